Context: an optimization exercise on an open-source flow, tuned for small area, a short achievable clock period and few clock cycles per item. The choices shown serve that exercise and are no tape-out recipe. At most, simulation tests tie the RTL to the original design; equivalence was not proved. Runs are listed by start time; runs that overlapped did not see each other's results, and the first one shown may already differ from the original design. The series may have gaps, and a smaller design here may also do less where the tests do not look. For runs 1, 2 and 4, only the layout was checked, not whether the RTL still works. Power figures rest on the tool's default switching activity, not on a simulated workload.

===== flow/config.mk =====
export PLATFORM = sky130hd
export DESIGN_NAME = GCD
export DESIGN_NICKNAME = GCD
export VERILOG_FILES = /design/flow/design.v
export SDC_FILE = /design/flow/constraint.sdc
export NUM_CORES = 4
export LEC_CHECK = 0
export CAP_MARGIN = 20
export CORE_MARGIN = 2
export CORE_UTILIZATION = 40
export SLEW_MARGIN = 20

===== flow/constraint.sdc =====
create_clock -name core_clock -period 4.5 [get_ports {clk}]
set_input_delay 0.9000 -clock core_clock [delete_from_list [all_inputs] [get_ports {clk}]]
set_output_delay 0.9000 -clock core_clock [all_outputs]
set_load 0.01 [all_outputs]

===== flow/design.v =====
`timescale 1ns/1ps
module GCD (
input  logic clk,
input  logic rst_n,
input  logic [31:0] a_in,
input  logic [31:0] b_in,
output logic done,
output logic [31:0] gcd
);
localparam int SH = 3;
localparam logic [1:0] LOAD = 2'd0, RUN = 2'd1, FIN = 2'd2;
logic [1:0]  state;
logic [31:0] a, b;
logic [4:0]  k;
logic        half;    
wire swap1 = half | (~a[0] & ~b[0]);    
wire use_a = ~(a[0] & ~b[0]) | half;    
wire use_b = a[0] & ~half;              
wire [31:0] x = a & {32{use_a}};
wire [31:0] y = b & {32{use_b}};
wire [31:0] gp [0:5];
wire [31:0] pp [0:5];
assign gp[0] = x & ~y;
assign pp[0] = ~(x ^ y);
for (genvar l = 0; l < 5; l++) begin : g_lvl
  for (genvar i = 0; i < 32; i++) begin : g_bit
    if ((i >> l) & 1) begin : g_op
      localparam int J = ((i >> l) << l) - 1;
      assign gp[l+1][i] = gp[l][i] | (pp[l][i] & gp[l][J]);
      assign pp[l+1][i] = pp[l][i] & pp[l][J];
    end else begin : g_pass
      assign gp[l+1][i] = gp[l][i];
      assign pp[l+1][i] = pp[l][i];
    end
  end
end
wire [31:0] gpre = gp[5];
wire [31:0] ppre = pp[5];
wire ge = gpre[31] | ppre[31];        
wire eq = ppre[31];                   
wire [31:0] c1 = {gpre[30:0] | ppre[30:0], 1'b1};
wire [31:0] c0 = {gpre[30:0], 1'b0};
wire [31:0] r = ge ? (pp[0] ^ c1) : ~(pp[0] ^ c0);    
wire [SH-1:0] dl = x[SH-1:0] - y[SH-1:0];
logic [31:0] r_sh;
always_comb begin
  logic z;
  r_sh = r >> 1;
  z = ~swap1;
  for (int i = 2; i <= SH; i++) begin
    z = z & ~dl[i-1];
    if (z) r_sh = r >> i;
  end
end
wire kz = (k == 5'd0);
assign done = shl & kz;
assign gcd = a;
wire run  = (state == RUN);
wire load = (state == LOAD);
wire fin  = (state == FIN);
wire shl  = fin | (run & eq);
always_ff @(posedge clk) begin
  if (load) begin
    a <= a_in;
    b <= b_in;
    k <= 5'd0;
    half <= 1'b0;
  end else begin
    b <= r_sh;
    half <= run & swap1 & ~half;
    if (shl) begin
      a <= {a[30:0], 1'b0};
      k <= k - 5'd1;
    end else begin
      if (ge) a <= b;
      if (half) k <= k + 5'd1;
    end
  end
end
always_ff @(posedge clk) begin
  if (rst_n) state <= LOAD;
  else if (load) state <= RUN;
  else if (shl && kz) state <= LOAD;
  else if (shl) state <= FIN;
end
endmodule

===== flow/run.sh =====
#!/bin/bash
# synth_recipe.tcl (not shown) runs the flow's synth.tcl, then flattens the netlist and writes it again
# the make line also repeats each setting of config.mk as NAME=value (left out here)
make -C /OpenROAD-flow-scripts/flow DESIGN_CONFIG=/design/flow/config.mk WORK_HOME=/design/flow/orfs CLKGATE_MAP_FILE= SYNTH_SCRIPT=/design/flow/synth_recipe.tcl finish

==> results of run 1 <==
[flip-flops by register name, indices dropped and copies added, names as in the netlist]
name / count
a: 32
b: 32
half: 1
k: 5
state: 2
[worst paths after layout]
check | endpoint | cells past startpoint | from | slack, ns
worst max-delay path | b[2] | 17 | half | 0.36
worst min-delay path | k[4] | 2 | k[4] | 0.53
worst max register to register | b[2] | 17 | half | 0.36
worst min register to register | k[4] | 2 | k[4] | 0.53
[cell type report]
class / instances / area [sq um] / share of cell area, %
Multi-Input combinational cell: 628 / 4450 / 54.8
Sequential cell: 72 / 1760 / 21.7
Timing Repair Buffer: 133 / 1260 / 15.5
Tap cell: 216 / 270 / 3.33
Clock buffer: 9 / 225 / 2.77
Inverter: 21 / 78.8 / 0.970
Clock inverter: 7 / 70.1 / 0.862
[routing by layer]
metal | vias to the layer above | global-route usage, % | wire, microns
li1 | 2991 | - | -
met1 | 2981 | 31.4 | 9320
met2 | 209 | 48.4 | 11400
met5 | - | 0 | 0
met3 | 43 | 3.58 | 990
met4 | 0 | 11.2 | 845
[synth_stat cells, types with 3 or more instances]
master,number
or3_1,3
clkbuf_1,33
a31oi_1,4
mux2i_1,63
xor2_1,13
o21ai_1,7
nand3_1,6
a221oi_1,6
o221ai_1,3
o22ai_1,6
nor2b_1,35
ha_1,36
nand4_1,6
buf_2,7
o21ai_0,29
and2_1,33
o21a_1,7
a22oi_1,8
nand2_1,80
dfxtp_1,40
o21bai_1,7
a21o_1,12
or2_2,5
and3_1,4
o211ai_1,4
mux2_2,5
a21oi_1,87
fa_1,7
a211oi_1,35
edfxtp_1,32
nor3_1,6
buf_6,4
nor2_1,44
inv_1,21
o31ai_1,6
a211o_1,8
xnor2_1,23
[critical path: stages (launching register included)]
cell	delay, ns
dfxtp_1	0.37
nor2b_4	0.19
nand2b_4	0.12
buf_4	0.22
and2_1	0.18
ha_1	0.29
buf_4	0.14
nand4_1	0.19
nor3_1	0.32
o31a_1	0.31
o21a_4	0.18
o21ai_4	0.06
nand2_4	0.27
buf_12	0.20
mux2i_1	0.32
xnor2_1	0.22
a21oi_1	0.11
a211o_1	0.31
[what timing repair did]
| item | CTS | global route |
|---|---|---|
| pin swaps | 0 | 1 |
| buffers inserted | 0 | 1 |
| endpoints found under the setup margin | 1 | 1 |
| resized for setup | 6 | 4 |
[through the flow]
stage / util (%) / hold WS, ns
finish: 51.3 / 0.526
global route: 51.3 / 0.559
CTS: 51.0 / 0.531
detailed placement: 49.0 / 0.513
global placement: 49.0 / 0.502
floorplan: - / 0.470
[placed cells by master, fill, tap and decap left out, types with 7 or more instances in the layout]
cell type	count
edfxtp_1	32
a21oi_1	87
and2_1	33
xor2_1	13
a211oi_1	35
dfxtp_1	38
o21ai_0	29
clkbuf_16	9
nor2_1	42
a211o_1	8
mux2i_1	63
fa_1	7
o21a_1	7
buf_4	33
a22oi_1	8
inv_1	21
ha_1	33
a21o_1	12
nor2b_1	34
clkdlybuf4s50_1	97
nand2_1	80
o21ai_1	7
o21bai_1	7
xnor2_1	22
[cell families (layout without fill, tap and decap cells)]
kind of cell | Yosys count | in the layout
AOI/OAI and AO/OA | 244 | 244
xor gates and xnor gates | 36 | 36
adders and majority gates | 43 | 43
buffers and inverters | 67 | 170
DFF | 72 | 72
muxes | 71 | 71
and+or+nand+nor | 234 | 234
==> impl_metrics.tcl, run 1 <==
set metrics [dict create \
    drv_slew 0 \
    antenna_cells 0 \
    numPortBuffers 98 \
    grt_pass1_wl_microns 34000 \
    die_y_microns 131 \
    placedCellCount 1069 \
    period_share_pct 92.1 \
    drc 0 \
    fin_skew_ns 0.00750 \
    crit_required_ns 4.72 \
    synth_top_family_by_area "compound AO/OA/AOI/OAI gates" \
    hp-class "flip-flop to flip-flop" \
    crit_path_end_kind "flip-flop" \
    setup-tns-final_ns 0 \
    max_slew_margin_pct 56.2 \
    syn_inst 767 \
    rsz0062_at_grt "false" \
    fmax_mhz 241 \
    synthesis.area_sq_mm 0.00644 \
    synth-simple-area-share_pct 18.2 \
    cts_root_buf "clkbuf_16" \
    synth_compound_area_share_pct 24.4 \
    cts_hold_buf 0 \
    cts_sinks 72 \
    drtAntennaViolNets 0 \
    final_cell_area_sq_mm 0.00812 \
    fillers 1517 \
    grt_max_degree 69 \
    post_drt_via_cell_ratio 5.73 \
    wl_microns 22500 \
    tightest_slew_ns 0.656 \
    syn_to_final_growth_pct 26.2 \
    status "no timing/DRC/antenna violations" \
    coreArea_sq_mm 0.0158 \
    dr_total_vias 6224 \
    place_congestion 0.976 \
    firstDrtPassIters 4 \
    cts_buffers 9 \
    layout-drive-gt1-share_pct 9.54 \
    setup_viol 0 \
    fin_crit_ns 4.14 \
    clock_path_buffers 2 \
    syn-num-nets 876 \
    clock_latency_ns 0.35 \
    synth_seq_cells 72 \
    antenna_found_initial 0 \
    finalHoldViolations 0 \
    stdcell_count 1086 \
    nets 974 \
    synthMuxAreaShare_pct 11.3 \
    wire_per_inst_microns 20.7 \
    cap_violations 0 \
    arrival_ns 4.37 \
    ys_seq_area_share_pct 27.4 \
    ys.flop_type "dfxtp_1" \
    htreeDepth 3 \
    synth_area_leaders "edfxtp_1, dfxtp_1, mux2i_1, ha_1, a21oi_1" \
    grt_util_all_layers_pct 26.6 \
    path_class "flip-flop to flip-flop" \
    yosysWarnings 1 \
    synth-edff-count 32 \
    place_area_sq_mm 0.00776 \
    synth.top_cell.area_share_pct 14.9 \
    cts.reportedPaths.clkPinSlew_ns 0.06 \
    setup_slack_ns 0.355 \
    start_kind "flip-flop" \
    num_io_pins 99 \
    dieArea_sq_mm 0.0171 \
    first_global_vias 6108 \
    die_x_microns 131 \
    synth_xor_xnor_area_share_pct 4.90 \
    crit_fanout 19 \
    dp_hpwl_microns 17100 \
    syn_area_per_cell_sq_um 8.40 \
    start_util_pct 40.7 \
    ys_async_sr_fraction_pct 0 \
    dpl_worst_slack_ns 0.138 \
    yosysUniqueCellTypes 64 \
    synth_adder_area_share_pct 9.17 \
    cts_tree "done" \
    row_count 46 \
    drt_iter0_markers 399 \
    overflow 0 \
    synth.largest_area_cell "edfxtp_1" \
]
Power of run 1 is not shown: default switching activity piles up to over one toggle a cycle in this logic, so the estimate is an artifact.
==> run 2, diff against run 1 <==
--- a/flow/config.mk
+++ b/flow/config.mk
@@ -9,3 +9,4 @@
 export CORE_MARGIN = 2
 export CORE_UTILIZATION = 40
+export SETUP_SLACK_MARGIN = 1.5
 export SLEW_MARGIN = 20
==> run 2 against run 1 <==
Against the previous run:
- largest cell class unchanged
- cell count increased by 5.2%
- via count increased by 5.8%
- utilization increased by 8.6 points
- critical endpoint is now b[15]
- setup slack improved by 0.34 ns
==> impl_metrics.tcl, run 2 <==
set metrics [dict create \
    cpMostUsedCell "buf_12" \
    crit_path_end_kind "flip-flop" \
    drv_slew 0 \
    drc 0 \
    overflow 0 \
    syn-num-nets 876 \
    cts.reportedPaths.clkPinSlew_ns 0.06 \
    utilization_pct 59.9 \
    firstDrtPassIters 5 \
    cts_hold_buf 0 \
    fin_crit_ns 3.81 \
    grt_util_all_layers_pct 26.8 \
    num_io_pins 99 \
    cts_root_buf "clkbuf_16" \
    layout-drive-gt1-share_pct 27.1 \
    max_slew_margin_pct 26.2 \
    htreeDepth 3 \
    syn_to_final_growth_pct 47.2 \
    syn_inst 767 \
    coreArea_sq_mm 0.0158 \
    antenna_found_initial 0 \
    cts_sinks 72 \
    ys_async_sr_fraction_pct 0 \
    die_y_microns 131 \
    drt_iter0_markers 404 \
    cp_slowest_cell "edfxtp_1" \
    tightest_slew_ns 1.11 \
    critPathBufInv 3 \
    fin_skew_ns 0.00893 \
    wire_per_inst_microns 20.1 \
    fillers 1415 \
    dieArea_sq_mm 0.0171 \
    setup_viol 0 \
    path_cells "nor2b_4 > buf_12 > nand2b_4 > and2_4 > ha_4 > fa_2 > nand3_4 > a21oi_4 > o31a_1 > o21a_4 > o21ai_4 > buf_12 > nand2_8 > buf_12 > mux2i_4 > xor2_2 > mux2_4 > a221oi_2" \
    drtAntennaViolNets 0 \
    first_global_vias 6605 \
    yosys-top-cells-count "a21oi_1, nand2_1, mux2i_1, nor2_1, dfxtp_1" \
    final_common_cell "clkdlybuf4s50_1" \
    reg_top3 "a (32), b (32), k (5)" \
    yosysWarnings 1 \
    slowest_delay_ns 0.37 \
    synth_area_leaders "edfxtp_1, dfxtp_1, mux2i_1, ha_1, a21oi_1" \
    hp-class "flip-flop to flip-flop" \
    ys_seq_area_share_pct 27.4 \
    grt_max_degree 37 \
    synth_most_common_cell "a21oi_1" \
    numPortBuffers 98 \
    ys.flop_type "dfxtp_1" \
    dp_hpwl_microns 15300 \
    cts_buffers 9 \
    finalHoldViolations 0 \
    yosysUniqueCellTypes 64 \
    synth.top_cell.area_share_pct 14.9 \
    post_drt_via_cell_ratio 5.76 \
    layout_common_cells "clkdlybuf4s50_1, a21oi_1, nand2_1, buf_4, mux2i_1" \
    clock_latency_ns 0.35 \
    crit_fanout 8 \
    clock_path_buffers 2 \
    row_count 46 \
    period_share_pct 84.7 \
    cts_tree "done" \
    dr_total_vias 6582 \
    rsz0062_at_grt "true" \
    synth.largest_area_cell "edfxtp_1" \
    status "no timing/DRC/antenna violations" \
    grt_pass1_wl_microns 34900 \
    cap_violations 0 \
    arrival_ns 4.07 \
    path_class "flip-flop to flip-flop" \
    synth_seq_cells 72 \
    antenna_cells 0 \
    crit_required_ns 4.76 \
    synth-edff-count 32 \
    start_util_pct 40.7 \
    crit_family "compound AO/OA/AOI/OAI gates" \
    fmax_mhz 262 \
    start_kind "flip-flop" \
    syn_area_per_cell_sq_um 8.40 \
    setup-tns-final_ns 0 \
    place_congestion 0.965 \
    synthesis.area_sq_mm 0.00644 \
    nets 1030 \
    die_x_microns 131 \
    wl_microns 23000 \
]
run 2: cell counts after synthesis:
No cell type changed its count.
run 2: final cells by class:
cell class              count  area, sq um  share of cell area [%]
repair buffers            185         1780                    18.8
flip-flops and latches     72         1760                    18.6
clock buffers              13          262                    2.76
clock inverters             3         15.0                   0.158
multi-input cells         632         5310                    56.0
inverters                  21         83.8                   0.884
well taps                 216          270                    2.85
run 2: repair_timing:
| item | in CTS | in global routing |
|---|---|---|
| pin swaps | 62 | 23 |
| setup buffers | 51 | 12 |
| endpoints found under the setup margin | 101 | 101 |
| gates resized for setup | 83 | 50 |
| cloned | 5 | 1 |
run 2: kinds of logic (layout without fill, tap and decap cells):
kind of cell,count (synthesis),in the layout,share of synthesized area (%)
AO/OA/AOI/OAI,244,244,24.4
XOR/XNOR,36,36,4.90
adder cells (fa/ha/maj),43,43,9.17
buffers and inverters,67,222,4.57
flip-flops,72,72,27.4
multiplexers,71,71,11.3
AND/OR/NAND/NOR,234,238,18.2
run 2: worst min-delay path: cells and delay by family (launching register included):
family	cells	cell delay, ns
simple gates	1	0.07
flops	1	0.34
xor+xnor	1	0.08
run 2: final timing paths:
check                           from  slack [ns]  cells past startpoint  endpoint
worst max register to register  a[0]        0.69                     18     b[15]
worst max-delay path            a[0]        0.69                     18     b[15]
worst min register to register  k[4]        0.53                      2      k[4]
worst min-delay path            k[4]        0.53                      2      k[4]
run 2: stage by stage:
| stage | worst slack (ns) | std cells | hold WS, ns | cell area [sq um] |
|---|---|---|---|---|
| global route | 0.598 | 1142 | 0.564 | 9480 |
| global placement | 0.265 | 1057 | 0.502 | 7940 |
| finish | 0.690 | 1142 | 0.528 | 9480 |
| floorplan | 0.454 | 767 | 0.470 | 6800 |
| detailed placement | 0.145 | 1057 | 0.512 | 7940 |
| CTS | 0.811 | 1129 | 0.534 | 9130 |
run 2: layer usage:
layer | GRT usage (%) | wire, microns | vias up
met5 | 0 | 0 | -
li1 | - | - | 3113
met2 | 46.3 | 11300 | 208
met4 | 10.1 | 564 | 0
met1 | 33.6 | 10000 | 3214
met3 | 4.40 | 1160 | 47
Power of run 2 is left out for the same reason.
==> run 3, diff against run 2 <==
--- a/flow/design.v
+++ b/flow/design.v
@@ -15,6 +15,5 @@
 logic        half;    
 wire swap1 = half | (~a[0] & ~b[0]);    
-wire use_a = ~(a[0] & ~b[0]) | half;    
-wire use_b = a[0] & ~half;              
+logic use_a, use_b;
 wire [31:0] x = a & {32{use_a}};
 wire [31:0] y = b & {32{use_b}};
@@ -42,5 +41,5 @@
 wire [31:0] c0 = {gpre[30:0], 1'b0};
 wire [31:0] r = ge ? (pp[0] ^ c1) : ~(pp[0] ^ c0);    
-wire [SH-1:0] dl = x[SH-1:0] - y[SH-1:0];
+wire [SH:0] dl = x[SH:0] - y[SH:0];
 logic [31:0] r_sh;
 always_comb begin
@@ -60,4 +59,7 @@
 wire fin  = (state == FIN);
 wire shl  = fin | (run & eq);
+wire half_nx = run & swap1 & ~half;
+wire a0_nx = swap1 ? b[0] : 1'b1;
+wire b0_nx = swap1 ? a[1] : |dl[SH:1];
 always_ff @(posedge clk) begin
   if (load) begin
@@ -66,7 +68,11 @@
     k <= 5'd0;
     half <= 1'b0;
+    use_a <= ~(a_in[0] & ~b_in[0]);
+    use_b <= a_in[0];
   end else begin
+    use_a <= ~(a0_nx & ~b0_nx) | half_nx;
+    use_b <= a0_nx & ~half_nx;
     b <= r_sh;
-    half <= run & swap1 & ~half;
+    half <= half_nx;
     if (shl) begin
       a <= {a[30:0], 1'b0};
--- a/flow/config.mk
+++ b/flow/config.mk
@@ -9,4 +9,3 @@
 export CORE_MARGIN = 2
 export CORE_UTILIZATION = 40
-export SETUP_SLACK_MARGIN = 1.5
 export SLEW_MARGIN = 20
==> run 3 against run 2 <==
Against the previous run:
- area after synthesis increased by 3.7%
- first-iteration DRC count increased by 32%
- utilization decreased by 9.5 points
- still clean
- synthesized cell count increased by 5.5%
- cell count decreased by 1.4%
- wire length decreased by 14%
- critical path depth decreased by 8
- critical path type is now flip-flop to output pin
- maximum frequency decreased by 8.6%
==> impl_metrics.tcl, run 3 <==
set metrics [dict create \
    syn_area_per_cell_sq_um 8.25 \
    cts_root_buf "clkbuf_16" \
    numPortBuffers 98 \
    die_y_microns 133 \
    post_cts_buffers 0 \
    final_cell_area_sq_mm 0.00830 \
    arrival_ns 3.27 \
    cts_tree "done" \
    first_global_vias 6198 \
    crit_path_end_kind "output pin" \
    synthesis.area_sq_mm 0.00668 \
    dr_total_vias 6388 \
    final_common_cell "nand2_1" \
    synth-edff-count 32 \
    slowest_delay_ns 0.57 \
    setup-tns-final_ns 0 \
    synth_seq_cells 74 \
    synth.top_cell.area_share_pct 14.4 \
    htreeDepth 3 \
    num_io_pins 99 \
    finalHoldViolations 0 \
    cts_sinks 74 \
    r2r-start "use_b" \
    clock_path_buffers 2 \
    fin_skew_ns 0.00799 \
    status "no timing/DRC/antenna violations" \
    syn_inst 809 \
    setup_viol 0 \
    ys_seq_area_share_pct 27.0 \
    drt_iter0_markers 533 \
    layout-drive-gt1-share_pct 9.82 \
    drtAntennaViolNets 0 \
    cts_buffers 9 \
    ys_async_sr_fraction_pct 0 \
    reg2reg_setup_slack_ns 0.57 \
    timing.rr.end "b[12]" \
    cap_violations 0 \
    period_share_pct 92.7 \
    row_count 47 \
    antenna_found_initial 0 \
    wl_microns 19700 \
    fmax_mhz 240 \
    post_drt_via_cell_ratio 5.67 \
    place_area_sq_mm 0.00798 \
    start_util_pct 40.6 \
    synth_most_common_cell "nand2_1" \
    layout_common_cells "nand2_1, clkdlybuf4s50_1, o21ai_0, mux2i_1, a21oi_1" \
    crit_end "done" \
    clock_latency_ns 0.36 \
    nets 1010 \
    yosys-top-cells-count "nand2_1, o21ai_0, mux2i_1, a21oi_1, nor2_1" \
    path_cells "buf_4 > and2_1 > ha_1 > and4_1 > nand3_1 > nor4_2 > buf_4 > a31oi_4 > nor3_2 > clkdlybuf4s50_1" \
    yosysWarnings 1 \
    drc 0 \
    cts.reportedPaths.clkPinSlew_ns 0.06 \
    wire_per_inst_microns 17.5 \
    firstDrtPassIters 6 \
    grt_max_degree 55 \
    dp_hpwl_microns 14400 \
    tightest_slew_ns 0.836 \
    overflow 0 \
    grt_util_all_layers_pct 22.6 \
    coreArea_sq_mm 0.0165 \
    synth.largest_area_cell "edfxtp_1" \
    path_class "flip-flop to output pin" \
    crit_fanout 19 \
    grt_pass1_wl_microns 32100 \
    place_congestion 0.932 \
    ys.flop_type "dfxtp_1" \
    max_slew_margin_pct 44.1 \
    antenna_cells 0 \
    rr_worst_depth 14 \
    start_kind "flip-flop" \
    reg_top3 "a (32), b (32), k (5)" \
    die_x_microns 133 \
    crit_required_ns 3.60 \
    dieArea_sq_mm 0.0177 \
    fin_crit_ns 4.17 \
    cp-startpoint "use_a" \
    rsz0062_at_grt "false" \
    synth_area_leaders "edfxtp_1, dfxtp_1, mux2i_1, ha_1, nand2_1" \
    drv_slew 0 \
    hp-class "flip-flop to flip-flop" \
    cp_slowest_cell "clkdlybuf4s50_1" \
    syn_to_final_growth_pct 24.3 \
    cpMostUsedCell "buf_4" \
    yosysUniqueCellTypes 73 \
    syn-num-nets 918 \
]
==> run 3: cell types whose count changed in the layout (fill, tap and decap cells not counted), moves of 28 or more <==
cell      change
o21ai_0      +54
nand2_1      +43
buf_4        -36
a211oi_1     -31
a21oi_1      -30
nor2b_1      -28
==> run 3: cell families after synthesis <==
kind of cell	Yosys count	synth area share [%]
xor+xnor	37	4.85
simple gates	269	19.4
mux	71	10.8
fa+ha+maj	43	8.84
flops	74	27.0
compound gates	237	24.0
buf+inv	78	5.13
==> run 3: how the worst min path moves through the flow <==
stage,start,end,cells past startpoint
after floorplan,k[3],k[3],2
after global placement,k[4],k[4],2
after detailed placement,k[4],k[4],2
after CTS,k[4],k[4],2
after global routing,k[2],k[2],2
final,k[4],k[4],2
==> run 3: timing repair <==
item                                    in CTS  in global routing
endpoints found under the setup margin       0                  1
hold buffers                                 0                  0
resized for setup                            0                  1
==> run 3: area by class of cell <==
cell class,instances,area (sq um)
Timing Repair Buffer,132,1240
Sequential cell,74,1800
Clock inverter,4,46.3
Fill cell,1614,8160
Clock buffer,12,268
Inverter,27,101
Multi-Input combinational cell,657,4570
Tap cell,220,275
==> run 3: per-stage QoR <==
stage	worst slack, ns	util (%)	hold slack (ns)	std cells
final	0.330	50.4	0.526	1126
after global routing	0.0935	50.4	0.564	1126
after floorplan	0.256	-	0.475	809
after CTS	0.244	50.4	0.528	1126
after detailed placement	0.617	48.5	0.514	1110
after global placement	0.647	48.5	0.502	1110
==> run 3: critical path: cells and delay by family (launching register included) <==
kind / cells / cell delay (ns)
adders and majority gates: 1 / 0.47
AOI/OAI and AO/OA: 1 / 0.10
buffers and inverters: 3 / 0.98
DFF: 1 / 0.31
and+or+nand+nor: 5 / 1.06
==> run 3: metal layers <==
metal	wire [microns]	share of wire [%]	GRT usage, %
met5	0	0	0
met3	932	4.7	4.22
met2	9030	46	36.5
met1	9400	48	31.0
met4	329	1.7	6.44
Testbench counts for the RTL of run 3, summed over its fixed seeds: cycles 83,220, items 4,000.
Power of run 3 is left out for the same reason.
==> run 4, diff against run 3 <==
--- a/flow/design.v
+++ b/flow/design.v
@@ -8,5 +8,5 @@
 output logic [31:0] gcd
 );
-localparam int SH = 3;
+localparam int SH = 4;
 localparam logic [1:0] LOAD = 2'd0, RUN = 2'd1, FIN = 2'd2;
 logic [1:0]  state;
@@ -15,5 +15,6 @@
 logic        half;    
 wire swap1 = half | (~a[0] & ~b[0]);    
-logic use_a, use_b;
+wire use_a = ~(a[0] & ~b[0]) | half;    
+wire use_b = a[0] & ~half;              
 wire [31:0] x = a & {32{use_a}};
 wire [31:0] y = b & {32{use_b}};
@@ -41,5 +42,5 @@
 wire [31:0] c0 = {gpre[30:0], 1'b0};
 wire [31:0] r = ge ? (pp[0] ^ c1) : ~(pp[0] ^ c0);    
-wire [SH:0] dl = x[SH:0] - y[SH:0];
+wire [SH-1:0] dl = x[SH-1:0] - y[SH-1:0];
 logic [31:0] r_sh;
 always_comb begin
@@ -59,7 +60,4 @@
 wire fin  = (state == FIN);
 wire shl  = fin | (run & eq);
-wire half_nx = run & swap1 & ~half;
-wire a0_nx = swap1 ? b[0] : 1'b1;
-wire b0_nx = swap1 ? a[1] : |dl[SH:1];
 always_ff @(posedge clk) begin
   if (load) begin
@@ -68,11 +66,7 @@
     k <= 5'd0;
     half <= 1'b0;
-    use_a <= ~(a_in[0] & ~b_in[0]);
-    use_b <= a_in[0];
   end else begin
-    use_a <= ~(a0_nx & ~b0_nx) | half_nx;
-    use_b <= a0_nx & ~half_nx;
     b <= r_sh;
-    half <= half_nx;
+    half <= run & swap1 & ~half;
     if (shl) begin
       a <= {a[30:0], 1'b0};
==> run 4 against run 3 <==
Against the previous run:
- via count is 4.1% higher
- design area grew 2.8%
- cell count grew 1.3%
- global-route usage is 1.5 points higher
- still clean
- setup slack got worse by 0.069 ns
- highest routed layer unchanged
- critical endpoint is now b[23]
- area after synthesis rose by 0.26%
- maximum frequency shrank 1.6%
- count of clock-buffer cells in the layout decreased by 2
- register-to-register slack got worse by 0.31 ns
- sequential share of layout area is 1.1 points lower
- synthesized cell count increased by 0.37%
==> impl_metrics.tcl, run 4 <==
set metrics [dict create \
    crit_path_end_kind "flip-flop" \
    htreeDepth 3 \
    cts_tree "done" \
    met2_usage_pct 38.0 \
    fillers 1596 \
    start_kind "flip-flop" \
    tightest_slew_ns 0.860 \
    overflow 0 \
    cts_root_buf "clkbuf_16" \
    synth_most_common_cell "nand2_1" \
    ys_async_sr_fraction_pct 0 \
    die_x_microns 133 \
    drc 0 \
    hp-class "flip-flop to flip-flop" \
    crit_required_ns 4.74 \
    layout_common_cells "nand2_1, clkdlybuf4s50_1, mux2i_1, o21ai_0, nor2_1" \
    max_slew_margin_pct 42.5 \
    setup_viol 0 \
    num_io_pins 99 \
    yosysUniqueCellTypes 79 \
    synth_seq_cells 72 \
    synth_area_leaders "edfxtp_1, dfxtp_1, mux2i_1, ha_1, nand2_1" \
    drv_slew 0 \
    crit_family "simple AND/OR/NAND/NOR gates" \
    yosys-top-cells-count "nand2_1, mux2i_1, o21ai_0, nor2_1, a21oi_1" \
    clock_path_buffers 2 \
    use_met3_pct 4.79 \
    dieArea_sq_mm 0.0178 \
    setup-tns-final_ns 0 \
    start_util_pct 40.7 \
    syn-num-nets 921 \
    die_y_microns 133 \
    cts_hold_buf 0 \
    ys_seq_area_share_pct 26.3 \
    wire_per_inst_microns 18.7 \
    coreArea_sq_mm 0.0165 \
    syn_to_final_growth_pct 27.4 \
    synth.largest_area_cell "edfxtp_1" \
    drtAntennaViolNets 0 \
    cp_slowest_cell "nor4b_2" \
    path_cells "nor2b_4 > nand2b_1 > buf_4 > and2_1 > ha_1 > fa_1 > nand3_1 > nand2_2 > a221oi_2 > o31a_2 > and2_4 > buf_4 > nor4b_1 > nor4b_2 > mux2i_1 > o221a_2" \
    layout-drive-gt1-share_pct 13.1 \
    drt_iter0_markers 535 \
    grt_util_all_layers_pct 24.1 \
    met1_usage_pct 33.0 \
    cts.reportedPaths.clkPinSlew_ns 0.06 \
    cap_violations 0 \
    top_usage_layer "met2" \
    fmax_mhz 236 \
    numPortBuffers 98 \
    critPathBufInv 2 \
    path_class "flip-flop to flip-flop" \
    cts_buffers 9 \
    cts_sinks 72 \
    dr_total_vias 6650 \
    fin_skew_ns 0.00633 \
    place_congestion 0.903 \
    synth.top_cell.area_share_pct 14.4 \
    status "no timing/DRC/antenna violations" \
    antenna_found_initial 0 \
    crit_fanout 17 \
    reg_top3 "a (32), b (32), k (5)" \
    syn_area_per_cell_sq_um 8.25 \
    nets 1025 \
    dpl_worst_slack_ns 0.192 \
    fin_crit_ns 4.24 \
    dp_hpwl_microns 15500 \
    slowest_delay_ns 0.51 \
    rsz0062_at_grt "false" \
    row_count 47 \
    cpMostUsedCell "buf_4" \
    synth-edff-count 32 \
    multi_input_area_sq_mm 0.00477 \
    period_share_pct 94.2 \
    finalHoldViolations 0 \
    final_common_cell "nand2_1" \
    grt_max_degree 67 \
    clock_latency_ns 0.35 \
    ys.flop_type "dfxtp_1" \
    wl_microns 21300 \
    grt_pass1_wl_microns 34300 \
    post_drt_via_cell_ratio 5.83 \
    synthesis.area_sq_mm 0.00670 \
    antenna_cells 0 \
    yosysWarnings 1 \
    setup_slack_ns 0.261 \
    firstDrtPassIters 4 \
    syn_inst 812 \
    first_global_vias 6519 \
    arrival_ns 4.48 \
    regArea_sq_mm 0.00176 \
]
run 4: cell types whose count changed in the layout (fill, tap and decap cells not counted), moves of 6 or more:
cell,before,now
inv_1,27,21
ha_4,0,7
nor2_1,45,52
o21ai_0,64,58
a211oi_1,2,11
nor3_1,14,8
buf_4,34,50
o221a_2,0,7
ha_1,36,27
mux2_2,7,1
a31oi_1,13,6
run 4: cell type report:
class	instances	area share, %
Multi-Input combinational cell	664	55.9
Sequential cell	72	20.7
Clock inverter	6	0.704
Inverter	21	0.924
Tap cell	220	3.23
Clock buffer	10	2.68
Timing Repair Buffer	148	15.9
run 4: worst register-to-register path, cell delays in order, from the launching register on:
cell      delay [ns]
edfxtp_1        0.35
nor2b_4         0.17
nand2b_1        0.08
buf_4           0.20
and2_1          0.19
ha_1            0.21
fa_1            0.47
nand3_1         0.18
nand2_2         0.11
a221oi_2        0.33
o31a_2          0.32
and2_4          0.29
buf_4           0.24
nor4b_1         0.09
nor4b_2         0.51
mux2i_1         0.15
o221a_2         0.24
run 4: final timing paths:
check	slack, ns	cells past startpoint	from	endpoint
worst max-delay path	0.26	16	a[0]	b[23]
worst min register to register	0.53	2	k[4]	k[4]
worst max register to register	0.26	16	a[0]	b[23]
worst min-delay path	0.53	2	k[4]	k[4]
run 4: logic make-up after synthesis:
| logic type | Yosys count | share of synthesized area, % |
|---|---|---|
| compound gates | 245 | 25.3 |
| xor+xnor | 33 | 4.32 |
| buf+inv | 76 | 5.12 |
| fa+ha+maj | 43 | 8.82 |
| mux | 61 | 9.23 |
| simple gates | 282 | 20.9 |
| flops | 72 | 26.3 |
run 4: routing by layer:
layer	wire length (microns)	part of all wire, %
met3	1110	5.2
met1	10100	47
met4	516	2.4
met2	9640	45
met5	0	0
run 4: per-stage QoR:
step	utilization, %	cells	instance area (sq um)	hold slack (ns)
floorplan	-	812	6700	0.470
global placement	48.9	1121	8060	0.513
detailed placement	48.9	1121	8060	0.511
CTS	51.2	1139	8440	0.526
global route	51.8	1141	8530	0.535
finish	51.8	1141	8530	0.527
run 4: what timing repair did:
action | in CTS | in global routing
endpoints found under the setup margin | 1 | 9
resized for setup | 12 | 12
buffers inserted | 2 | 2
pin swaps | 2 | 5
Power of run 4 is left out for the same reason.
==> run 5, diff against run 4 <==
--- a/flow/design.v
+++ b/flow/design.v
@@ -8,5 +8,5 @@
 output logic [31:0] gcd
 );
-localparam int SH = 4;
+localparam int SH = 3;
 localparam logic [1:0] LOAD = 2'd0, RUN = 2'd1, FIN = 2'd2;
 logic [1:0]  state;
@@ -15,6 +15,5 @@
 logic        half;    
 wire swap1 = half | (~a[0] & ~b[0]);    
-wire use_a = ~(a[0] & ~b[0]) | half;    
-wire use_b = a[0] & ~half;              
+logic use_a, use_b;
 wire [31:0] x = a & {32{use_a}};
 wire [31:0] y = b & {32{use_b}};
@@ -42,5 +41,5 @@
 wire [31:0] c0 = {gpre[30:0], 1'b0};
 wire [31:0] r = ge ? (pp[0] ^ c1) : ~(pp[0] ^ c0);    
-wire [SH-1:0] dl = x[SH-1:0] - y[SH-1:0];
+wire [SH:0] dl = x[SH:0] - y[SH:0];
 logic [31:0] r_sh;
 always_comb begin
@@ -60,4 +59,7 @@
 wire fin  = (state == FIN);
 wire shl  = fin | (run & eq);
+wire half_nx = run & swap1 & ~half;
+wire a0_nx = swap1 ? b[0] : 1'b1;
+wire b0_nx = swap1 ? a[1] : |dl[SH:1];
 always_ff @(posedge clk) begin
   if (load) begin
@@ -66,7 +68,11 @@
     k <= 5'd0;
     half <= 1'b0;
+    use_a <= ~(a_in[0] & ~b_in[0]);
+    use_b <= a_in[0];
   end else begin
+    use_a <= ~(a0_nx & ~b0_nx) | half_nx;
+    use_b <= a0_nx & ~half_nx;
     b <= r_sh;
-    half <= run & swap1 & ~half;
+    half <= half_nx;
     if (shl) begin
       a <= {a[30:0], 1'b0};
==> flow/flow/run.sh (new file) <==
#!/bin/bash
# The standard layout (standard.sh: ORFS synthesis through finish),
# with each port buffered by a small sky130_fd_sc_hd__buf_1 instead of the
# buffer cell buffer_ports picks by default. Nothing else changes.
set -euo pipefail
export BUFFER_PORTS_ARGS="-buffer_cell sky130_fd_sc_hd__buf_1"
bash standard.sh > standard.log 2>&1
==> flow/standard.sh (new file) <==
#!/bin/bash
# synth_recipe.tcl (not shown) runs the flow's synth.tcl, then flattens the netlist and writes it again
# the make line also repeats each setting of config.mk as NAME=value (left out here)
make -C /OpenROAD-flow-scripts/flow DESIGN_CONFIG=/design/flow/config.mk WORK_HOME=/design/flow/orfs CLKGATE_MAP_FILE= SYNTH_SCRIPT=/design/flow/synth_recipe.tcl "${@:-finish}"
removed: flow/run.sh
==> run 5 against run 4 <==
Against the previous run:
- synthesized cell count shrank 0.37%
- register-to-register slack gained 0.26 ns
- setup slack gained 0.14 ns
- sequential cell count grew 2
- first-iteration DRC count shrank 14%
- count of clock-buffer cells in the layout grew 1
- utilization shrank 5.3 points
- wire length shrank 9.2%
- non-clock buffer count shrank 21
- die area shrank 0.25%
- maximum frequency grew 3.3%
==> impl_metrics.tcl, run 5 <==
set metrics [dict create \
    dp_hpwl_microns 14300 \
    tightest_slew_ns 0.961 \
    yosys-top-cells-count "nand2_1, o21ai_0, mux2i_1, a21oi_1, nor2_1" \
    first_global_vias 6219 \
    syn-num-nets 918 \
    yosysUniqueCellTypes 73 \
    synth_seq_cells 74 \
    synth_area_leaders "edfxtp_1, dfxtp_1, mux2i_1, ha_1, nand2_1" \
    die_y_microns 133 \
    grt_max_degree 48 \
    clock_latency_ns 0.35 \
    setup-tns-final_ns 0 \
    die_x_microns 133 \
    place_congestion 0.925 \
    synthesis.area_sq_mm 0.00668 \
    arrival_ns 3.20 \
    fmax_mhz 244 \
    drv_slew 0 \
    cap_violations 0 \
    ys_async_sr_fraction_pct 0 \
    yosysWarnings 1 \
    htreeDepth 3 \
    drt_iter0_markers 458 \
    fin_skew_ns 0.00668 \
    synth.largest_area_cell "edfxtp_1" \
    nets 1005 \
    num_io_pins 99 \
    fillers 1710 \
    crit_fanout 16 \
    synth-edff-count 32 \
    layout_common_cells "nand2_1, buf_1, o21ai_0, mux2i_1, a21oi_1" \
    syn_inst 809 \
    firstDrtPassIters 5 \
    overflow 0 \
    wl_microns 19400 \
    cts_hold_buf 0 \
    synth_most_common_cell "nand2_1" \
    cts_sinks 74 \
    row_count 47 \
    numPortBuffers 98 \
    crit_path_end_kind "output pin" \
    dr_total_vias 6264 \
    start_kind "flip-flop" \
    grt_util_all_layers_pct 22.3 \
    syn_area_per_cell_sq_um 8.25 \
    start_util_pct 40.6 \
    clock_path_buffers 2 \
    syn_to_final_growth_pct 14.6 \
    ys.flop_type "dfxtp_1" \
    fin_crit_ns 4.10 \
    status "no timing/DRC/antenna violations" \
    period_share_pct 91.2 \
    path_class "flip-flop to output pin" \
    reg2reg_setup_slack_ns 0.52 \
    wire_per_inst_microns 17.3 \
    drc 0 \
    final_common_cell "nand2_1" \
    synth.top_cell.area_share_pct 14.4 \
    coreArea_sq_mm 0.0165 \
    cts_resized 0 \
    reg_top3 "a (32), b (32), k (5)" \
    post_drt_via_cell_ratio 5.59 \
    cts_tree "done" \
    ys_seq_area_share_pct 27.0 \
    post_cts_buffers 0 \
    dieArea_sq_mm 0.0177 \
    rsz0062_at_grt "false" \
    hp-class "flip-flop to flip-flop" \
    layout-drive-gt1-share_pct 9.32 \
    cts_buffers 9 \
    max_slew_margin_pct 35.8 \
    antenna_found_initial 0 \
    cts.reportedPaths.clkPinSlew_ns 0.06 \
    grt_pass1_wl_microns 31900 \
    finalHoldViolations 0 \
    crit_required_ns 3.60 \
    antenna_cells 0 \
    drtAntennaViolNets 0 \
    cts_root_buf "clkbuf_16" \
    setup_viol 0 \
]
## run 5: cell types whose count changed after synthesis, moves of 6 or more
cell,before,now
nor3_1,9,15
inv_1,21,27
o21ai_0,58,64
nor2_1,53,46
o221a_2,7,0
a211oi_1,11,2
a31oi_1,6,14
## run 5: cell families (layout without fill, tap and decap cells)
kind of cell	after synthesis	count (layout)	share of synthesized area, %
AO/OA/AOI/OAI	237	237	24.0
flip-flops	74	74	27.0
XOR/XNOR	37	37	4.85
AND/OR/NAND/NOR	269	269	19.4
adder cells (fa/ha/maj)	43	43	8.84
buffers and inverters	78	170	5.13
multiplexers	71	71	10.8
## run 5: worst max-delay path, stage by stage, from the launching register on
cell and delay, ns:
dfxtp_1 0.34, buf_4 0.24, nand2_1 0.09, ha_1 0.46
and4_1 0.33, nand2_1 0.22, nor4_2 0.48, a31oi_4 0.19
nor3_1 0.30, buf_1 0.19
## run 5: layout make-up
| class | instances | area (sq um) | area share (%) |
|---|---|---|---|
| multi-input combinational | 657 | 4570 | 59.7 |
| sequential | 74 | 1800 | 23.6 |
| timing repair buffer | 127 | 598 | 7.82 |
| tap | 220 | 275 | 3.60 |
| clock buffer | 11 | 253 | 3.30 |
| inverter | 27 | 101 | 1.32 |
| clock inverter | 5 | 52.6 | 0.687 |
## run 5: per-stage QoR
step	hold WS [ns]	setup slack [ns]	instance area [sq um]	cells	util (%)
final	0.540	0.397	7650	1121	46.5
after global placement	0.516	0.723	7340	1105	44.6
after global routing	0.546	0.106	7650	1121	46.5
after floorplan	0.475	0.256	6680	809	-
after detailed placement	0.520	0.635	7340	1105	44.6
after CTS	0.537	0.339	7650	1121	46.5
## run 5: final timing paths
check	from	cells after the start	to
worst min register to register	k[2]	2	k[2]
worst max-delay path	use_b	9	done
worst min-delay path	k[2]	2	k[2]
worst max register to register	use_b	14	b[13]
## run 5: metal layers
| metal | GRT usage, % | up-vias | routed length, microns |
|---|---|---|---|
| met1 | 30.1 | 2928 | 9110 |
| met2 | 36.7 | 183 | 8910 |
| met3 | 2.93 | 28 | 930 |
| met4 | 8.10 | 0 | 430 |
| li1 | - | 3125 | - |
| met5 | 0 | - | 0 |
Testbench counts for the RTL of run 5, summed over its fixed seeds: cycles 83,220, items 4,000.
Power of run 5 is left out for the same reason.
==> run 6, diff against run 5 <==
--- a/flow/config.mk
+++ b/flow/config.mk
@@ -8,4 +8,5 @@
 export CAP_MARGIN = 20
 export CORE_MARGIN = 2
-export CORE_UTILIZATION = 40
+export CORE_UTILIZATION = 60
+export SETUP_SLACK_MARGIN = 0.8
 export SLEW_MARGIN = 20
==> run 6 against run 5 <==
Against the previous run:
- still clean
- sequential share of layout area shrank 1.7 points
- area after synthesis unchanged
- highest routed layer unchanged
- count of clock-buffer cells in the layout did not move
==> impl_metrics.tcl, run 6 <==
set metrics [dict create \
    status "no timing/DRC/antenna violations" \
    cts_root_buf "clkbuf_8" \
    syn_area_per_cell_sq_um 8.25 \
    crit_family "compound AO/OA/AOI/OAI gates" \
    dieArea_sq_mm 0.0120 \
    ys_seq_area_share_pct 27.0 \
    final_common_cell "nand2_1" \
    grt_pass1_wl_microns 31400 \
    setup-tns-final_ns 0 \
    slowest_delay_ns 0.51 \
    post_drt_via_cell_ratio 6.36 \
    fin_crit_ns 3.69 \
    cts_sinks 74 \
    firstDrtPassIters 5 \
    reg_top3 "a (32), b (32), k (5)" \
    fin_skew_ns 0.0172 \
    finalHoldViolations 0 \
    stdcell_count 1084 \
    period_share_pct 82.0 \
    cts.reportedPaths.clkPinSlew_ns 0.08 \
    row_count 38 \
    arrival_ns 3.93 \
    placedCellCount 1018 \
    fmax_mhz 271 \
    syn-num-nets 918 \
    synth.top_cell.area_share_pct 14.4 \
    dp_hpwl_microns 14200 \
    path_class "flip-flop to flip-flop" \
    drv_slew 0 \
    overflow 0 \
    start_util_pct 61.6 \
    cts_buffers 9 \
    antenna_found_initial 0 \
    max_slew_margin_pct 35.0 \
    place_congestion 0.911 \
    clock_latency_ns 0.39 \
    synth.largest_area_cell "edfxtp_1" \
    coreArea_sq_mm 0.0108 \
    yosys-top-cells-count "nand2_1, o21ai_0, mux2i_1, a21oi_1, nor2_1" \
    layout_common_cells "nand2_1, buf_1, o21ai_0, buf_4, mux2i_1" \
    first_global_vias 6437 \
    crit_required_ns 4.75 \
    drtAntennaViolNets 0 \
    grt_util_all_layers_pct 33.6 \
    drc 0 \
    numPortBuffers 98 \
    crit_path_end_kind "flip-flop" \
    antenna_cells 0 \
    layout-drive-gt1-share_pct 18.8 \
    r2r-start "use_b" \
    synth_seq_cells 74 \
    clock_path_buffers 2 \
    synth-edff-count 32 \
    wl_microns 22000 \
    num_io_pins 99 \
    path_cells "buf_8 > nand2_1 > ha_1 > fa_2 > a211o_1 > o221a_4 > nor2_8 > o221ai_4 > o21ai_4 > mux2_4 > o21ai_1 > a2111oi_1 > a21oi_1" \
    cts_tree "done" \
    ys.flop_type "dfxtp_1" \
    timing.rr.end "b[17]" \
    cap_violations 0 \
    drt_iter0_markers 620 \
    min_to "k[4]" \
    rsz0062_at_grt "true" \
    cp_slowest_cell "a2111oi_1" \
    rr_worst_depth 13 \
    wire_per_inst_microns 20.3 \
    yosysUniqueCellTypes 73 \
    die_x_microns 109 \
    syn_inst 809 \
    min_path_cells 2 \
    htreeDepth 3 \
    hp-class "flip-flop to flip-flop" \
    setup_viol 0 \
    grt_max_degree 91 \
    critPathBufInv 1 \
    reg2reg_setup_slack_ns 0.81 \
    tightest_slew_ns 0.972 \
    yosysWarnings 1 \
    ys_async_sr_fraction_pct 0 \
    start_kind "flip-flop" \
    dr_total_vias 6894 \
    synth_most_common_cell "nand2_1" \
    synth_area_leaders "edfxtp_1, dfxtp_1, mux2i_1, ha_1, nand2_1" \
    syn_to_final_growth_pct 24.0 \
    die_y_microns 109 \
    nets 1048 \
    crit_fanout 9 \
    synthesis.area_sq_mm 0.00668 \
    hp-start "k[4]" \
]
run 6: logic make-up (layout without fill, tap and decap cells):
| logic type | after synthesis | count (layout) | share of synthesized area [%] |
|---|---|---|---|
| XOR/XNOR | 37 | 37 | 4.85 |
| adder cells (fa/ha/maj) | 43 | 43 | 8.84 |
| flip-flops | 74 | 74 | 27.0 |
| AO/OA/AOI/OAI | 237 | 239 | 24.0 |
| buffers and inverters | 78 | 211 | 5.13 |
| AND/OR/NAND/NOR | 269 | 269 | 19.4 |
| multiplexers | 71 | 71 | 10.8 |
run 6: final cells by class:
type                            instances  area (sq um)
Inverter                               27           101
Clock buffer                           11           141
Sequential cell                        74          1810
Multi-Input combinational cell        659          5000
Fill cell                             798          2560
Tap cell                              140           175
Timing Repair Buffer                  168           976
Clock inverter                          5          77.6
run 6: worst max-delay path by stage:
stage	slack, ns	depth (start not counted)	start	endpoint
3_5_place_dp	0.16	13	use_a	b[13]
3_3_place_gp	0.41	13	use_a	b[29]
5_1_grt	0.70	13	use_a	b[8]
6_report	0.81	13	use_b	b[17]
4_1_cts	0.74	11	use_a	done
2_1_floorplan	0.85	17	use_b	k[4]
run 6: per-layer routing:
layer / global-route usage [%] / share of wire (%)
met5: 0 / 0
met4: 14.0 / 3.4
met3: 5.22 / 7.7
met2: 56.4 / 47
met1: 42.8 / 41
run 6: worst register-to-register path, cell delays in order, from the launching register on:
cell       delay [ns]
dfxtp_4          0.41
buf_8            0.17
nand2_1          0.10
ha_1             0.23
fa_2             0.38
a211o_1          0.30
o221a_4          0.26
nor2_8           0.16
o221ai_4         0.19
o21ai_4          0.39
mux2_4           0.25
o21ai_1          0.06
a2111oi_1        0.51
a21oi_1          0.15
run 6: metrics by stage:
step           hold WS [ns]  instance area (sq um)  setup slack (ns)  utilization, %
2_1_floorplan         0.475                   6700             0.850               -
3_3_place_gp          0.498                   7200             0.410            66.4
3_5_place_dp          0.507                   7200             0.162            66.4
4_1_cts               0.533                   7610             0.736            70.2
5_1_grt               0.570                   8280             0.697            76.4
6_report              0.535                   8280             0.812            76.4
run 6: what timing repair did:
item	CTS	global route
gates cloned	1	3
hold buffers	0	0
resized for setup	35	65
buffers inserted	9	37
pin swaps	6	24
endpoints found under the setup margin	94	65
Power of run 6 is left out for the same reason.
==> run 7, diff against run 6 <==
==> flow/design.v (replaced) <==
`timescale 1ns/1ps
module GCD (
input  logic clk,
input  logic rst_n,
input  logic [31:0] a_in,
input  logic [31:0] b_in,
output logic done,
output logic [31:0] gcd
);
localparam int SH = 3;
localparam logic [1:0] LOAD = 2'd0, RUN = 2'd1, FIN = 2'd2;
logic [1:0]  state;
logic [31:0] a, b;
logic [4:0]  k;
logic        half;      
logic        swap1;     
logic        m_sub, m_a, m_b;
wire run  = (state == RUN);
wire load = (state == LOAD);
wire fin  = (state == FIN);
wire [31:0] gp [0:5];
wire [31:0] pp [0:5];
assign gp[0] = a & ~b;
assign pp[0] = ~(a ^ b);
for (genvar l = 0; l < 5; l++) begin : g_lvl
  for (genvar i = 0; i < 32; i++) begin : g_bit
    if ((i >> l) & 1) begin : g_op
      localparam int J = ((i >> l) << l) - 1;
      assign gp[l+1][i] = gp[l][i] | (pp[l][i] & gp[l][J]);
      assign pp[l+1][i] = pp[l][i] & pp[l][J];
    end else begin : g_pass
      assign gp[l+1][i] = gp[l][i];
      assign pp[l+1][i] = pp[l][i];
    end
  end
end
wire [31:0] gpre = gp[5];
wire [31:0] ppre = pp[5];
wire ge = gpre[31] | ppre[31];                        
wire eq = ppre[31];                                   
wire [31:0] c1 = {gpre[30:0] | ppre[30:0], 1'b1};
wire [31:0] c0 = {gpre[30:0], 1'b0};
wire [31:0] d_ab = pp[0] ^ c1;                        
wire [31:0] d_ba = ~(pp[0] ^ c0);                     
wire [31:0] r = ({32{m_sub &  ge}} & d_ab) |
                ({32{m_sub & ~ge}} & d_ba) |
                ({32{m_a}} & a) |
                ({32{m_b}} & b);
wire [SH:0] t = m_sub ? ~pp[0][SH:0] : m_a ? a[SH:0] : b[SH:0];
logic [31:0] r_sh;
always_comb begin
  logic z;
  r_sh = r >> 1;
  z = ~swap1;
  for (int i = 2; i <= SH; i++) begin
    z = z & ~t[i-1];
    if (z) r_sh = r >> i;
  end
end
wire kz  = (k == 5'd0);
wire shl = fin | (run & m_sub & eq);
assign done = shl & kz;
assign gcd = a;
wire half_nx = run & swap1 & ~half;
wire a0_nx   = swap1 ? b[0] : 1'b1;
wire b0_nx   = swap1 ? a[1] : |t[SH:1];
always_ff @(posedge clk) begin
  if (load) begin
    a <= a_in;
    b <= b_in;
    k <= 5'd0;
    half  <= 1'b0;
    swap1 <= ~a_in[0] & ~b_in[0];
    m_sub <= a_in[0] & b_in[0];
    m_a   <= ~a_in[0];
    m_b   <= a_in[0] & ~b_in[0];
  end else begin
    b <= r_sh;
    half  <= half_nx;
    swap1 <= half_nx | (~a0_nx & ~b0_nx);
    m_sub <= a0_nx & b0_nx & ~half_nx;
    m_a   <= ~a0_nx | half_nx;
    m_b   <= a0_nx & ~b0_nx & ~half_nx;
    if (shl) begin
      a <= {a[30:0], 1'b0};
      k <= k - 5'd1;
    end else begin
      if ((m_sub & ge) | m_a) a <= b;
      if (half) k <= k + 5'd1;
    end
  end
end
always_ff @(posedge clk) begin
  if (rst_n) state <= LOAD;
  else if (load) state <= RUN;
  else if (shl && kz) state <= LOAD;
  else if (shl) state <= FIN;
end
endmodule
==> run 7 against run 6 <==
Against the previous run:
- still clean on timing, DRC and antenna
- register-to-register slack barely moved
- area after synthesis down 3.3%
- global-route usage up 1.9 points
==> impl_metrics.tcl, run 7 <==
set metrics [dict create \
    syn_inst 793 \
    synth_area_leaders "edfxtp_1, dfxtp_1, ha_1, nand2_1, a22oi_1" \
    cts_sinks 76 \
    drtAntennaViolNets 0 \
    hp-class "flip-flop to flip-flop" \
    synth_seq_cells 76 \
    cts.reportedPaths.clkPinSlew_ns 0.08 \
    numPortBuffers 98 \
    layout-drive-gt1-share_pct 16.1 \
    start_kind "flip-flop" \
    drc 0 \
    grt_pass1_wl_microns 32400 \
    first_global_vias 6495 \
    synth-edff-count 32 \
    yosysWarnings 1 \
    overflow 0 \
    dr_total_vias 7021 \
    ys_seq_area_share_pct 28.5 \
    start_util_pct 62.3 \
    post_drt_via_cell_ratio 6.64 \
    row_count 37 \
    cap_violations 0 \
    crit_fanout 5 \
    path_class "flip-flop to flip-flop" \
    rsz0062_at_grt "true" \
    tightest_slew_ns 0.789 \
    yosys-top-cells-count "nand2_1, a21oi_1, a22oi_1, nor2_1, inv_1" \
    antenna_cells 0 \
    cts_hold_buf 0 \
    min_to "k[4]" \
    ys_async_sr_fraction_pct 0 \
    layout_common_cells "nand2_1, buf_1, buf_4, a22oi_1" \
    period_share_pct 82.0 \
    finalHoldViolations 0 \
    syn_to_final_growth_pct 19.9 \
    clock_path_buffers 2 \
    drv_slew 0 \
    cts_root_buf "clkbuf_8" \
    dieArea_sq_mm 0.0116 \
    wl_microns 21300 \
    cts_tree "done" \
    fin_skew_ns 0.0135 \
    dp_hpwl_microns 14600 \
    crit_required_ns 4.76 \
    setup-tns-final_ns 0 \
    synth_most_common_cell "nand2_1" \
    nets 1024 \
    rr_worst_depth 13 \
    timing.rr.end "b[25]" \
    final_common_cell "nand2_1" \
    reg2reg_setup_slack_ns 0.81 \
    hp-start "k[4]" \
    fin_crit_ns 3.69 \
    r2r-start "a[0]" \
    firstDrtPassIters 5 \
    min_path_cells 2 \
    drt_iter0_markers 646 \
    arrival_ns 3.95 \
    crit_path_end_kind "flip-flop" \
    ys.flop_type "dfxtp_1" \
    htreeDepth 3 \
    max_slew_margin_pct 47.3 \
    yosysUniqueCellTypes 73 \
    antenna_found_initial 0 \
    grt_max_degree 46 \
    status "no timing/DRC/antenna violations" \
    setup_viol 0 \
    syn_area_per_cell_sq_um 8.15 \
    cts_buffers 9 \
    synthesis.area_sq_mm 0.00646 \
    timing.hold.ws_ns 0.532 \
    syn-num-nets 901 \
    coreArea_sq_mm 0.0104 \
    grt_util_all_layers_pct 35.5 \
    die_y_microns 108 \
    synth.largest_area_cell "edfxtp_1" \
    wire_per_inst_microns 20.1 \
    reg_top3 "a (32), b (32), k (5)" \
    die_x_microns 108 \
    place_congestion 0.995 \
    synth.top_cell.area_share_pct 14.9 \
    num_io_pins 99 \
    clock_latency_ns 0.37 \
    fmax_mhz 271 \
]
run 7: area by class of cell:
cell class                 instances  area, sq um
sequential                        76         1850
tap                              136          170
clock inverter                     4         46.3
fill                             804         2620
multi-input combinational        623         4490
clock buffer                      12          155
timing repair buffer             161          866
inverter                          45          169
run 7: cells by family after synthesis:
family	after synthesis	synth area share, %
multiplexers	31	4.86
AO/OA/AOI/OAI	277	31.0
buffers and inverters	94	5.98
flip-flops	76	28.5
XOR/XNOR	29	3.93
adder cells (fa/ha/maj)	42	8.83
AND/OR/NAND/NOR	244	16.8
run 7: worst max-delay path, stage by stage, from the launching register on:
cell and delay [ns]:
edfxtp_1 0.41, ha_4 0.15, inv_2 0.04, fa_2 0.36, nand2b_4 0.16, a211o_4 0.36, a21bo_4 0.25, a31oi_1 0.48
a41oi_1 0.21, xor2_1 0.18, a311oi_1 0.47, a21o_1 0.19, a21oi_1 0.04, a221o_1 0.29
run 7: worst max path at each step:
stage          start     to  slack, ns  cells after the start
2_1_floorplan   a[2]   k[4]       0.84                     17
3_3_place_gp    a[0]  b[21]       0.55                     14
3_5_place_dp    b[0]  b[21]       0.38                     15
4_1_cts         a[1]   done       0.71                      9
5_1_grt         b[0]  b[21]       0.71                     16
6_report        a[0]  b[25]       0.81                     13
run 7: metrics by stage:
stage	area, sq um	cells	worst slack [ns]	util (%)
floorplan	6460	793	0.844	-
CTS	7250	1022	0.715	69.9
finish	7750	1057	0.810	74.7
detailed placement	6950	999	0.376	67.0
global placement	6950	999	0.552	67.0
global route	7750	1057	0.706	74.7
run 7: metal layers:
| metal | GRT usage, % | part of all wire [%] | vias to the layer above |
|---|---|---|---|
| met5 | 0 | 0 | - |
| met4 | 17.4 | 3.7 | 0 |
| met2 | 57.4 | 47 | 426 |
| li1 | - | - | 3225 |
| met3 | 6.23 | 9.4 | 80 |
| met1 | 45.6 | 40 | 3290 |
run 7: repair_timing:
action | 4_1_cts | 5_1_grt
cloned | 0 | 0
resized for setup | 15 | 56
buffers inserted | 7 | 35
pin swaps | 4 | 28
endpoints found under the setup margin | 54 | 50
Testbench counts for the RTL of run 7, summed over its fixed seeds: cycles 83,220, items 4,000.
Power of run 7 is not shown: the default activity estimate is doubtful for this run.
==> run 8, diff against run 7 <==
--- a/flow/design.v
+++ b/flow/design.v
@@ -8,5 +8,5 @@
 output logic [31:0] gcd
 );
-localparam int SH = 3;
+localparam int SH = 4;
 localparam logic [1:0] LOAD = 2'd0, RUN = 2'd1, FIN = 2'd2;
 logic [1:0]  state;
==> run 8 against run 7 <==
Against the previous run:
- highest routed layer unchanged
- largest cell class unchanged
- register-to-register slack got worse by 0.02 ns
- wire length up 6.5%
- maximum frequency down 0.53%
- still clean on timing, DRC and antenna
==> impl_metrics.tcl, run 8 <==
set metrics [dict create \
    dp_hpwl_microns 15000 \
    drc 0 \
    multi_input_area_sq_mm 0.00455 \
    drt_iter0_markers 1008 \
    die_y_microns 107 \
    intPower_mw 3.25 \
    combPwrFrac_pct 71.1 \
    clock_path_buffers 2 \
    wire_per_inst_microns 20.9 \
    start_kind "flip-flop" \
    die_x_microns 107 \
    synth_area_leaders "edfxtp_1, dfxtp_1, a22oi_1, ha_1, nand2_1" \
    cts_tree "done" \
    numPortBuffers 98 \
    dr_total_vias 7260 \
    num_io_pins 99 \
    htreeDepth 3 \
    synthMuxAreaShare_pct 2.67 \
    synth_compound_area_share_pct 31.1 \
    synth-simple-area-share_pct 18.5 \
    nets 1051 \
    synth-edff-count 32 \
    cts_root_buf "clkbuf_8" \
    period_share_pct 82.4 \
    status "no timing/DRC/antenna violations" \
    stdcell_count 1084 \
    ys_seq_area_share_pct 28.7 \
    layout_common_cells "nand2_1, buf_1, buf_4, nor2_1, a22oi_1" \
    syn-num-nets 918 \
    synthesis.area_sq_mm 0.00641 \
    synth.largest_area_cell "edfxtp_1" \
    antenna_cells 0 \
    syn_to_final_growth_pct 22.2 \
    ir_worst_vdd_mv 0.431 \
    clock_latency_ns 0.39 \
    dieArea_sq_mm 0.0115 \
    regArea_sq_mm 0.00185 \
    ys.flop_type "dfxtp_1" \
    reg_top3 "a (32), b (32), k (5)" \
    placedCellCount 1023 \
    path_class "flip-flop to flip-flop" \
    yosysWarnings 1 \
    cts_hold_buf 0 \
    syn_area_per_cell_sq_um 7.91 \
    antenna_found_initial 0 \
    setup_viol 0 \
    hp-class "flip-flop to flip-flop" \
    final_common_cell "nand2_1" \
    yosys-top-cells-count "nand2_1, nor2_1, o21ai_0, a22oi_1, a21oi_1" \
    wl_microns 22700 \
    utilization_pct 75.5 \
    synth_most_common_cell "nand2_1" \
    synth.top_cell.area_share_pct 15.0 \
    p_total_mw 6.46 \
    grt_max_degree 44 \
    pwr_density_cell_mw_per_mm2 825 \
    finalHoldViolations 0 \
    tightest_slew_ns 0.765 \
    crit_fanout 14 \
    power.net_switching_mw 3.21 \
    firstDrtPassIters 6 \
    arrival_ns 3.97 \
    crit_path_end_kind "flip-flop" \
    cts_sinks 76 \
    swShare_pct 49.8 \
    cts.reportedPaths.clkPinSlew_ns 0.08 \
    cts_buffers 9 \
    p_seq_share_pct 19.7 \
    synth_xor_xnor_area_share_pct 4.37 \
    crit_required_ns 4.76 \
    setup-tns-final_ns 0 \
    synth_adder_area_share_pct 8.90 \
    drv_slew 0 \
    clkPwrFrac_pct 9.2 \
    grt_util_all_layers_pct 37.2 \
    overflow 0 \
    drtAntennaViolNets 0 \
    place_congestion 0.996 \
    coreArea_sq_mm 0.0104 \
    fillers 824 \
    layout-drive-gt1-share_pct 15.4 \
    fin_skew_ns 0.0130 \
    syn_inst 810 \
    post_drt_via_cell_ratio 6.70 \
    row_count 37 \
    synth_seq_cells 76 \
    reg2reg_setup_slack_ns 0.79 \
    start_util_pct 61.8 \
    max_slew_margin_pct 49.0 \
    rsz0062_at_grt "false" \
    place_area_sq_mm 0.00695 \
    ys_async_sr_fraction_pct 0 \
    yosysUniqueCellTypes 75 \
    cap_violations 0 \
    synth_top_family_by_area "compound AO/OA/AOI/OAI gates" \
    grt_pass1_wl_microns 33400 \
    p_leak_nw 3.25 \
    first_global_vias 6778 \
    final_cell_area_sq_mm 0.00783 \
    fmax_mhz 270 \
    fin_crit_ns 3.71 \
]
## run 8: cell types whose count changed after synthesis, moves of 4 or more
cell      previous run  this run
mux2i_1             28        16
a21o_1              20        14
a22oi_1             49        60
nand3_1             13        18
a31oi_1             13         4
a22o_1               7         2
xor2_1              13        17
nor2_1              49        67
nand2b_1             4         8
a221o_1             10         3
o21ai_0             36        65
and2_1              12         5
nor3_1              16         7
## run 8: routing by layer
layer,part of all wire (%),GRT usage [%],vias up
met3,12,8.60,85
li1,-,-,3281
met4,4.4,18.7,0
met5,0,0,-
met2,45,57.5,507
met1,38,49.0,3387
## run 8: cell families after synthesis
group / after synthesis
compound gates: 292
simple gates: 259
buf+inv: 92
flops: 76
fa+ha+maj: 42
xor+xnor: 32
mux: 17
## run 8: power by group through the flow
stage / Combinational [mW] / Sequential, mW / Clock (mW)
after global routing: 4.96 / 1.30 / 0.621
final: 4.60 / 1.27 / 0.592
after detailed placement: 3.78 / 1.26 / 0
after global placement: 3.68 / 1.24 / 0
after CTS: 3.92 / 1.24 / 0.594
after floorplan: 2.86 / 1.22 / 0
## run 8: worst paths after layout
| path | depth (start not counted) | endpoint | start |
|---|---|---|---|
| max | 15 | b[15] | a[6] |
| min | 2 | k[3] | k[3] |
| max reg2reg | 15 | b[15] | a[6] |
| min reg2reg | 2 | k[3] | k[3] |
## run 8: critical path, stage by stage (launching register included)
cell and delay, ns:
edfxtp_1 0.48, ha_2 0.36, o21ai_1 0.27, o21bai_2 0.17, o21a_2 0.28, o311ai_4 0.41
nand3_4 0.14, buf_12 0.19, buf_4 0.14, mux2i_2 0.14, xnor2_1 0.12, a222oi_1 0.24
buf_4 0.20, o22ai_1 0.09, a221oi_1 0.24, o21ai_1 0.10
## run 8: through the flow
stage	setup slack [ns]	hold slack [ns]
5_1_grt	0.599	0.578
3_5_place_dp	0.563	0.517
3_3_place_gp	0.704	0.498
2_1_floorplan	0.805	0.456
4_1_cts	0.691	0.530
6_report	0.790	0.531
## run 8: area by class of cell
class,count,area share [%]
Tap cell,136,2.17
Inverter,48,2.30
Timing Repair Buffer,163,11.1
Clock inverter,6,1.13
Sequential cell,76,23.6
Multi-Input combinational cell,645,58.1
Clock buffer,10,1.63
## run 8: what timing repair did
action	4_1_cts	5_1_grt
setup buffers	6	36
endpoints found under the setup margin	53	30
gates resized for setup	16	55
gates cloned	1	2
pin swaps	6	21
Testbench counts for the RTL of run 8, summed over its fixed seeds: cycles 78,976, items 4,000.
==> run 9, diff against run 8 <==
--- a/flow/config.mk
+++ b/flow/config.mk
@@ -9,4 +9,4 @@
 export CORE_MARGIN = 2
 export CORE_UTILIZATION = 60
-export SETUP_SLACK_MARGIN = 0.8
+export SETUP_SLACK_MARGIN = 0.5
 export SLEW_MARGIN = 20
==> run 9 against run 8 <==
Against the previous run:
- clock skew down 0.00072 ns
- cell count down 3.1%
- die area unchanged
==> impl_metrics.tcl, run 9 <==
set metrics [dict create \
    first_global_vias 6494 \
    cts.reportedPaths.clkPinSlew_ns 0.08 \
    coreArea_sq_mm 0.0104 \
    synth.largest_area_cell "edfxtp_1" \
    status "no timing/DRC/antenna violations" \
    synth.top_cell.area_share_pct 15.0 \
    synth_seq_cells 76 \
    dp_hpwl_microns 14800 \
    grt_util_all_layers_pct 36.3 \
    numPortBuffers 98 \
    row_count 37 \
    cts_tree "done" \
    start_kind "flip-flop" \
    ys_async_sr_fraction_pct 0 \
    clock_path_buffers 2 \
    grt_max_degree 35 \
    arrival_ns 2.94 \
    final_common_cell "nand2_1" \
    crit_fanout 10 \
    hp-class "flip-flop to flip-flop" \
    placedCellCount 1022 \
    period_share_pct 85.3 \
    stdcell_count 1050 \
    wl_microns 21200 \
    path_class "flip-flop to output pin" \
    antenna_cells 0 \
    place_congestion 1.02 \
    combPwrFrac_pct 69.5 \
    yosys-top-cells-count "nand2_1, nor2_1, o21ai_0, a22oi_1, a21oi_1" \
    clock_latency_ns 0.38 \
    cts_root_buf "clkbuf_8" \
    p_leak_nw 3.08 \
    synth_area_leaders "edfxtp_1, dfxtp_1, a22oi_1, ha_1, nand2_1" \
    yosysWarnings 1 \
    drv_slew 0 \
    start_util_pct 61.8 \
    synthesis.area_sq_mm 0.00641 \
    layout_common_cells "nand2_1, buf_1, nor2_1, o21ai_0, a22oi_1" \
    finalHoldViolations 0 \
    crit_path_end_kind "output pin" \
    fin_crit_ns 3.84 \
    cts_hold_buf 0 \
    overflow 0 \
    die_y_microns 107 \
    rsz0062_at_grt "false" \
    setup-tns-final_ns 0 \
    layout-drive-gt1-share_pct 8.53 \
    post_drt_via_cell_ratio 6.64 \
    grt_pass1_wl_microns 32700 \
    nets 1017 \
    intPower_mw 2.85 \
    max_slew_margin_pct 42.3 \
    drtAntennaViolNets 0 \
    multi_input_area_sq_mm 0.00428 \
    syn_to_final_growth_pct 13.5 \
    cap_violations 0 \
    antenna_found_initial 0 \
    regArea_sq_mm 0.00184 \
    clkPwrFrac_pct 9.0 \
    swShare_pct 51.2 \
    syn-num-nets 918 \
    firstDrtPassIters 8 \
    crit_required_ns 3.60 \
    ys.flop_type "dfxtp_1" \
    setup_viol 0 \
    syn_area_per_cell_sq_um 7.91 \
    ys_seq_area_share_pct 28.7 \
    yosysUniqueCellTypes 75 \
    wire_per_inst_microns 20.2 \
    die_x_microns 107 \
    ir_worst_vdd_mv 0.429 \
    pwr_density_cell_mw_per_mm2 804 \
    num_io_pins 99 \
    htreeDepth 3 \
    fin_skew_ns 0.0123 \
    cts_buffers 9 \
    p_seq_share_pct 21.5 \
    synth_most_common_cell "nand2_1" \
    fmax_mhz 260 \
    power.net_switching_mw 2.99 \
    synth-edff-count 32 \
    reg_top3 "a (32), b (32), k (5)" \
    dieArea_sq_mm 0.0115 \
    drt_iter0_markers 815 \
    cts_sinks 76 \
    fillers 895 \
    syn_inst 810 \
    drc 0 \
    dr_total_vias 6977 \
    tightest_slew_ns 0.855 \
]
run 9: cell types whose count changed in the layout (fill, tap and decap cells not counted), sizes merged:
cell / delta
clkinv: +1
buf: -31
bufinv: -2
inv: +2
clkinvlp: -2
and3: -2
run 9: what timing repair did:
| item | 4_1_cts | 5_1_grt |
|---|---|---|
| setup buffers | 2 | 9 |
| pin swaps | 1 | 7 |
| endpoints found under the setup margin | 1 | 27 |
| endpoints found under the hold margin | 0 | 0 |
| gates cloned | 0 | 1 |
| gates resized for setup | 2 | 11 |
run 9: metrics by stage:
stage               hold slack, ns  setup slack (ns)  cell area, sq um  total power [mW]  util, %
floorplan                    0.456             0.614              6410              4.07        -
global placement             0.498             0.750              6940              4.92     67.0
detailed placement           0.510             0.571              6940              5.02     67.0
CTS                          0.523             0.543              7160              5.57     69.0
global route                 0.557             0.506              7280              6.27     70.2
finish                       0.518             0.660              7280              5.85     70.2
run 9: cell type report:
cell class | instances | area share (%)
clock inverter | 5 | 0.430
multi-input combinational | 643 | 58.8
sequential | 76 | 25.3
clock buffer | 11 | 2.23
tap | 136 | 2.34
timing repair buffer | 131 | 8.46
inverter | 48 | 2.48
run 9: final timing paths:
kind         cells past startpoint  slack (ns)    end   from
max                             10        0.66   done  a[18]
min                              1        0.52   half   half
max reg2reg                     13        0.71  b[27]  a[25]
min reg2reg                      1        0.52   half   half
run 9: layer usage:
metal  track usage, %  up-vias  routed length [microns]  share of wire (%)
li1                 -     3210                        -                  -
met1             49.1     3277                     8680                 41
met2             55.4      415                     9510                 45
met3             7.63       75                     2170                 10
met4             17.4        0                      839                4.0
met5                0        -                        0                  0
run 9: cell families after synthesis:
group / count (synthesis) / synth area share [%]
AOI/OAI and AO/OA: 292 / 31.1
and+or+nand+nor: 259 / 18.5
buffers and inverters: 92 / 5.70
DFF: 76 / 28.7
adders and majority gates: 42 / 8.90
xor gates and xnor gates: 32 / 4.37
muxes: 17 / 2.67
run 9: critical path, stage by stage (launching register included):
cell and delay [ns]:
edfxtp_1 0.46, ha_2 0.42, and4_1 0.25, and3_2 0.23, and3_2 0.23, and2_1 0.21
nand3_1 0.09, nor2_1 0.11, mux2_4 0.22, and3_1 0.19, buf_1 0.15
run 9: power by group through the flow:
stage / combinational (mW) / sequential, mW / clock (mW)
floorplan: 2.86 / 1.22 / 0
global placement: 3.67 / 1.25 / 0
detailed placement: 3.76 / 1.26 / 0
CTS: 3.79 / 1.24 / 0.537
global route: 4.43 / 1.28 / 0.555
finish: 4.06 / 1.25 / 0.529
==> run 10, diff against run 9 <==
--- a/flow/config.mk
+++ b/flow/config.mk
@@ -9,4 +9,4 @@
 export CORE_MARGIN = 2
 export CORE_UTILIZATION = 60
-export SETUP_SLACK_MARGIN = 0.5
+export SETUP_SLACK_MARGIN = 0.4
 export SLEW_MARGIN = 20
==> run 10 against run 9 <==
Against the previous run:
- still clean
- clock skew fell by 0.0012 ns
- global-route usage fell by 0.064 points
- area after synthesis is the same
- cell count down 0.57%
- sequential cell count unchanged
- via count is 0.34% lower
- utilization fell by 0.60 points
- count of clock-buffer cells in the layout did not move
- largest cell class unchanged
==> impl_metrics.tcl, run 10 <==
set metrics [dict create \
    antenna_cells 0 \
    post_drt_via_cell_ratio 6.66 \
    status "no timing/DRC/antenna violations" \
    synth_most_common_cell "nand2_1" \
    cts_hold_buf 0 \
    drv_slew 0 \
    use_met3_pct 7.63 \
    place_congestion 1.02 \
    stdcell_count 1044 \
    syn_to_final_growth_pct 12.5 \
    fin_skew_ns 0.0111 \
    finalHoldViolations 0 \
    arrival_ns 3.02 \
    nets 1011 \
    die_y_microns 107 \
    cts_buffers 9 \
    crit_path_end_kind "output pin" \
    synth.largest_area_cell "edfxtp_1" \
    htreeDepth 3 \
    numPortBuffers 98 \
    cp_slowest_cell "edfxtp_1" \
    setup_viol 0 \
    crit_required_ns 3.60 \
    ys_seq_area_share_pct 28.7 \
    yosysUniqueCellTypes 75 \
    fmax_mhz 255 \
    tightest_slew_ns 0.811 \
    syn_area_per_cell_sq_um 7.91 \
    placedCellCount 1022 \
    dp_hpwl_microns 14800 \
    yosys-top-cells-count "nand2_1, nor2_1, o21ai_0, a22oi_1, a21oi_1" \
    coreArea_sq_mm 0.0104 \
    max_slew_margin_pct 45.3 \
    ir_worst_vdd_mv 0.424 \
    crit_family "simple AND/OR/NAND/NOR gates" \
    crit_fanout 10 \
    hp-class "flip-flop to flip-flop" \
    top_usage_layer "met2" \
    layout_common_cells "nand2_1, buf_1, nor2_1, o21ai_0, a22oi_1" \
    drc 0 \
    met1_usage_pct 49.0 \
    cts_root_buf "clkbuf_8" \
    path_class "flip-flop to output pin" \
    dpl_worst_slack_ns 0.571 \
    setup-tns-final_ns 0 \
    syn-num-nets 918 \
    wire_per_inst_microns 19.9 \
    start_util_pct 61.8 \
    dr_total_vias 6953 \
    period_share_pct 87.1 \
    setup_slack_ns 0.578 \
    critPathBufInv 1 \
    first_global_vias 6492 \
    cts_tree "done" \
    wl_microns 20800 \
    clock_path_buffers 2 \
    synth-edff-count 32 \
    synth_area_leaders "edfxtp_1, dfxtp_1, a22oi_1, ha_1, nand2_1" \
    final_common_cell "nand2_1" \
    num_io_pins 99 \
    drt_iter0_markers 759 \
    fin_crit_ns 3.92 \
    met2_usage_pct 55.2 \
    reg_top3 "a (32), b (32), k (5)" \
    synth_seq_cells 76 \
    ys_async_sr_fraction_pct 0 \
    start_kind "flip-flop" \
    overflow 0 \
    path_cells "ha_4 > and4_1 > and3_1 > and3_1 > and2_1 > nand3_1 > nor2_1 > mux2_4 > and3_1 > buf_1" \
    row_count 37 \
    p_leak_nw 3.05 \
    grt_max_degree 35 \
    ys.flop_type "dfxtp_1" \
    syn_inst 810 \
    drtAntennaViolNets 0 \
    layout-drive-gt1-share_pct 7.60 \
    die_x_microns 107 \
    cts_sinks 76 \
    clock_latency_ns 0.38 \
    grt_util_all_layers_pct 36.2 \
    antenna_found_initial 0 \
    cap_violations 0 \
    synth.top_cell.area_share_pct 15.0 \
    slowest_delay_ns 0.52 \
    synthesis.area_sq_mm 0.00641 \
    pwr_density_cell_mw_per_mm2 796 \
    firstDrtPassIters 6 \
    yosysWarnings 1 \
    grt_pass1_wl_microns 32600 \
    dieArea_sq_mm 0.0115 \
    rsz0062_at_grt "true" \
    cts.reportedPaths.clkPinSlew_ns 0.08 \
    cpMostUsedCell "and3_1" \
]
## run 10: cell counts after synthesis
No cell type changed its count.
## run 10: cell families (layout without fill, tap and decap cells)
family | Yosys count | count (layout) | synth area share, %
buffers and inverters | 92 | 190 | 5.70
XOR/XNOR | 32 | 32 | 4.37
AO/OA/AOI/OAI | 292 | 292 | 31.1
adder cells (fa/ha/maj) | 42 | 42 | 8.90
AND/OR/NAND/NOR | 259 | 259 | 18.5
multiplexers | 17 | 17 | 2.67
flip-flops | 76 | 76 | 28.7
## run 10: stage by stage
stage / cell area (sq um) / utilization (%) / hold WS [ns] / power, mW
4_1_cts: 7150 / 68.9 / 0.523 / 5.56
5_1_grt: 7220 / 69.6 / 0.557 / 6.17
3_5_place_dp: 6940 / 67.0 / 0.510 / 5.02
2_1_floorplan: 6410 / - / 0.456 / 4.07
3_3_place_gp: 6940 / 67.0 / 0.498 / 4.92
6_report: 7220 / 69.6 / 0.523 / 5.74
## run 10: worst register-to-register path: stages, from the launching register on
cell and delay, ns:
edfxtp_1 0.46, ha_1 0.38, a21o_1 0.21, a2111oi_0 0.48, a21bo_2 0.30, nand3_1 0.17, and3_4 0.41, mux2i_1 0.25
xnor2_1 0.09, a222oi_1 0.53, o22ai_1 0.18, a221oi_1 0.25, o21ai_1 0.10
## run 10: worst paths after layout
kind,start,to,cells after the start,slack [ns]
max,a[16],done,10,0.58
min,half,half,1,0.52
max reg2reg,a[25],b[27],12,0.61
min reg2reg,half,half,1,0.52
## run 10: metal layers
metal	wire, microns	share of wire [%]
met5	0	0
met3	2150	10
met2	9360	45
met4	816	3.9
met1	8490	41
## run 10: repair_timing
action,in CTS,in global routing
pin swaps,1,4
gates resized for setup,1,6
buffers inserted,1,5
setup endpoints to repair,1,18
## run 10: final cells by class
cell class	instances	area (sq um)
clock buffer	11	163
clock inverter	5	31.3
fill	901	3150
inverter	48	180
multi-input combinational	642	4250
sequential	76	1840
tap	136	170
timing repair buffer	126	578
## run 10: where the power goes
group / leakage, nW / internal, mW / switching [mW] / total [mW]
Sequential: 0.706 / 0.991 / 0.263 / 1.25
Clock: 0.105 / 0.248 / 0.277 / 0.526
Combinational: 2.24 / 1.56 / 2.41 / 3.96
Total: 3.05 / 2.80 / 2.95 / 5.74
==> run 11, diff against run 10 <==
--- a/flow/config.mk
+++ b/flow/config.mk
@@ -9,4 +9,5 @@
 export CORE_MARGIN = 2
 export CORE_UTILIZATION = 60
-export SETUP_SLACK_MARGIN = 0.4
+export SETUP_SLACK_MARGIN = 0.6
 export SLEW_MARGIN = 20
+export TNS_END_PERCENT = 5
==> run 11 against run 10 <==
Against the previous run:
- still clean
- count of clock-buffer cells in the layout did not move
- clock power is essentially flat
- die area stayed put
- via count shrank 0.20%
- area after synthesis unchanged
- maximum frequency decreased by 0.17%
- non-clock buffer count rose by 1
- register-to-register slack got worse by 0.04 ns
- worst hold slack got worse by 0.0023 ns
- synthesized cell count unchanged
- combinational power is essentially flat
- utilization rose by 0.097 points
- largest cell class unchanged
==> impl_metrics.tcl, run 11 <==
set metrics [dict create \
    critPathBufInv 0 \
    fmax_mhz 255 \
    p_leak_nw 3.06 \
    synth_most_common_cell "nand2_1" \
    status "no timing/DRC/antenna violations" \
    die_y_microns 107 \
    synth-edff-count 32 \
    start_util_pct 61.8 \
    place_congestion 1.02 \
    cts_hold_buf 0 \
    setup-tns-final_ns 0 \
    synth.largest_area_cell "edfxtp_1" \
    cts.reportedPaths.clkPinSlew_ns 0.09 \
    antenna_cells 0 \
    dr_total_vias 6939 \
    drv_slew 0 \
    fin_crit_ns 3.93 \
    cts_sinks 76 \
    nets 1013 \
    crit_required_ns 4.82 \
    cts_root_buf "clkbuf_8" \
    die_x_microns 107 \
    utilization_pct 69.7 \
    row_count 37 \
    layout-drive-gt1-share_pct 7.80 \
    ys.flop_type "dfxtp_1" \
    arrival_ns 4.25 \
    ys_async_sr_fraction_pct 0 \
    rsz0062_at_grt "true" \
    start_kind "flip-flop" \
    htreeDepth 3 \
    dp_hpwl_microns 14800 \
    ys_seq_area_share_pct 28.7 \
    wl_microns 21100 \
    drc 0 \
    wire_per_inst_microns 20.1 \
    fin_skew_ns 0.0124 \
    dieArea_sq_mm 0.0115 \
    syn_inst 810 \
    crit_fanout 6 \
    dr_wl_met2_microns 9410 \
    layout_common_cells "nand2_1, buf_1, nor2_1, o21ai_0, a22oi_1" \
    post_drt_via_cell_ratio 6.63 \
    reg_top3 "a (32), b (32), k (5)" \
    clock_path_buffers 2 \
    syn_area_per_cell_sq_um 7.91 \
    grt_util_all_layers_pct 36.6 \
    synthesis.area_sq_mm 0.00641 \
    crit_family "compound AO/OA/AOI/OAI gates" \
    coreArea_sq_mm 0.0104 \
    cts_tree "done" \
    clock_latency_ns 0.38 \
    final_common_cell "nand2_1" \
    synth_area_leaders "edfxtp_1, dfxtp_1, a22oi_1, ha_1, nand2_1" \
    numPortBuffers 98 \
    crit_path_end_kind "flip-flop" \
    synth.top_cell.area_share_pct 15.0 \
    grt_max_degree 35 \
    pwr_density_cell_mw_per_mm2 796 \
    slowest_delay_ns 0.55 \
    yosys-top-cells-count "nand2_1, nor2_1, o21ai_0, a22oi_1, a21oi_1" \
    setup_viol 0 \
    cpMostUsedCell "o21ai_0" \
    ir_worst_vdd_mv 0.424 \
    cap_violations 0 \
    drtAntennaViolNets 0 \
    drt_iter0_markers 831 \
    firstDrtPassIters 6 \
    max_slew_margin_pct 40.2 \
    wl_met1_microns 8720 \
    yosysUniqueCellTypes 75 \
    yosysWarnings 1 \
    period_share_pct 87.3 \
    topRoutingLayerUsed "met4" \
    num_io_pins 99 \
    path_class "flip-flop to flip-flop" \
    syn_to_final_growth_pct 12.7 \
    wl_met3_microns 2000 \
    cts_buffers 9 \
    hp-class "flip-flop to flip-flop" \
    cp_slowest_cell "o21ai_0" \
    syn-num-nets 918 \
    tightest_slew_ns 0.886 \
    path_cells "ha_1 > a211oi_2 > o21bai_2 > o21a_2 > or3_1 > a21boi_0 > o21ai_0 > a21o_1 > xnor2_1 > o21ai_0 > o21ai_0 > o21ai_0" \
    antenna_found_initial 0 \
    synth_seq_cells 76 \
    grt_pass1_wl_microns 32900 \
    first_global_vias 6532 \
    finalHoldViolations 0 \
    overflow 0 \
]
## run 11: cell counts after synthesis
Identical to the previous run, type by type.
## run 11: kinds of logic (layout without fill, tap and decap cells)
kind of cell	count (synthesis)	in the layout	synth area share, %
xor gates and xnor gates	32	32	4.37
AOI/OAI and AO/OA	292	292	31.1
and+or+nand+nor	259	260	18.5
DFF	76	76	28.7
adders and majority gates	42	42	8.90
buffers and inverters	92	191	5.70
muxes	17	17	2.67
## run 11: per-layer routing
| layer | up-vias | track usage (%) |
|---|---|---|
| met4 | 0 | 17.7 |
| met5 | - | 0 |
| met3 | 87 | 7.45 |
| met1 | 3281 | 49.5 |
| li1 | 3190 | - |
| met2 | 381 | 56.0 |
## run 11: area by class of cell
cell class	instances	area (sq um)
multi-input combinational	643	4250
fill	895	3140
sequential	76	1840
timing repair buffer	127	586
inverter	48	180
tap	136	170
clock buffer	11	163
clock inverter	5	31.3
## run 11: worst reg2reg max path, cell delays in order (launching register included)
cell	delay, ns
edfxtp_1	0.44
ha_1	0.40
a211oi_2	0.29
o21bai_2	0.18
o21a_2	0.26
or3_1	0.46
a21boi_0	0.46
o21ai_0	0.17
a21o_1	0.21
xnor2_1	0.11
o21ai_0	0.55
o21ai_0	0.18
o21ai_0	0.16
## run 11: report_power, final
part	internal (mW)	total, mW	switching, mW	leakage (nW)
clock network	0.249	0.526	0.278	0.105
registers	0.991	1.25	0.259	0.706
logic	1.55	3.98	2.42	2.25
total	2.79	5.75	2.96	3.06
## run 11: worst paths after layout
path,slack (ns),start,endpoint,depth (start not counted)
min,0.52,half,half,1
max reg2reg,0.57,a[5],b[20],12
max,0.57,a[5],b[20],12
min reg2reg,0.52,half,half,1
## run 11: timing repair
action	in CTS	in global routing
endpoints found under the setup margin	4	28
gates resized for setup	3	2
pin swaps	3	4
cloned	1	0
setup buffers	3	4
## run 11: metrics by stage
step	total power, mW	hold slack (ns)	instances	setup slack [ns]	area [sq um]
after floorplan	4.07	0.456	810	0.614	6410
after global placement	4.92	0.498	1022	0.750	6940
after detailed placement	5.02	0.510	1022	0.571	6940
after CTS	5.59	0.523	1042	0.587	7180
after global routing	6.17	0.557	1046	0.412	7230
final	5.75	0.520	1046	0.572	7230

-- afterwards: timing with drivers on the ports --
In the flow no input, the clock included, has a driving cell. The finished layouts below were timed again as built, in two steps.
Step 1: set_driving_cell puts a clkbuf_16 on clk and a buf_2 on each other input, an assumption about the parent block.
Step 2 also shifts input and output timing later by t, the mid clock arrival at the registers, as if the neighbouring blocks saw the same clock.
Slacks: ideal ports / drivers / drivers and shift; pairs: ideal ports / drivers.
run	t, ns	setup slack, ns	worst setup path at the end	slew at the worst register clock pin (ns)
run 1	0.390	0.355 / 0.355 / 0.355	register to register	0.06 / 0.06
run 2	0.392	0.690 / 0.690 / 0.690	register to register	0.06 / 0.06
run 3	0.394	0.330 / 0.291 / 0.571	register to register	0.06 / 0.06
run 4	0.392	0.261 / 0.261 / 0.261	register to register	0.06 / 0.06
run 5	0.392	0.397 / 0.354 / 0.521	register to register	0.06 / 0.06
run 6	0.422	0.812 / 0.793 / 0.812	register to register	0.09 / 0.09
run 7	0.401	0.810 / 0.810 / 0.810	register to register	0.09 / 0.09
run 8	0.421	0.790 / 0.754 / 0.790	register to register	0.09 / 0.09
run 9	0.414	0.660 / 0.621 / 0.707	register to register	0.09 / 0.09
run 10	0.413	0.578 / 0.543 / 0.607	register to register	0.09 / 0.09
run 11	0.413	0.572 / 0.571 / 0.572	register to register	0.09 / 0.09
After both steps setup and hold are still met in every run listed.
